This is an optimization exercise on Yosys and OpenROAD, whose aim is small area and a short achievable clock period, not a production implementation. At most, simulation tests tie the RTL to the original design; equivalence was not proved. Runs are listed by start time; runs that overlapped did not see each other's results, and the first one shown may already differ from the original design. Not every run is shown, and edits may drop behaviour that the tests do not exercise. For run 1, only the layout was checked, not whether the RTL still works. No activity file was given, so power comes from the tool's default toggle rates.

==> flow/design.v <==
module cla(
		input  [3:0] A, B,
		input  CIN,
		output COUT,
		output [3:0] SUM,
		output [3:0] BAND,
		output [3:0] BXOR
	);
	wire [3:0] P, G; 
	assign P = A ^ B;
	assign G = A & B;
	wire [3:0] CARRY;
	assign CARRY[0] = G[0] | (P[0] & CIN);																															 
	assign CARRY[1] = G[1] | (P[1] & G[0]) | (P[1] & P[0] & CIN);																							 
	assign CARRY[2] = G[2] | (P[2] & G[1]) | (P[2] & P[1] & G[0]) | (P[2] & P[1] & P[0] & CIN);													 
	assign CARRY[3] = G[3] | (P[3] & G[2]) | (P[3] & P[2] & G[1]) | (P[3] & P[2] & P[1] & G[0]) | (P[3] & P[2] & P[1] & P[0] & CIN);  
	assign COUT  = CARRY[3];
	assign SUM = P ^ {CARRY[2:0], CIN};
	assign BXOR = P;
	assign BAND = G;
endmodule 
module cla_add(
		input  [3:0] A, B,
		input  CIN,
		output COUT,
		output [3:0] SUM
	);
	wire [3:0] P, G; 
	assign P = A ^ B;
	assign G = A & B;
	wire [3:0] CARRY;
	assign CARRY[0] = G[0] | (P[0] & CIN);																															 
	assign CARRY[1] = G[1] | (P[1] & G[0]) | (P[1] & P[0] & CIN);																							 
	assign CARRY[2] = G[2] | (P[2] & G[1]) | (P[2] & P[1] & G[0]) | (P[2] & P[1] & P[0] & CIN);													 
	assign CARRY[3] = G[3] | (P[3] & G[2]) | (P[3] & P[2] & G[1]) | (P[3] & P[2] & P[1] & G[0]) | (P[3] & P[2] & P[1] & P[0] & CIN);  
	assign COUT  = CARRY[3];
	assign SUM = P ^ {CARRY[2:0], CIN};
endmodule 
module cla32(
		input [31:0] A, B,
		input CIN,
		output OF,
		output [31:0] SUM, BAND, BXOR
	);
	wire [7:0] COUT;
	cla cla0(.A(A[3:0]  ), .B(B[3:0]), .CIN(CIN),     .COUT(COUT[0]), 
			   .SUM(SUM[3:0]  ), .BAND(BAND[3:0]  ), .BXOR(BXOR[3:0]  ));
	cla cla1(.A(A[7:4]  ), .B(B[7:4]), .CIN(COUT[0]), .COUT(COUT[1]), 
	         .SUM(SUM[7:4]  ), .BAND(BAND[7:4]  ), .BXOR(BXOR[7:4]  ));		
	cla cla2(.A(A[11:8] ), .B(B[11:8]), .CIN(COUT[1]), .COUT(COUT[2]), 
				.SUM(SUM[11:8] ), .BAND(BAND[11:8] ), .BXOR(BXOR[11:8] ));
	cla cla3(.A(A[15:12]), .B(B[15:12]), .CIN(COUT[2]), .COUT(COUT[3]), 
				.SUM(SUM[15:12]), .BAND(BAND[15:12]), .BXOR(BXOR[15:12]));
	cla cla4(.A(A[19:16]), .B(B[19:16]), .CIN(COUT[3]), .COUT(COUT[4]), 
				.SUM(SUM[19:16]), .BAND(BAND[19:16]), .BXOR(BXOR[19:16]));
	cla cla5(.A(A[23:20]), .B(B[23:20]), .CIN(COUT[4]), .COUT(COUT[5]), 
				.SUM(SUM[23:20]), .BAND(BAND[23:20]), .BXOR(BXOR[23:20]));
	cla cla6(.A(A[27:24]), .B(B[27:24]), .CIN(COUT[5]), .COUT(COUT[6]), 
				.SUM(SUM[27:24]), .BAND(BAND[27:24]), .BXOR(BXOR[27:24]));
	cla cla7(.A(A[31:28]), .B(B[31:28]), .CIN(COUT[6]), .COUT(COUT[7]), 
				.SUM(SUM[31:28]), .BAND(BAND[31:28]), .BXOR(BXOR[31:28]));
	assign OF = COUT[7];
endmodule 
module add(
		input [31:0] A, B,
		input CIN,
		output OF,
		output [31:0] SUM
	);
	wire [7:0] COUT;
	cla_add cla0(.A(A[3:0]  ), .B(B[3:0]), .CIN(CIN),     .COUT(COUT[0]), 
			   .SUM(SUM[3:0]  ));
	cla_add cla1(.A(A[7:4]  ), .B(B[7:4]), .CIN(COUT[0]), .COUT(COUT[1]), 
	         .SUM(SUM[7:4]  ));		
	cla_add cla2(.A(A[11:8] ), .B(B[11:8]), .CIN(COUT[1]), .COUT(COUT[2]), 
				.SUM(SUM[11:8] ));
	cla_add cla3(.A(A[15:12]), .B(B[15:12]), .CIN(COUT[2]), .COUT(COUT[3]), 
				.SUM(SUM[15:12]));
	cla_add cla4(.A(A[19:16]), .B(B[19:16]), .CIN(COUT[3]), .COUT(COUT[4]), 
				.SUM(SUM[19:16]));
	cla_add cla5(.A(A[23:20]), .B(B[23:20]), .CIN(COUT[4]), .COUT(COUT[5]), 
				.SUM(SUM[23:20]));
	cla_add cla6(.A(A[27:24]), .B(B[27:24]), .CIN(COUT[5]), .COUT(COUT[6]), 
				.SUM(SUM[27:24]));
	cla_add cla7(.A(A[31:28]), .B(B[31:28]), .CIN(COUT[6]), .COUT(COUT[7]), 
				.SUM(SUM[31:28]));
	assign OF = COUT[7];
endmodule 
`timescale 1ns / 1ps
module alu(
		input  [31:0] A, B,
		input  [3:0]  CTRL,
		input  [3:0]  BRANCHCONDITION,
		output reg [31:0] OUT,
		output reg BRANCHFLAG
	);
	reg  [31:0] A_ALU, B_ALU;
	wire [31:0] SUM, BAND, BXOR;
	reg   CIN;
	cla32 cla32_0(.A(A_ALU),  .B(B_ALU^{32{CIN}}),  .CIN(CIN),  .OF(),  .SUM(SUM),  .BAND(BAND),  .BXOR(BXOR));
	parameter ADD = 4'b0000,  SUB = 4'b0001,  SLL = 4'b0010, 
				 SRL = 4'b0011,  SRA = 4'b0100,  AND = 4'b0101,
				 OR  = 4'b0110,  XOR = 4'b0111,  SLT = 4'b1000, 
				 SLTU = 4'b1001;
	parameter BEQ = 4'b1000, BNE = 4'b1001, BLT = 4'b1100,
				 BGE = 4'b1101, BLTU= 4'b1110, BGEU= 4'b1111,
				 JMP = 4'b1010; 
	always@(*) begin
		case (CTRL)
			ADD: 
				begin 
					CIN <= 1'b0;  
					A_ALU <= A;     
					B_ALU <= B;     
					OUT <= SUM;     
				end
			SUB: 
				begin 
					CIN <= 1'b1;  
					A_ALU <= A;     
					B_ALU <= B;     
					OUT <= SUM;	    
				end
			AND: 
				begin 
					CIN <= 1'b0;  
					A_ALU <= A;     
					B_ALU <= B;	   
					OUT <= BAND;    
				end	
			OR:  
				begin 
					CIN <= 1'b0;  
					A_ALU <= A;     
					B_ALU <= B;     
					OUT <= A|B;     
				end
			XOR: 
				begin 
					CIN <= 1'b0;  
					A_ALU <= A;     
					B_ALU <= B;     
					OUT <= BXOR;    
				end
			SLL: 
				begin 
					CIN <= 1'b0;  
					A_ALU <= A; 
					B_ALU <= B;	
					OUT <= A << B;  
				end
			SRL: 
				begin 
					CIN <= 1'b0;  
					A_ALU <= A; 
					B_ALU <= B; 
					OUT <= A >> B;  
				end
			SRA: 
				begin 
					CIN <= 1'b0;  
					A_ALU <= A; 
					B_ALU <= B; 
					OUT <= $signed(A) >>> B; 
				end
			SLT: 
				begin 
					CIN <= 1'b1;  
					A_ALU <= A;     
					B_ALU <= B;     
					OUT <= {31'b0, SUM[31]}; 
				end
			SLTU:
				begin 
					CIN <= 1'b0;  
					A_ALU <= A; 
					B_ALU <= B; 
					OUT <= (A < B) ? 32'b1 : 32'b0; 
				end
			default:	
				begin	
					A_ALU <= A; 
					B_ALU <= B; 
					CIN	<= 1'b0; 
					OUT <= SUM;
				end
		endcase
		case(BRANCHCONDITION)
			BEQ:
				BRANCHFLAG <= ~|{SUM};
			BNE:
				BRANCHFLAG <= |{SUM};
			BLT:
				BRANCHFLAG <= OUT[0];
			BGE:
				BRANCHFLAG <= ~OUT[0];
			BLTU:
				BRANCHFLAG <= OUT[0];
			BGEU:
				BRANCHFLAG <= ~OUT[0];
			JMP:
				BRANCHFLAG <= 1'b1;
			default:
				BRANCHFLAG <= 1'b0;
		endcase
	end
endmodule 
module alu_ctrl(
		input [1:0] ALUOp,
		input [2:0] FUNC3,
		input FUNC7, IMMFLAG,
		output reg [3:0] ALUCTRL,
		output reg [3:0] BRANCHCONDITION
	);
	parameter ADD = 4'b0000,  SUB = 4'b0001,  SLL = 4'b0010, 
				 SRL = 4'b0011,  SRA = 4'b0100,  AND = 4'b0101,
				 OR  = 4'b0110,  XOR = 4'b0111,  SLT = 4'b1000, 
				 SLTU = 4'b1001;
	always@(*) begin
		if (ALUOp == 2'b10) begin	 
			case (FUNC3)
				3'b000:
					begin
						if (FUNC7 && ~IMMFLAG)
							ALUCTRL <= SUB;
						else
							ALUCTRL <= ADD;
					end
				3'b001:
					ALUCTRL <= SLL;
				3'b010:
					ALUCTRL <= SLT;
				3'b011:
					ALUCTRL <= SLTU;
				3'b100:
					ALUCTRL <= XOR;
				3'b101:
					begin
						if (~FUNC7) 
							ALUCTRL <= SRL;
						else 
							ALUCTRL <= SRA;
					end
				3'b110:
					ALUCTRL <= OR;
				3'b111:
					ALUCTRL <= AND;
				default:
					ALUCTRL <= ADD;
			endcase		
		end else if (ALUOp == 2'b00) begin
			ALUCTRL <= ADD;
		end else if (ALUOp == 2'b01) begin
			case(FUNC3[2:1])
				2'b00:
					ALUCTRL <= SUB;
				2'b10:
					ALUCTRL <= SLT;
				2'b11:
					ALUCTRL <= SLTU;
				default:
					ALUCTRL <= ADD;
			endcase
		end else begin
			ALUCTRL <= ADD;
		end
		if (ALUOp == 2'b01) begin
			BRANCHCONDITION <= {1'b1,FUNC3};
		end else if (ALUOp == 2'b11) begin
			BRANCHCONDITION <= 4'b1010;
		end else begin
			BRANCHCONDITION <= 4'b0000;
		end
	end	
endmodule 
`timescale 1ns / 1ps
module Control_Unit(
    input [31:0] instruction,   
	 input clk,
	 output reg MEMWRITE, ALUSRC, REGWRITE, IMMTOREG, STALLSIG,
	 output reg [1:0] ALUOP, BRANCH, REGWRITESEL
);
    always @(*) begin
        case (instruction[6:0])
            7'b0110011:  
					begin
						ALUSRC       <= 1'b0;
						IMMTOREG     <= 1'b0;
						STALLSIG		 <= 1'b0;
						REGWRITE     <= 1'b1;
						MEMWRITE     <= 1'b0;
						ALUOP        <= 2'b10;
						BRANCH       <= 2'b01;
						REGWRITESEL  <= 2'b00;
					end
            7'b0010011: 
					begin
						ALUSRC       <= 1'b1;
						IMMTOREG     <= 1'b0;
						STALLSIG		 <= 1'b0;
						REGWRITE     <= 1'b1;
						MEMWRITE     <= 1'b0;
						ALUOP        <= 2'b10;
						BRANCH       <= 2'b01;
						REGWRITESEL  <= 2'b00;
					end
            7'b0000011: 
					begin
						ALUSRC       <= 1'b1;
						IMMTOREG     <= 1'b1;
						STALLSIG		 <= 1'b1;
						REGWRITE     <= 1'b1;
						MEMWRITE     <= 1'b0;
						ALUOP        <= 2'b00;
						BRANCH       <= 2'b01;
						REGWRITESEL  <= 2'b01;
					end
            7'b1100111: 
					begin
						ALUSRC       <= 1'b1;
						IMMTOREG     <= 1'b0;
						STALLSIG		 <= 1'b0;
						REGWRITE     <= 1'b1;
						MEMWRITE     <= 1'b0;
						ALUOP        <= 2'b11;
						BRANCH       <= 2'b10;
						REGWRITESEL  <= 2'b10;
					end
            7'b0100011: 
					begin
						ALUSRC       <= 1'b1;
						IMMTOREG     <= 1'b0;
						STALLSIG		 <= 1'b0;
						REGWRITE     <= 1'b0;
						MEMWRITE     <= 1'b1;
						ALUOP        <= 2'b00;
						BRANCH       <= 2'b01;
						REGWRITESEL  <= 2'b00;
					end
            7'b1100011: 
					begin
						ALUSRC       <= 1'b0;
						IMMTOREG     <= 1'b0;
						STALLSIG		 <= 1'b0;
						REGWRITE     <= 1'b0;
						MEMWRITE     <= 1'b0;
						ALUOP        <= 2'b01;
						BRANCH       <= 2'b11;
						REGWRITESEL  <= 2'b00;
					end
            7'b0110111: 
					begin
						ALUSRC       <= 1'b1;
						IMMTOREG     <= 1'b1;
						STALLSIG		 <= 1'b0;
						REGWRITE     <= 1'b1;
						MEMWRITE     <= 1'b0;
						ALUOP        <= 2'b00;		 
						BRANCH       <= 2'b01;
						REGWRITESEL  <= 2'b00;		 
					end
            7'b0010111: 
					begin
						ALUSRC       <= 1'b1;
						IMMTOREG     <= 1'b0;
						STALLSIG		 <= 1'b0;
						REGWRITE     <= 1'b1;
						MEMWRITE     <= 1'b0;
						ALUOP        <= 2'b00;
						BRANCH       <= 2'b01;
						REGWRITESEL  <= 2'b11;
					end
            7'b1101111: 
					begin
						ALUSRC       <= 1'b1;
						IMMTOREG     <= 1'b0;
						STALLSIG		 <= 1'b0;
						REGWRITE     <= 1'b1;
						MEMWRITE     <= 1'b0;
						ALUOP        <= 2'b11;
						BRANCH       <= 2'b11;
						REGWRITESEL  <= 2'b10;
					end
            default: 
					begin
						ALUSRC       <= 1'b1;
						IMMTOREG     <= 1'b0;
						STALLSIG		 <= 1'b0;
						REGWRITE     <= 1'b0;
						MEMWRITE     <= 1'b0;
						ALUOP        <= 2'b00;
						BRANCH       <= 2'b01;
						REGWRITESEL  <= 2'b00;
					end
        endcase
    end
endmodule 
`timescale 1ns / 1ps
module datafwd(
		input [4:0] rs1, rs2, exerd, memrd, 
		input ctrl_alusrc, clk, E_REGWRITE, M_REGWRITE, E_MEMWRITE, M_MEMWRITE,
		output reg [1:0] rs1sel, rs2sel, ddatasel
	);
	always@(posedge clk) begin
		if ((rs1 == exerd) & (E_REGWRITE | E_MEMWRITE) & (rs1 != 5'b0))
			rs1sel <= 2'b01;
		else if ((rs1 == memrd) & (M_REGWRITE | M_MEMWRITE) & (rs1 != 5'b0))
			rs1sel <= 2'b10;
		else
			rs1sel <= 2'b00;
		if (ctrl_alusrc)
			rs2sel <= 2'b11;
		else if ((rs2 == exerd) & (E_REGWRITE | E_MEMWRITE) & (rs2 != 5'b0))
			rs2sel <= 2'b01;
		else if ((rs2 == memrd) & (M_REGWRITE | M_MEMWRITE) & (rs2 != 5'b0))
			rs2sel <= 2'b10;
		else
			rs2sel <= 2'b00;
		if ((rs2 == exerd) & (E_REGWRITE | E_MEMWRITE) & (rs2 != 5'b0))
			ddatasel <= 2'b01;
		else if ((rs2 == memrd) & (M_REGWRITE | M_MEMWRITE) & (rs2 != 5'b0))
			ddatasel <= 2'b10;
		else
			ddatasel <= 2'b00;
	end
endmodule 
`timescale 1ns / 1ps
module immediate_gen(
		input  [31:0] INSTRUCTION,
		output reg [31:0] IMMEDIATE_OUT
	);
	always@(*) begin
		case(INSTRUCTION[6:0])				
			7'b0110111:							 
				begin
					IMMEDIATE_OUT[31:12] <= INSTRUCTION[31:12];
					IMMEDIATE_OUT[11:0]  <= 12'b0;
				end
			7'b0010111:							 
				begin
					IMMEDIATE_OUT[31:11] <= {INSTRUCTION[31], INSTRUCTION[31:12]};
					IMMEDIATE_OUT[10:0]  <= 11'b0;
				end
			7'b1101111:							 
				begin
					IMMEDIATE_OUT[31:19] <= {13{INSTRUCTION[31]}};
					IMMEDIATE_OUT[18:11] <= INSTRUCTION[19:12];
					IMMEDIATE_OUT[10]    <= INSTRUCTION[20];
					IMMEDIATE_OUT[9:0]  <= INSTRUCTION[30:21];
				end
			7'b1100111:							 
				begin
					IMMEDIATE_OUT[31:12] <= {20{INSTRUCTION[31]}};
					IMMEDIATE_OUT[11:0]  <= INSTRUCTION[31:20];
				end
			7'b0010011:							 
				begin
					if ((INSTRUCTION[14:12] == 3'b001)|(INSTRUCTION[14:12] == 3'b101)) begin
						IMMEDIATE_OUT[31:5]  <= 27'b0;
						IMMEDIATE_OUT[4:0]   <= INSTRUCTION[24:20];
					end else begin
						IMMEDIATE_OUT[31:12] <= {20{INSTRUCTION[31]}};
						IMMEDIATE_OUT[11:0]  <= INSTRUCTION[31:20];
					end						
				end
			7'b0100011:		 
				begin
					IMMEDIATE_OUT[31:12] <= {20{INSTRUCTION[31]}};
					IMMEDIATE_OUT[11:5]  <= INSTRUCTION[31:25];
					IMMEDIATE_OUT[4:0]   <= INSTRUCTION[11:7];
				end
			7'b0000011:		 
				begin
					IMMEDIATE_OUT[31:12] <= {20{INSTRUCTION[31]}};
					IMMEDIATE_OUT[11:0]  <= INSTRUCTION[31:20];
				end
			7'b1100011:		 
				begin
					IMMEDIATE_OUT[31:12] <= {20{INSTRUCTION[31]}};
					IMMEDIATE_OUT[11]    <= INSTRUCTION[31];
					IMMEDIATE_OUT[10]    <= INSTRUCTION[7];
					IMMEDIATE_OUT[9:4]  <= INSTRUCTION[30:25];
					IMMEDIATE_OUT[3:0]   <= INSTRUCTION[11:8];
				end
			default:
				IMMEDIATE_OUT[31:0] <= 32'b0;
		endcase
	end
endmodule 
`timescale 1ns / 1ps
module Register_File(
    input [4:0] Read_reg01,  
    input [4:0] Read_reg02,  
    input [4:0] Write_reg,    
    input [31:0] Write_data,  
    output reg [31:0] Read_data01,
    output reg [31:0] Read_data02,
    input write_signal ,
    input clk
   );
    reg [31:0] registers [31:0]; 
    always @(*) begin
        Read_data01    = registers[Read_reg01];
        Read_data02    = registers[Read_reg02];
    end
    always @(negedge clk) begin
		registers[0] <= 32'b0;
        if (write_signal) begin
				if (Write_reg != 5'b0) 
					registers[Write_reg] <= Write_data;
        end
    end  
endmodule
`timescale 1ns / 1ps
module processor_main(
		input  clk, reset_n,                       
		input  [31:0] dmem_datain, 
		input  [31:0] imem_data,                   
		output [31:0] dmem_addr, dmem_dataout, PC,
		output dmem_rw, io_rw
   );
	reg [31:0] PFD_PC, PDE_PC, PEM_PC, PMW_PC, PFD_INST, PDE_IMM, PDE_RS1, PDE_RS2, PEM_RS2, PEM_PCADDIMM, PMW_PCADDIMM, PEM_ALUOUT, 
				  PEM_CALOUT, PMW_CALOUT, PMW_DOUT;				  
	reg [2:0] PDE_F3;
	reg PDE_F7, PDE_CTRL_MEMWRITE, PEM_CTRL_MEMWRITE, PDE_CTRL_REGWRITE, PEM_CTRL_REGWRITE, PMW_CTRL_REGWRITE, PDE_CTRL_ALUSRC, 
		 PDE_CRTL_IMMTOREG, PEM_BRANCHFLAG, PFD_TAKENFLAG, PDE_TAKENFLAG, PEM_TAKENFLAG;
	reg [1:0] PDE_CTRL_ALUOP, PDE_CTRL_BRANCH, PDE_CTRL_REGWRITESEL, PEM_CTRL_BRANCH, PEM_CTRL_REGWRITESEL, PMW_CTRL_REGWRITESEL;
	reg [4:0] PDE_RDA, PEM_RDA, PMW_RDA;
	wire STALL, PFD_FLUSH, PDE_FLUSH, TAKENFLAG;
	assign PC = PFD_PC;
	wire ALU_BRANCHFLAG, ALU_BRANCHFLAG_int;	
	assign ALU_BRANCHFLAG = (PEM_PC == 32'b0) ? 1'b0 : ALU_BRANCHFLAG_int;
   wire [31:0] next_instruction, PCADD4;     
   wire [31:0] inst;                 
	wire [31:0] data_rs1;
	wire [31:0] data_rs2, ALU_OUT, PCADDIMM;
	wire [31:0] REALBRANCH;
	assign REALBRANCH = ({(PDE_CTRL_BRANCH[1] & ALU_BRANCHFLAG), PDE_CTRL_BRANCH[0]} == 2'b00) ? PDE_PC :
							  ({(PDE_CTRL_BRANCH[1] & ALU_BRANCHFLAG), PDE_CTRL_BRANCH[0]} == 2'b01) ? PDE_PC :
							  ({(PDE_CTRL_BRANCH[1] & ALU_BRANCHFLAG), PDE_CTRL_BRANCH[0]} == 2'b10) ? ALU_OUT : PCADDIMM;
	add pcadd4(.A(PFD_PC), .B(32'd4), .CIN(1'b0), .OF(), .SUM(PCADD4));
	wire [31:0] NEXTPREDICTED;
	assign NEXTPREDICTED = PCADD4;	 
	assign TAKENFLAG = 1'b0;  
	assign next_instruction = (ALU_BRANCHFLAG ^ PDE_TAKENFLAG) ? REALBRANCH : NEXTPREDICTED;
	assign PFD_FLUSH = ALU_BRANCHFLAG ^ PDE_TAKENFLAG;
	assign PDE_FLUSH = ALU_BRANCHFLAG ^ PDE_TAKENFLAG;
   assign inst = imem_data;
	wire CTRL_MEMWRITE, CTRL_ALUSRC, CTRL_REGWRITE, CRTL_IMMTOREG;
	wire [1:0] CTRL_ALUOP, CTRL_BRANCH, CTRL_REGWRITESEL;
	Control_Unit cu(
		.instruction(PFD_INST),
		.clk(clk),
		.MEMWRITE(CTRL_MEMWRITE), 
		.ALUSRC(CTRL_ALUSRC), 
		.REGWRITE(CTRL_REGWRITE), 
		.IMMTOREG(CRTL_IMMTOREG),
		.STALLSIG(),
		.ALUOP(CTRL_ALUOP), 
		.BRANCH(CTRL_BRANCH), 
		.REGWRITESEL(CTRL_REGWRITESEL)
	);
	wire [31:0] REGWRITE_DATA;
	Register_File register(
		.Read_reg01(PFD_INST[19:15]),
		.Read_reg02(PFD_INST[24:20]),
		.Write_reg(PMW_RDA),
		.Write_data(REGWRITE_DATA),
		.Read_data01(data_rs1),
		.Read_data02(data_rs2),
		.write_signal(PMW_CTRL_REGWRITE),
		.clk(clk)
	);
	wire [31:0] IMM_EXT;  
	immediate_gen immgen(
		.INSTRUCTION(PFD_INST),
		.IMMEDIATE_OUT(IMM_EXT)		
	); 
	wire [3:0] ALU_OPCMD;
	wire [3:0] ALU_BRANCHCMD;
	wire [1:0] rs1sel, rs2sel, ddatasel;
	alu_ctrl aluctrl(
		.ALUOp(PDE_CTRL_ALUOP),
		.FUNC3(PDE_F3),
		.FUNC7(PDE_F7),
		.IMMFLAG(&{rs2sel}),  
		.ALUCTRL(ALU_OPCMD),
		.BRANCHCONDITION(ALU_BRANCHCMD)
	);
	datafwd fwd(
		.rs1(PFD_INST[19:15]), 
		.rs2(PFD_INST[24:20]), 
		.exerd(PDE_RDA), 
		.memrd(PEM_RDA), 
		.ctrl_alusrc(CTRL_ALUSRC),  
		.clk(clk),
		.E_REGWRITE(PDE_CTRL_REGWRITE), 
		.M_REGWRITE(PEM_CTRL_REGWRITE),
		.E_MEMWRITE(PDE_CTRL_MEMWRITE),
		.M_MEMWRITE(PEM_CTRL_MEMWRITE),
		.rs1sel(rs1sel), 
		.rs2sel(rs2sel),
		.ddatasel(ddatasel)
	);	
	wire [31:0] B_RS2_IMM;
	reg [31:0] ALU_A, ALU_B, E_RS2;
	always@(*) begin
		case (rs1sel)
			2'b00:
				ALU_A <= PDE_RS1;
			2'b01:
				ALU_A <= PEM_CALOUT;
			2'b10:
				ALU_A <= REGWRITE_DATA;
			2'b11:
				ALU_A <= PDE_RS1;
			default:
				ALU_A <= PDE_RS1;
		endcase
		case (rs2sel)
			2'b00:
				ALU_B <= PDE_RS2;
			2'b01:
				ALU_B <= PEM_CALOUT;
			2'b10:
				ALU_B <= REGWRITE_DATA;
			2'b11:
				ALU_B <= PDE_IMM;
			default:
				ALU_B <= PDE_RS2;
		endcase
		case (ddatasel)
			2'b00:
				E_RS2 <= PDE_RS2;
			2'b01:
				E_RS2 <= PEM_CALOUT;
			2'b10:
				E_RS2 <= REGWRITE_DATA;
			2'b11:
				E_RS2 <= PDE_RS2;
			default:
				E_RS2 <= PDE_RS2;
		endcase
	end
	alu alu(
		.A(ALU_A), 
		.B(ALU_B),
		.CTRL(ALU_OPCMD),
		.BRANCHCONDITION(ALU_BRANCHCMD),
		.OUT(ALU_OUT),
		.BRANCHFLAG(ALU_BRANCHFLAG_int)
	);
	wire [31:0] PCADDIMM_int;	
	add pcaddimm0(.A(PDE_PC), .B(PDE_IMM << 1), .CIN(1'b0), .OF(), .SUM(PCADDIMM_int));
	add pcaddimm1(.A(PCADDIMM_int), .B(~(32'd4)), .CIN(1'b1), .OF(), .SUM(PCADDIMM));
	wire [31:0] CAL_OUT;
	assign CAL_OUT = (PDE_CRTL_IMMTOREG == 1'b0) ? ALU_OUT : PDE_IMM;
	wire [31:0] DMEM_OUT;
	wire IOSEL;
	assign dmem_addr    = PEM_ALUOUT;
	assign dmem_dataout = PEM_RS2;
	assign DMEM_OUT     = dmem_datain;
	assign IOSEL = &{PEM_ALUOUT[31:2]};
	assign dmem_rw      = PEM_CTRL_MEMWRITE & ~IOSEL;
	assign io_rw        = PEM_CTRL_MEMWRITE & IOSEL;
	assign STALL = 1'b0;    
	assign REGWRITE_DATA = (PMW_CTRL_REGWRITESEL == 2'b00) ? PMW_CALOUT :
								  (PMW_CTRL_REGWRITESEL == 2'b01) ? PMW_DOUT : 
								  (PMW_CTRL_REGWRITESEL == 2'b10) ? PMW_PC : PMW_PCADDIMM;
	reg NEGEDGESTALL;
	always@(posedge clk or negedge reset_n) begin	
		if (~reset_n) begin
			PFD_PC   <= 32'b0;
			PFD_INST <= 32'b0;
			PFD_TAKENFLAG <= 1'b0;	
		end else	if (~STALL) begin
			if (PFD_FLUSH) begin
				PFD_PC   <= next_instruction;
				PFD_INST <= 32'b0;
				PFD_TAKENFLAG <= 1'b0;	
			end else begin
				PFD_PC   <= next_instruction;
				PFD_INST <= inst;
				PFD_TAKENFLAG <= TAKENFLAG;
			end
		end
	end
	always@(posedge clk or negedge reset_n) begin
		if (~reset_n) begin
			PDE_PC   <= 32'b0;
			PDE_F7   <= 1'b0;
			PDE_F3   <= 3'b0;
			PDE_IMM  <= 32'b0;
			PDE_RDA  <= 5'b0;
			PDE_RS1  <= 32'b0;
			PDE_RS2  <= 32'b0;
			PDE_TAKENFLAG		<= 1'b0;
			PDE_CTRL_REGWRITE <= 1'b0; 
			PDE_CTRL_MEMWRITE <= 1'b0; 
			PDE_CRTL_IMMTOREG <= 1'b0;			 
			PDE_CTRL_ALUOP    <= 1'b0;
			PDE_CTRL_BRANCH   <= 2'b01;
			PDE_CTRL_REGWRITESEL <= 2'b0;
		end else if (~STALL) begin
			if (PDE_FLUSH) begin
				PDE_PC   <= 32'b0;
				PDE_F7   <= 1'b0;
				PDE_F3   <= 3'b0;
				PDE_IMM  <= 32'b0;
				PDE_RDA  <= 5'b0;
				PDE_RS1  <= 32'b0;
				PDE_RS2  <= 32'b0;				
				PDE_TAKENFLAG		<= 1'b0;
				PDE_CTRL_REGWRITE <= 1'b0; 
				PDE_CTRL_MEMWRITE <= 1'b0; 
				PDE_CRTL_IMMTOREG <= 1'b0;			 
				PDE_CTRL_ALUOP    <= 1'b0;
				PDE_CTRL_BRANCH   <= 2'b01;
				PDE_CTRL_REGWRITESEL <= 2'b0;
			end else begin
				PDE_PC  <= PFD_PC;
				PDE_F7  <= PFD_INST[30];
				PDE_F3  <= PFD_INST[14:12];
				PDE_IMM <= IMM_EXT;
				PDE_RDA <= PFD_INST[11:7];
				PDE_RS1 <= data_rs1;
				PDE_RS2 <= data_rs2;
				PDE_TAKENFLAG <= PFD_TAKENFLAG;
				PDE_CTRL_REGWRITE <= CTRL_REGWRITE; 
				PDE_CTRL_MEMWRITE <= CTRL_MEMWRITE; 
				PDE_CRTL_IMMTOREG <= CRTL_IMMTOREG;			 
				PDE_CTRL_ALUOP    <= CTRL_ALUOP;				 
				PDE_CTRL_BRANCH   <= CTRL_BRANCH;	
				PDE_CTRL_REGWRITESEL <= CTRL_REGWRITESEL;
			end
		end
	end
	always@(posedge clk or negedge reset_n) begin
		if (~reset_n) begin
			PEM_PC      <= 32'b0;
			PEM_PCADDIMM <= 32'b0;
			PEM_RDA		<= 5'b0;
			PEM_ALUOUT  <= 32'b0;
			PEM_BRANCHFLAG <= 1'b0;
			PEM_RS2		<= 32'b0;
			PEM_CALOUT	<= 32'b0;
			PEM_TAKENFLAG <= 1'b0;
			PEM_CTRL_REGWRITE <= 1'b0;
			PEM_CTRL_MEMWRITE <= 1'b0;
			PEM_CTRL_BRANCH	<= 2'b01;
			PEM_CTRL_REGWRITESEL <= 2'b0;
		end else if (~STALL) begin
			PEM_PC      <= PDE_PC;
			PEM_PCADDIMM <= PCADDIMM;
			PEM_RDA		<= PDE_RDA;
			PEM_ALUOUT  <= ALU_OUT;
			PEM_BRANCHFLAG <= ALU_BRANCHFLAG;
			PEM_RS2		<= E_RS2;
			PEM_CALOUT	<= CAL_OUT;
			PEM_TAKENFLAG <= PDE_TAKENFLAG;
			PEM_CTRL_REGWRITE <= PDE_CTRL_REGWRITE;
			PEM_CTRL_MEMWRITE <= PDE_CTRL_MEMWRITE;
			PEM_CTRL_BRANCH	<= PDE_CTRL_BRANCH;
			PEM_CTRL_REGWRITESEL <= PDE_CTRL_REGWRITESEL;
		end
	end
	always@(posedge clk or negedge reset_n) begin
		if (~reset_n) begin
			PMW_PC       <= 32'b0;
			PMW_PCADDIMM <= 32'b0;
			PMW_RDA      <= 5'b0;
			PMW_CALOUT   <= 32'b0;
			PMW_DOUT     <= 32'b0;
			PMW_CTRL_REGWRITE <= 1'b0;
			PMW_CTRL_REGWRITESEL <= 2'b0;
		end else if (~STALL) begin
			PMW_PC       <= PEM_PC;
			PMW_PCADDIMM <= PEM_PCADDIMM;
			PMW_RDA      <= PEM_RDA;
			PMW_CALOUT   <= PEM_CALOUT;
			PMW_DOUT     <= DMEM_OUT;
			PMW_CTRL_REGWRITE <= PEM_CTRL_REGWRITE;
			PMW_CTRL_REGWRITESEL <= PEM_CTRL_REGWRITESEL;
		end		
	end								  
endmodule 
==> flow/constraint.sdc <==
create_clock -name core_clock -period 11.0 [get_ports {clk}]
set_input_delay 2.2000 -clock core_clock [delete_from_list [all_inputs] [get_ports {clk}]]
set_output_delay 2.2000 -clock core_clock [all_outputs]
set_load 0.01 [all_outputs]
==> flow/config.mk <==
export PLATFORM = sky130hd
export DESIGN_NAME = processor_main
export DESIGN_NICKNAME = processor_main
export VERILOG_FILES = /design/flow/design.v
export SDC_FILE = /design/flow/constraint.sdc
export NUM_CORES = 4
export LEC_CHECK = 0
export CAP_MARGIN = 20
export CORE_MARGIN = 2
export CORE_UTILIZATION = 40
export SLEW_MARGIN = 20
==> flow/run.sh <==
#!/bin/bash
# synth_recipe.tcl (not shown) runs the flow's synth.tcl, then flattens the netlist and writes it again
# the make line also repeats each setting of config.mk as NAME=value (left out here)
make -C /OpenROAD-flow-scripts/flow DESIGN_CONFIG=/design/flow/config.mk WORK_HOME=/design/flow/orfs CLKGATE_MAP_FILE= SYNTH_SCRIPT=/design/flow/synth_recipe.tcl finish
==> summary.txt, run 1 <==
DIE HEIGHT - 445 um
Worst R2R End - PDE_RS1[7]$_DFF_PN0_
Clock Skew - 76.8 ps
status - complete, no violations
number of enable flip-flop cells after synthesis - 992
sw power - 6.04 mW
I/O Buffers - 163
synth warn - 7
r2r setup slk - 1640 ps
delay-heaviest family, CP - simple AND/OR/NAND/NOR gates
Core Area - 193000 um2
critical setup path kind - reg2reg
Slew @ Worst Pin - 1210 ps
Hold Path End - PMW_PCADDIMM[19]$_DFF_PN0_
Final Setup Violations - 0
slowest CP cell - a221oi_1
Fin Setup TNS - 0 ps
sw frac - 0.334
cts hold-fix bufs - 0
MaxCap Viol Count - 0
worst path arrival time - 10050 ps
clock-pin slew on the worst setup and hold paths - 70 ps
final WL - 308000 um
final net count - 6555
internal power - 12.1 mW
combinational power share - 0.178
commonest non-fill, non-tap cell in the layout - inv_1
Via density - 6.20
Final period util - 0.851
initial core utilization - 0.403
num rows - 161
FF-to-FF path depth - 31
Peak supply drop - 0.000159 V
vias after detailed routing - 55.8k
layout cells sized above 1 - 0.212
Synth Register Bits - 1543
TritonCTS clock tree - built
Hold Crit Class - reg2reg
Setup Buffers After CTS - 0
Crit Path Max Fanout - 41
Worst R2R Start - PDE_F3[2]$_DFF_PN0_
min cycle time layout - 9360 ps
die width - 445 um
IO Pins - 164
total CTS buffers - 170
sequential area share after synthesis - 0.558
min-delay src - PEM_PCADDIMM[19]$_DFF_PN0_
unrepaired setup endpoints after global routing - no
Final Max Slew Viols - 0
Synth async-reset ratio - 0.332
Post-Synthesis Cells - 5101
Synth cell types - 102
Main synth FF type - edfxtp_1
Design Area, Final - 93200 um2
initial DRC count - 6525
drt first pass iters - 14
clock sink count - 1543
pwr dens - 194 nW/um2
Clock power frac - 0.421
post-cts resize count - 0
LEAKAGE - 37.4 nW
vias in the first global route - 57.4k
clock latency (worst-skew pair) - 850 ps
Syn Std Cell Area - 77800 um2
Critical path buffers and inverters - 5
first-pass GRT wire length - 427000 um
# H-tree levels - 4
pin count of the biggest net entering global routing - 145
final hold violations - 0
Startpoint Class - register
Area Overhead vs Synth - 19.8%
Root Driver - clkbuf_16
initial antenna violation count - 29
die area - 198000 um2
GRT Total Usage - 0.309
WP data required - 11690 ps
Tot Pwr - 18.1 mW
Setup crit end kind - register
slowest stage delay, CP - 620 ps
clock tree buffer depth - 3
Slew headroom - 0.182
WL per Instance - 34.2 um
GP Congestion - 1.02
hold path depth - 0
FMAX - 0.107 GHz
sequential share of power - 0.402
DPL Wire Length - 211000 um
DRC viols - 0
Placed Area - 83200 um2
Syn Area/Cell - 15.2 um2
GRT Residual Overflow - 0
most frequent cells in the layout - inv_1, edfxtp_1, mux4_2, dfrtp_1, nand2_1
post-route ant nets - 0
## worst reg2reg max path, delay by kind of cell (launching register included)
kind / cells / cell delay, ps
AO/OA/AOI/OAI: 8 / 2470
multiplexers: 1 / 280
adder cells (fa/ha/maj): 3 / 1220
flip-flops: 1 / 480
buffers and inverters: 5 / 1370
XOR/XNOR: 1 / 150
AND/OR/NAND/NOR: 13 / 3260
## cell type report
class,count,area [um2]
clock inverters,1148,5370
inverters,99,372
fillers,16773,99600
flip-flops and latches,1543,43400
diodes,17,42.5
clock buffers,191,4570
multi-input cells,3133,33000
well taps,2526,3160
repair buffers,356,3230
## Yosys cell counts (61+ instances only)
master | instances | share of area
nor3_1 | 61 | 0.0039
ha_1 | 147 | 0.024
mux4_2 | 674 | 0.20
mux2i_1 | 231 | 0.030
nor2_1 | 240 | 0.012
xnor2_1 | 94 | 0.011
nor2b_1 | 96 | 0.0077
edfxtp_1 | 992 | 0.38
dfrtp_1 | 512 | 0.16
nand3_1 | 75 | 0.0048
nand2_1 | 248 | 0.012
a21oi_1 | 151 | 0.0097
clkbuf_1 | 246 | 0.012
buf_1 | 64 | 0.0031
o21ai_0 | 160 | 0.010
mux2_2 | 96 | 0.014
a22oi_1 | 77 | 0.0074
inv_1 | 95 | 0.0046
## registers in the layout, indices dropped and copies added, names as in the netlist, 3 cells and up
register,cells
PMW_RDA,5
PDE_RS1,32
PDE_F3,3
PDE_RS2,32
PMW_PCADDIMM,32
PEM_RDA,5
PFD_INST,32
register.registers,1024
PMW_PC,31
PEM_ALUOUT,32
PDE_RDA,5
PEM_CALOUT,32
PDE_PC,32
PMW_DOUT,32
PDE_IMM,32
PEM_PCADDIMM,32
PFD_PC,32
PMW_CALOUT,32
PEM_RS2,32
PEM_PC,31
## worst max path at each step
stage	to	start	cells after the start
6_report	PDE_RS1[7]$_DFF_PN0_	PDE_F3[2]$_DFF_PN0_	31
5_1_grt	PDE_RS2[10]$_DFF_PN0_	PDE_F3[2]$_DFF_PN0_	31
4_1_cts	PDE_RS1[9]$_DFF_PN0_	PDE_F3[2]$_DFF_PN0_	31
3_5_place_dp	PDE_IMM[2]$_DFF_PN0_	PDE_F3[2]$_DFF_PN0_	31
3_3_place_gp	PDE_RS2[9]$_DFF_PN0_	PDE_F3[2]$_DFF_PN0_	31
2_1_floorplan	register.registers[7][0]$_DFFE_NP_	PMW_RDA[4]$_DFF_PN0_	2
## logic make-up (layout without fill, tap and decap cells)
group	Yosys count	after routing	synth area share
DFF	1543	1543	0.558
muxes	1001	1001	0.239
xor gates and xnor gates	127	127	0.0145
and+or+nand+nor	990	990	0.0642
buffers and inverters	456	1794	0.0238
other	1	49	0.0000482
adders and majority gates	162	162	0.0275
AOI/OAI and AO/OA	821	821	0.0732
## stage by stage
stage                     hold WS [ps]  instances  setup WS, ps   util
after floorplan                    331       5132          2760      -
after global placement             333       7657          2010  0.431
after detailed placement           335       7657          1870  0.431
after CTS                          339       8995          1860  0.483
after global routing               351       9000          1080  0.483
final                              340       9013          1640  0.483
## metal layers
metal	GRT usage	wire, um
met2	0.484	146000
met1	0.388	118000
met5	0	61
met4	0.185	18800
met3	0.0763	25100
## power by group through the flow
stage	Clock (mW)	Sequential, mW	Combinational (mW)
2_1_floorplan	0.551	7.13	1.65
3_3_place_gp	0.551	7.35	3.14
3_5_place_dp	0.551	7.35	3.15
4_1_cts	7.78	7.27	3.16
5_1_grt	8.31	7.29	3.34
6_report	7.62	7.28	3.22
==> run 2, diff against run 1 <==
==> flow/design.v (replaced) <==
module alu(
    input  [31:0] A, B,
    input         sub,
    input         s_sum, s_slt, s_sltu, s_and, s_or, s_xor, s_sll, s_sr, s_imm,
    input         sra,
    input  [31:0] imm,
    output [31:0] out,
    output [31:0] sum,
    output        lt,       
    output        ltu,      
    output        eq        
);
    wire [31:0] bx = B ^ {32{sub}};
    wire [32:0] s  = {1'b0, A} + {1'b0, bx} + {32'b0, sub};
    assign sum = s[31:0];
    assign lt  = s[31];
    assign ltu = ~s[32];
    assign eq  = (A == B);
    wire big  = |B[31:5];
    wire fill = sra & A[31];
    wire [31:0] shl = A << B[4:0];
    wire [31:0] shr = $signed({fill, A}) >>> B[4:0];
    assign out = ({32{s_sum}}  & sum)
               | ({32{s_slt}}  & {31'b0, lt})
               | ({32{s_sltu}} & {31'b0, ltu})
               | ({32{s_and}}  & (A & B))
               | ({32{s_or}}   & (A | B))
               | ({32{s_xor}}  & (A ^ B))
               | ({32{s_sll & ~big}} & shl)
               | ({32{s_sr}}   & (big ? {32{fill}} : shr[31:0]))
               | ({32{s_imm}}  & imm);
endmodule
module Register_File(
    input             clk,
    input      [4:0]  ra1, ra2,
    output     [31:0] rd1, rd2,
    input             we,
    input      [4:0]  wa,
    input      [31:0] wd
);
    reg [31:0] regs [1:31];
    genvar i;
    generate
        for (i = 1; i < 32; i = i + 1) begin : g_reg
            always @(posedge clk)
                if (we && wa == i) regs[i] <= wd;
        end
    endgenerate
    reg [31:0] r1, r2;
    integer k;
    always @(*) begin
        r1 = 32'b0;
        r2 = 32'b0;
        for (k = 1; k < 32; k = k + 1) begin
            if (ra1 == k) r1 = regs[k];
            if (ra2 == k) r2 = regs[k];
        end
    end
    assign rd1 = r1;
    assign rd2 = r2;
endmodule
`timescale 1ns / 1ps
module processor_main(
    input  clk, reset_n,
    input  [31:0] dmem_datain,
    input  [31:0] imem_data,
    output [31:0] dmem_addr, dmem_dataout, PC,
    output dmem_rw, io_rw
);
    reg  [31:0] pc_q;                  
    reg  [31:0] fd_inst;
    reg         fd_valid;
    reg  [31:0] de_pc, de_rs1, de_rs2, de_imm;
    reg  [4:0]  de_rd;
    reg         de_z;                  
    reg         de_we, de_me;
    reg         de_j, de_beq, de_bne, de_blt, de_bge, de_bltu, de_bgeu;
    reg         de_jalr, de_link, de_auipc, de_load;
    reg         de_fa, de_fb, de_alusrc, de_sub, de_sra;
    reg         de_s_sum, de_s_slt, de_s_sltu, de_s_and, de_s_or, de_s_xor,
                de_s_sll, de_s_sr, de_s_imm;
    reg  [31:0] em_cal, em_x, em_st;
    reg  [4:0]  em_rd;
    reg         em_we, em_me, em_load, em_xsel;
    reg  [31:0] mw_val;
    reg  [4:0]  mw_rd;
    reg         mw_we;
    wire [31:0] ex_a  = de_fa ? em_cal : de_rs1;
    wire [31:0] ex_r2 = de_fb ? em_cal : de_rs2;
    wire [31:0] ex_b  = de_alusrc ? de_imm : ex_r2;
    wire [31:0] alu_out, alu_sum;
    wire        lt, ltu, eq;
    alu u_alu(
        .A(ex_a), .B(ex_b), .sub(de_sub),
        .s_sum(de_s_sum), .s_slt(de_s_slt), .s_sltu(de_s_sltu), .s_and(de_s_and),
        .s_or(de_s_or), .s_xor(de_s_xor), .s_sll(de_s_sll), .s_sr(de_s_sr),
        .s_imm(de_s_imm), .sra(de_sra), .imm(de_imm),
        .out(alu_out), .sum(alu_sum), .lt(lt), .ltu(ltu), .eq(eq)
    );
    wire [31:0] pc_rel = de_pc + {de_imm[30:0], 1'b0} - 32'd4;
    wire taken = de_j | (de_beq & eq) | (de_bne & ~eq) | (de_blt & lt) | (de_bge & ~lt)
               | (de_bltu & ltu) | (de_bgeu & ~ltu);
    wire flush = taken;
    wire [31:0] target = de_jalr ? alu_sum : pc_rel;
    wire [31:0] pc_next = flush ? target : pc_q + 32'd4;
    wire [31:0] ex_x = de_link ? de_pc : de_auipc ? pc_rel : alu_sum;
    wire io_sel = &em_x[31:2];
    assign dmem_addr    = em_x;
    assign dmem_dataout = em_st;
    assign dmem_rw      = em_me & ~io_sel;
    assign io_rw        = em_me & io_sel;
    assign PC           = pc_q;
    wire [31:0] m_val = em_load ? dmem_datain : em_xsel ? em_x : em_cal;
    wire [6:0] op  = fd_inst[6:0];
    wire [2:0] f3  = fd_inst[14:12];
    wire       f7b = fd_inst[30];
    wire [4:0] rs1 = fd_inst[19:15];
    wire [4:0] rs2 = fd_inst[24:20];
    wire [4:0] rd  = fd_inst[11:7];
    wire is_r     = (op == 7'b0110011);
    wire is_i     = (op == 7'b0010011);
    wire is_ld    = (op == 7'b0000011);
    wire is_jalr  = (op == 7'b1100111);
    wire is_st    = (op == 7'b0100011);
    wire is_br    = (op == 7'b1100011);
    wire is_lui   = (op == 7'b0110111);
    wire is_auipc = (op == 7'b0010111);
    wire is_jal   = (op == 7'b1101111);
    wire is_alu   = is_r | is_i;
    wire d_we     = is_r | is_i | is_ld | is_jalr | is_lui | is_auipc | is_jal;
    wire d_alusrc = ~(is_r | is_br);
    reg [31:0] d_imm;
    always @(*) begin
        case (op)
            7'b0110111: d_imm = {fd_inst[31:12], 12'b0};
            7'b0010111: d_imm = {fd_inst[31], fd_inst[31:12], 11'b0};
            7'b1101111: d_imm = {{13{fd_inst[31]}}, fd_inst[19:12], fd_inst[20], fd_inst[30:21]};
            7'b1100111: d_imm = {{20{fd_inst[31]}}, fd_inst[31:20]};
            7'b0010011: d_imm = (f3 == 3'b001 || f3 == 3'b101) ? {27'b0, fd_inst[24:20]}
                                                                : {{20{fd_inst[31]}}, fd_inst[31:20]};
            7'b0100011: d_imm = {{20{fd_inst[31]}}, fd_inst[31:25], fd_inst[11:7]};
            7'b0000011: d_imm = {{20{fd_inst[31]}}, fd_inst[31:20]};
            7'b1100011: d_imm = {{20{fd_inst[31]}}, fd_inst[31], fd_inst[7], fd_inst[30:25], fd_inst[11:8]};
            default:    d_imm = 32'b0;
        endcase
    end
    wire [31:0] rf1, rf2;
    Register_File u_rf(
        .clk(clk), .ra1(rs1), .ra2(rs2), .rd1(rf1), .rd2(rf2),
        .we(mw_we), .wa(mw_rd), .wd(mw_val)
    );
    wire m_fwd = em_we | em_me;
    wire m_hit1 = (rs1 == em_rd) & m_fwd & (rs1 != 5'b0);
    wire m_hit2 = (rs2 == em_rd) & m_fwd & (rs2 != 5'b0);
    wire w_hit1 = (rs1 == mw_rd) & mw_we & (rs1 != 5'b0);
    wire w_hit2 = (rs2 == mw_rd) & mw_we & (rs2 != 5'b0);
    wire [31:0] d_rs1 = m_hit1 ? m_val : w_hit1 ? mw_val : rf1;
    wire [31:0] d_rs2 = m_hit2 ? m_val : w_hit2 ? mw_val : rf2;
    wire e_fwd = de_we | de_me;
    wire e_hit1 = (rs1 == de_rd) & e_fwd & (rs1 != 5'b0);
    wire e_hit2 = (rs2 == de_rd) & e_fwd & (rs2 != 5'b0);
    wire f3_0 = (f3 == 3'b000), f3_1 = (f3 == 3'b001), f3_2 = (f3 == 3'b010), f3_3 = (f3 == 3'b011);
    wire f3_4 = (f3 == 3'b100), f3_5 = (f3 == 3'b101), f3_6 = (f3 == 3'b110), f3_7 = (f3 == 3'b111);
    wire d_s_imm  = is_ld | is_lui;
    wire d_s_sll  = is_alu & f3_1;
    wire d_s_slt  = is_alu & f3_2;
    wire d_s_sltu = is_alu & f3_3;
    wire d_s_xor  = is_alu & f3_4;
    wire d_s_sr   = is_alu & f3_5;
    wire d_s_or   = is_alu & f3_6;
    wire d_s_and  = is_alu & f3_7;
    wire d_s_sum  = ~d_s_imm & ~(is_alu & ~f3_0);
    wire d_sub    = is_br | (is_r & f3_0 & f7b) | (is_alu & (f3_2 | f3_3));
    wire bg = fd_valid & ~flush & ~de_z;
    always @(posedge clk or negedge reset_n) begin
        if (~reset_n) begin
            pc_q     <= 32'b0;
            fd_valid <= 1'b0;
            de_z     <= 1'b1;
            de_we    <= 1'b0;
            de_me    <= 1'b0;
            de_j     <= 1'b0;
            de_beq   <= 1'b0;
            de_bne   <= 1'b0;
            de_blt   <= 1'b0;
            de_bge   <= 1'b0;
            de_bltu  <= 1'b0;
            de_bgeu  <= 1'b0;
            em_we    <= 1'b0;
            em_me    <= 1'b0;
            mw_we    <= 1'b0;
        end else begin
            pc_q     <= pc_next;
            fd_valid <= ~flush;
            de_z     <= flush | (pc_q == 32'b0);
            de_we    <= fd_valid & ~flush & d_we;
            de_me    <= fd_valid & ~flush & is_st;
            de_j     <= bg & (is_jal | is_jalr | (is_br & f3_2));
            de_beq   <= bg & is_br & f3_0;
            de_bne   <= bg & is_br & f3_1;
            de_blt   <= bg & is_br & f3_4;
            de_bge   <= bg & is_br & f3_5;
            de_bltu  <= bg & is_br & f3_6;
            de_bgeu  <= bg & is_br & f3_7;
            em_we    <= de_we;
            em_me    <= de_me;
            mw_we    <= em_we;
        end
    end
    always @(posedge clk) begin
        fd_inst   <= imem_data;
        de_pc     <= pc_q;
        de_rs1    <= d_rs1;
        de_rs2    <= d_rs2;
        de_imm    <= d_imm;
        de_rd     <= rd;
        de_jalr   <= is_jalr;
        de_link   <= is_jal | is_jalr;
        de_auipc  <= is_auipc;
        de_load   <= is_ld;
        de_fa     <= e_hit1;
        de_fb     <= e_hit2;
        de_alusrc <= d_alusrc;
        de_sub    <= d_sub;
        de_sra    <= f7b;
        de_s_sum  <= d_s_sum;
        de_s_slt  <= d_s_slt;
        de_s_sltu <= d_s_sltu;
        de_s_and  <= d_s_and;
        de_s_or   <= d_s_or;
        de_s_xor  <= d_s_xor;
        de_s_sll  <= d_s_sll;
        de_s_sr   <= d_s_sr;
        de_s_imm  <= d_s_imm;
        em_cal    <= alu_out;
        em_x      <= ex_x;
        em_st     <= ex_r2;
        em_rd     <= de_rd;
        em_load   <= de_load;
        em_xsel   <= de_link | de_auipc;
        mw_val    <= m_val;
        mw_rd     <= em_rd;
    end
endmodule
==> summary.txt, run 2 <==
worst path arrival time - 7390 ps
crit path cell chain - buf_4 -> mux2_2 -> o21ai_2 -> buf_4 -> inv_2 -> o21a_1 -> fa_1 -> a211o_1 -> a211o_1 -> and3_4 -> o21ai_1 -> a31oi_1 -> a311o_1 -> a211o_1 -> a21o_1 -> o2111ai_4 -> buf_4 -> mux2_2
WL per Instance - 38.4 um
Critical path buffers and inverters - 4
Startpoint Class - register
Syn Std Cell Area - 68400 um2
Synth Register Bits - 1361
slowest CP cell - buf_4
Final period util - 0.608
Via density - 6.82
number of enable flip-flop cells after synthesis - 992
slowest stage delay, CP - 650 ps
met2 wire length - 147000 um
commonest non-fill, non-tap cell in the layout - edfxtp_1
internal power - 10.3 mW
layout cells sized above 1 - 0.119
drt first pass iters - 10
delay-heaviest family, CP - compound AO/OA/AOI/OAI gates
Setup Buffers After CTS - 0
initial antenna violation count - 26
Sequential cell area - 37400 um2
Slew headroom - 0.122
Core Area - 170000 um2
synth warn - 3
Slew @ Worst Pin - 1300 ps
die width - 417 um
Final Max Slew Viols - 0
Fin Setup TNS - 0 ps
Clock power frac - 0.335
post-route ant nets - 0
clock sink count - 1361
vias after detailed routing - 59.6k
final net count - 6604
Top Layer Used - met5
LEAKAGE - 28.5 nW
Final Setup Violations - 0
Syn Area/Cell - 11.0 um2
IO Pins - 164
cell accounting for the most synthesized area - edfxtp_1
Setup crit end kind - register
PnR worst setup slack - 4310 ps
pwr dens - 196 nW/um2
final WL - 335000 um
GRT Residual Overflow - 0
most frequent cells in the layout - edfxtp_1, nand2_1, o21ai_0, mux2i_1, nor2_1
I/O Buffers - 163
cts hold-fix bufs - 0
final hold violations - 0
XOR/XNOR Fraction of Synth Area - 0.0168
total CTS buffers - 151
post-synth top area share - 0.436
Main synth FF type - edfxtp_1
post-synthesis mux area share - 0.0848
WP data required - 11700 ps
sequential share of power - 0.427
simple-gate share of the synthesized area - 0.0974
combinational power share - 0.239
TritonCTS clock tree - built
clock-pin slew on the worst setup and hold paths - 70 ps
sw power - 5.15 mW
die area - 174000 um2
first-pass GRT wire length - 455000 um
post-cts resize count - 0
DRC viols - 0
sequential area share after synthesis - 0.547
DPL Wire Length - 234000 um
DIE HEIGHT - 417 um
clock tree buffer depth - 3
# H-tree levels - 4
WL met3 - 41900 um
# fillers - 15.6k
Peak supply drop - 0.000163 V
Post-Synthesis Cells - 6221
Largest Register - u_rf.regs
Clock Skew - 79.6 ps
GRT Total Usage - 0.373
met1 wire length - 116000 um
FMAX - 0.149 GHz
post-synthesis compound-gate area fraction - 0.188
initial DRC count - 9286
Synth area leaders - edfxtp_1, dfxtp_1, mux2i_1
Hold Crit Class - reg2reg
count leader, synth - edfxtp_1
num rows - 151
min cycle time layout - 6690 ps
clock latency (worst-skew pair) - 860 ps
Root Driver - clkbuf_16
flip-flop count of the largest register after layout - 992
Worst Hold Slack - 332 ps
status - complete, no violations
MaxCap Viol Count - 0
vias in the first global route - 56.2k
Crit Path Max Fanout - 43
GP Congestion - 1.02
initial core utilization - 0.403
sw frac - 0.334
Tot Pwr - 15.4 mW
unrepaired setup endpoints after global routing - no
Place WS - 4450 ps
critical setup path kind - reg2reg
Synth async-reset ratio - 0.0338
Synth cell types - 93
Multi-input gate area - 28900 um2
synth cell count leaders - edfxtp_1, nand2_1, o21ai_0
Area Overhead vs Synth - 15.1%
largest family of logic cells by synthesized area - compound AO/OA/AOI/OAI gates
pin count of the biggest net entering global routing - 75
Adder-Cell Fraction of Synth Area - 0.0293
-- run 2: cell count changes after synthesis, sizes merged, moves of 78 or more --
cell and delta:
dfrtp -467, nor2 +152, inv +140, o22ai +139, nand2 +276, dfxtp +285, a22oi +108, mux2i +153
clkbuf +78, mux4 -650, a21oi +201, o21ai +262
-- run 2: logic make-up (layout without fill, tap and decap cells) --
| family | count (synthesis) | in the layout |
|---|---|---|
| xor+xnor | 131 | 131 |
| other cells | 0 | 13 |
| fa+ha+maj | 159 | 159 |
| compound gates | 1917 | 1917 |
| flops | 1361 | 1361 |
| simple gates | 1466 | 1466 |
| mux | 533 | 533 |
| buf+inv | 654 | 937 |
-- run 2: worst paths after layout --
check,start,to,slack (ps),depth (start not counted)
worst max register to register,de_fb$_DFF_P_,pc_q[0]$_DFFE_PN0N_,4310,18
worst min register to register,de_load$_DFF_P_,em_load$_DFF_P_,330,0
worst min-delay path,de_load$_DFF_P_,em_load$_DFF_P_,330,0
worst max-delay path,de_fb$_DFF_P_,pc_q[0]$_DFFE_PN0N_,4310,18
min in group asynchronous,reset_n,pc_q[14]$_DFF_PN0_,1510,2
max in group asynchronous,reset_n,mw_we$_DFF_PN0_,8990,2
-- run 2: power by group through the flow --
stage | logic, mW | clock network, mW | registers (mW)
finish | 3.68 | 5.15 | 6.57
global route | 3.90 | 5.36 | 6.58
CTS | 3.58 | 5.16 | 6.54
detailed placement | 3.56 | 0 | 6.65
global placement | 3.54 | 0 | 6.65
floorplan | 1.96 | 0 | 6.50
-- run 2: layer usage --
layer,global-route usage,vias up
met5,0,-
met4,0.274,28
met3,0.115,1205
met2,0.572,4693
met1,0.443,29369
li1,-,24282
-- run 2: final cells by class --
class                      count  area share
multi-input combinational   4206       0.367
clock buffer                 206      0.0533
inverter                     239      0.0114
tap                         2218      0.0353
timing repair buffer         420      0.0465
antenna                       13    0.000414
clock inverter                72     0.00962
sequential                  1361       0.476
-- run 2: worst register-to-register path, cell delays in order, from the launching register on --
cell and delay, ps:
dfxtp_1 310, buf_4 460, mux2_2 490, o21ai_2 120, buf_4 370, inv_2 290
o21a_1 300, fa_1 490, a211o_1 360, a211o_1 340, and3_4 220, o21ai_1 300
a31oi_1 240, a311o_1 480, a211o_1 300, a21o_1 230, o2111ai_4 180, buf_4 650
mux2_2 430
-- run 2: metrics by stage --
stage / utilization / area [um2] / cells
floorplan: - / 68400 / 6221
global placement: 0.433 / 73500 / 8438
detailed placement: 0.434 / 73600 / 8440
CTS: 0.463 / 78600 / 8718
global route: 0.463 / 78600 / 8722
finish: 0.464 / 78700 / 8735
==> run 3, diff against run 2 <==
--- a/flow/config.mk
+++ b/flow/config.mk
@@ -7,5 +7,6 @@
 export LEC_CHECK = 0
 export CAP_MARGIN = 20
 export CORE_MARGIN = 2
-export CORE_UTILIZATION = 40
+export CORE_UTILIZATION = 60
+export CTS_BUF_LIST = sky130_fd_sc_hd__clkbuf_4 sky130_fd_sc_hd__clkbuf_8
 export SLEW_MARGIN = 20
==> summary.txt, run 3 <==
min cycle time layout - 7150 ps
Setup Buffers After CTS - 0
Core Area - 113000 um2
Synth area leaders - edfxtp_1, dfxtp_1, mux2i_1
Startpoint Class - register
slowest CP cell - buf_4
clock latency (worst-skew pair) - 970 ps
# fillers - 8354
FF-to-FF path depth - 17
worst path arrival time - 8010 ps
slowest stage delay, CP - 720 ps
cts hold-fix bufs - 0
synth warn - 3
clock-pin slew on the worst setup and hold paths - 70 ps
Area Overhead vs Synth - 12.7%
Slew @ Worst Pin - 1260 ps
I/O Buffers - 163
critical setup path kind - reg2reg
Clock Skew - 33.8 ps
GRT Total Usage - 0.505
Final period util - 0.650
DPL Wire Length - 211000 um
final WL - 302000 um
Final Max Slew Viols - 0
clock tree buffer depth - 3
flip-flop count of the largest register after layout - 992
post-synth top area share - 0.436
pin count of the biggest net entering global routing - 83
initial antenna violation count - 34
GP Congestion - 1.09
Root Driver - clkbuf_8
Syn Std Cell Area - 68400 um2
Syn Area/Cell - 11.0 um2
Placed Area - 72500 um2
Via density - 7.57
Synth cell types - 93
Worst Hold Slack - 340 ps
Design Area, Final - 77100 um2
sequential area share after synthesis - 0.547
initial core utilization - 0.606
Crit Path Max Fanout - 66
Largest Register - u_rf.regs
Peak supply drop - 0.000208 V
die area - 117000 um2
total CTS buffers - 217
min-delay src - de_load$_DFF_P_
IO Pins - 164
crit path cell chain - buf_4 -> mux2_2 -> mux2i_4 -> buf_4 -> xnor2_1 -> ha_1 -> a211o_1 -> a211o_1 -> and3_4 -> o21ai_1 -> a31oi_1 -> a311o_1 -> a211o_1 -> a21o_1 -> o2111ai_4 -> buf_4 -> mux2_2
number of enable flip-flop cells after synthesis - 992
die width - 342 um
placed cells - 7699
post-route ant nets - 0
final hold violations - 0
initial DRC count - 13.0k
WL per Instance - 37.1 um
FMAX - 0.140 GHz
Setup crit end kind - register
fin cells - 8129
first-pass GRT wire length - 417000 um
Synth Register Bits - 1361
LEAKAGE - 28.3 nW
Post-Synthesis Cells - 6221
post-cts resize count - 0
unrepaired setup endpoints after global routing - no
r2r setup slk - 3850 ps
GRT Residual Overflow - 0
cell accounting for the most synthesized area - edfxtp_1
TritonCTS clock tree - built
Hold Crit Class - reg2reg
layout cells sized above 1 - 0.137
Hold Path End - em_load$_DFF_P_
delay-heaviest family, CP - compound AO/OA/AOI/OAI gates
most frequent cells in the layout - edfxtp_1, nand2_1, o21ai_0, mux2i_1, nor2_1
# H-tree levels - 4
synth cell count leaders - edfxtp_1, nand2_1, o21ai_0
Worst R2R Start - de_fb$_DFF_P_
drt first pass iters - 12
Fin Setup TNS - 0 ps
hold path depth - 0
WP data required - 11850 ps
count leader, synth - edfxtp_1
DIE HEIGHT - 342 um
clock sink count - 1361
MaxCap Viol Count - 0
commonest non-fill, non-tap cell in the layout - edfxtp_1
num rows - 123
DRC viols - 0
Main synth FF type - edfxtp_1
Final Setup Violations - 0
vias after detailed routing - 61.5k
status - complete, no violations
Worst R2R End - pc_q[1]$_DFFE_PN0N_
final net count - 6643
Critical path buffers and inverters - 3
Post-Route Utilization - 0.683
Synth async-reset ratio - 0.0338
vias in the first global route - 56.6k
Slew headroom - 0.151
pwr dens - 191 nW/um2
==> run 3: worst max-delay path by stage <==
stage                        startpoint                  end  cells past startpoint
after detailed placement  de_fb$_DFF_P_   pc_q[31]$_DFF_PN0_                     17
final                     de_fb$_DFF_P_  pc_q[1]$_DFFE_PN0N_                     17
after floorplan           de_fb$_DFF_P_   pc_q[28]$_DFF_PN0_                     21
after CTS                 de_fb$_DFF_P_   pc_q[31]$_DFF_PN0_                     17
after global placement    de_fb$_DFF_P_   pc_q[31]$_DFF_PN0_                     17
after global routing      de_fb$_DFF_P_  pc_q[0]$_DFFE_PN0N_                     17
==> run 3: kinds of logic (layout without fill, tap and decap cells) <==
group,Yosys count,in the layout,share of synthesized area
AO/OA/AOI/OAI,1917,1917,0.188
XOR/XNOR,131,131,0.0168
adder cells (fa/ha/maj),159,159,0.0293
buffers and inverters,654,1036,0.0367
flip-flops,1361,1361,0.547
multiplexers,533,533,0.0848
other,0,26,0
AND/OR/NAND/NOR,1466,1466,0.0974
==> run 3: where the power goes <==
| group | internal (mW) | switching (mW) |
|---|---|---|
| clock network | 2.37 | 2.15 |
| logic | 1.31 | 2.25 |
| registers | 6.05 | 0.608 |
==> run 3: area by class of cell <==
| class | count | area, um2 | share of cell area |
|---|---|---|---|
| Sequential cell | 1361 | 37500 | 0.486 |
| Multi-Input combinational cell | 4206 | 28900 | 0.375 |
| Clock buffer | 309 | 3780 | 0.0490 |
| Timing Repair Buffer | 393 | 3390 | 0.0440 |
| Tap cell | 1500 | 1880 | 0.0244 |
| Inverter | 239 | 897 | 0.0116 |
| Clock inverter | 95 | 668 | 0.00867 |
| Antenna cell | 26 | 65.1 | 0.000844 |
==> run 3: per-stage QoR <==
step                      setup slack, ps  power [mW]
after floorplan                      5200        8.47
after detailed placement             4170        10.1
after global routing                 3810        15.1
final                                3850        14.7
after global placement               4180        10.0
after CTS                            4150        14.5
==> run 3: worst reg2reg max path: stages (launching register included) <==
cell and delay (ps):
dfxtp_1 310, buf_4 490, mux2_2 460, mux2i_4 140, buf_4 720, xnor2_1 170, ha_1 420, a211o_1 330
a211o_1 330, and3_4 220, o21ai_1 460, a31oi_1 360, a311o_1 530, a211o_1 430, a21o_1 280, o2111ai_4 180
buf_4 710, mux2_2 510
==> run 3: metal layers <==
metal,vias up,wire length [um],GRT usage
met4,26,17500,0.239
met3,1302,58200,0.248
li1,24394,-,-
met1,29334,108000,0.684
met2,6449,118000,0.673
met5,-,384,0.0110
==> run 4, diff against run 3 <==
--- a/flow/design.v
+++ b/flow/design.v
@@ -1,8 +1,10 @@
 module alu(
-    input  [31:0] A, B,
+    input  [31:0] A,
+    input  [31:0] B,        
+    input  [4:0]  sh,       
     input         sub,
     input         s_sum, s_slt, s_sltu, s_and, s_or, s_xor, s_sll, s_sr, s_imm,
-    input         sra,
+    input         sra,      
     input  [31:0] imm,
     output [31:0] out,
     output [31:0] sum,
@@ -10,33 +12,39 @@
     output        ltu,      
     output        eq        
 );
-    wire [31:0] bx = B ^ {32{sub}};
-    wire [32:0] s  = {1'b0, A} + {1'b0, bx} + {32'b0, sub};
+    wire [32:0] s  = {1'b0, A} + {1'b0, B} + {32'b0, sub};
     assign sum = s[31:0];
     assign lt  = s[31];
     assign ltu = ~s[32];
-    assign eq  = (A == B);
+    assign eq  = &(A ^ B);      
+    function [31:0] rev(input [31:0] v);
+        integer i;
+        for (i = 0; i < 32; i = i + 1) rev[i] = v[31 - i];
+    endfunction
     wire big  = |B[31:5];
     wire fill = sra & A[31];
-    wire [31:0] shl = A << B[4:0];
-    wire [31:0] shr = $signed({fill, A}) >>> B[4:0];
+    wire [31:0] sh_in = s_sll ? rev(A) : A;
+    wire [32:0] shr   = $signed({fill, sh_in}) >>> sh;
+    wire [31:0] shres = big ? {32{fill}} : shr[31:0];
     assign out = ({32{s_sum}}  & sum)
                | ({32{s_slt}}  & {31'b0, lt})
                | ({32{s_sltu}} & {31'b0, ltu})
                | ({32{s_and}}  & (A & B))
                | ({32{s_or}}   & (A | B))
                | ({32{s_xor}}  & (A ^ B))
-               | ({32{s_sll & ~big}} & shl)
-               | ({32{s_sr}}   & (big ? {32{fill}} : shr[31:0]))
+               | ({32{s_sll}}  & rev(shres))
+               | ({32{s_sr}}   & shres)
                | ({32{s_imm}}  & imm);
 endmodule
 module Register_File(
     input             clk,
-    input      [4:0]  ra1, ra2,
-    output     [31:0] rd1, rd2,
     input             we,
     input      [4:0]  wa,
-    input      [31:0] wd
+    input      [31:0] wd,
+    input      [31:1] oh1, oh2,       
+    input      [2:0]  bs1, bs2,       
+    input      [31:0] bv0, bv1, bv2,
+    output reg [31:0] rd1, rd2
 );
     reg [31:0] regs [1:31];
     genvar i;
@@ -49,15 +57,15 @@
     reg [31:0] r1, r2;
     integer k;
     always @(*) begin
-        r1 = 32'b0;
-        r2 = 32'b0;
+        r1 = ({32{bs1[0]}} & bv0) | ({32{bs1[1]}} & bv1);
+        r2 = ({32{bs2[0]}} & bv0) | ({32{bs2[1]}} & bv1);
         for (k = 1; k < 32; k = k + 1) begin
-            if (ra1 == k) r1 = regs[k];
-            if (ra2 == k) r2 = regs[k];
-        end
-    end
-    assign rd1 = r1;
-    assign rd2 = r2;
+            r1 = r1 | ({32{oh1[k]}} & regs[k]);
+            r2 = r2 | ({32{oh2[k]}} & regs[k]);
+        end
+        rd1 = bs1[2] ? bv2 : r1;
+        rd2 = bs2[2] ? bv2 : r2;
+    end
 endmodule
 `timescale 1ns / 1ps
 module processor_main(
@@ -69,48 +77,54 @@
 );
     reg  [31:0] pc_q;                  
     reg  [31:0] fd_inst;
+    reg  [31:0] fd_pc;                 
     reg         fd_valid;
-    reg  [31:0] de_pc, de_rs1, de_rs2, de_imm;
+    reg  [31:0] de_rs1, de_b, de_o;    
+    reg  [4:0]  de_sh;
     reg  [4:0]  de_rd;
     reg         de_z;                  
     reg         de_we, de_me;
     reg         de_j, de_beq, de_bne, de_blt, de_bge, de_bltu, de_bgeu;
     reg         de_jalr, de_link, de_auipc, de_load;
-    reg         de_fa, de_fb, de_alusrc, de_sub, de_sra;
+    reg         de_sub, de_sra;
+    reg  [31:1] fd_oh1, fd_oh2;
+    reg  [2:0]  fd_bs1, fd_bs2;
     reg         de_s_sum, de_s_slt, de_s_sltu, de_s_and, de_s_or, de_s_xor,
                 de_s_sll, de_s_sr, de_s_imm;
-    reg  [31:0] em_cal, em_x, em_st;
+    reg  [31:0] em_v, em_st;            
     reg  [4:0]  em_rd;
-    reg         em_we, em_me, em_load, em_xsel;
+    reg         em_we, em_rw, em_io, em_load;
     reg  [31:0] mw_val;
     reg  [4:0]  mw_rd;
     reg         mw_we;
-    wire [31:0] ex_a  = de_fa ? em_cal : de_rs1;
-    wire [31:0] ex_r2 = de_fb ? em_cal : de_rs2;
-    wire [31:0] ex_b  = de_alusrc ? de_imm : ex_r2;
+    wire [31:0] ex_a  = de_rs1;
+    wire [31:0] ex_b  = de_b;
+    wire [31:0] ex_st = de_o;
+    wire [31:0] io_p = ex_a ^ ex_b;
+    wire [31:0] io_g = ex_a & ex_b;
+    wire        io_c2 = io_g[1] | (io_p[1] & io_g[0]);
+    wire        io_ex = (io_p[2] ^ io_c2) & (&(io_p[31:3] ^ io_g[30:2]));
     wire [31:0] alu_out, alu_sum;
     wire        lt, ltu, eq;
     alu u_alu(
-        .A(ex_a), .B(ex_b), .sub(de_sub),
+        .A(ex_a), .B(ex_b), .sh(de_sh), .sub(de_sub),
         .s_sum(de_s_sum), .s_slt(de_s_slt), .s_sltu(de_s_sltu), .s_and(de_s_and),
         .s_or(de_s_or), .s_xor(de_s_xor), .s_sll(de_s_sll), .s_sr(de_s_sr),
-        .s_imm(de_s_imm), .sra(de_sra), .imm(de_imm),
+        .s_imm(de_s_imm), .sra(de_sra), .imm(de_o),
         .out(alu_out), .sum(alu_sum), .lt(lt), .ltu(ltu), .eq(eq)
     );
-    wire [31:0] pc_rel = de_pc + {de_imm[30:0], 1'b0} - 32'd4;
     wire taken = de_j | (de_beq & eq) | (de_bne & ~eq) | (de_blt & lt) | (de_bge & ~lt)
                | (de_bltu & ltu) | (de_bgeu & ~ltu);
     wire flush = taken;
-    wire [31:0] target = de_jalr ? alu_sum : pc_rel;
+    wire [31:0] target = de_jalr ? alu_sum : de_o;
     wire [31:0] pc_next = flush ? target : pc_q + 32'd4;
-    wire [31:0] ex_x = de_link ? de_pc : de_auipc ? pc_rel : alu_sum;
-    wire io_sel = &em_x[31:2];
-    assign dmem_addr    = em_x;
+    wire [31:0] ex_v = de_load ? alu_sum : de_link ? fd_pc : de_auipc ? de_o : alu_out;
+    assign dmem_addr    = em_v;
     assign dmem_dataout = em_st;
-    assign dmem_rw      = em_me & ~io_sel;
-    assign io_rw        = em_me & io_sel;
+    assign dmem_rw      = em_rw;
+    assign io_rw        = em_io;
     assign PC           = pc_q;
-    wire [31:0] m_val = em_load ? dmem_datain : em_xsel ? em_x : em_cal;
+    wire [31:0] m_val = em_load ? dmem_datain : em_v;
     wire [6:0] op  = fd_inst[6:0];
     wire [2:0] f3  = fd_inst[14:12];
     wire       f7b = fd_inst[30];
@@ -144,18 +158,36 @@
             default:    d_imm = 32'b0;
         endcase
     end
-    wire [31:0] rf1, rf2;
+    wire [31:0] d_rs1v, d_rs2v;
     Register_File u_rf(
-        .clk(clk), .ra1(rs1), .ra2(rs2), .rd1(rf1), .rd2(rf2),
-        .we(mw_we), .wa(mw_rd), .wd(mw_val)
+        .clk(clk), .we(mw_we), .wa(mw_rd), .wd(mw_val),
+        .oh1(fd_oh1), .oh2(fd_oh2), .bs1(fd_bs1), .bs2(fd_bs2),
+        .bv0(mw_val), .bv1(em_v), .bv2(dmem_datain),
+        .rd1(d_rs1v), .rd2(d_rs2v)
     );
-    wire m_fwd = em_we | em_me;
-    wire m_hit1 = (rs1 == em_rd) & m_fwd & (rs1 != 5'b0);
-    wire m_hit2 = (rs2 == em_rd) & m_fwd & (rs2 != 5'b0);
-    wire w_hit1 = (rs1 == mw_rd) & mw_we & (rs1 != 5'b0);
-    wire w_hit2 = (rs2 == mw_rd) & mw_we & (rs2 != 5'b0);
-    wire [31:0] d_rs1 = m_hit1 ? m_val : w_hit1 ? mw_val : rf1;
-    wire [31:0] d_rs2 = m_hit2 ? m_val : w_hit2 ? mw_val : rf2;
+    wire [31:0] imm_pc = ~fd_inst[2] ? {{19{fd_inst[31]}}, fd_inst[31], fd_inst[7], fd_inst[30:25], fd_inst[11:8], 1'b0}
+                       :  fd_inst[3] ? {{11{fd_inst[31]}}, fd_inst[31], fd_inst[19:12], fd_inst[20], fd_inst[30:21], 1'b0}
+                       :               {fd_inst[31:12], 12'b0};
+    wire [31:0] pc_rel = fd_pc + imm_pc;
+    wire        d_pcrel = is_br | is_jal | is_auipc;
+    wire [4:0] f_rs1 = imem_data[19:15];
+    wire [4:0] f_rs2 = imem_data[24:20];
+    wire f_mh1 = (f_rs1 == de_rd) & (de_we | de_me) & (f_rs1 != 5'b0);
+    wire f_mh2 = (f_rs2 == de_rd) & (de_we | de_me) & (f_rs2 != 5'b0);
+    wire f_wh1 = (f_rs1 == em_rd) & em_we & (f_rs1 != 5'b0);
+    wire f_wh2 = (f_rs2 == em_rd) & em_we & (f_rs2 != 5'b0);
+    wire [2:0] f_bs1 = {f_mh1 & de_load, f_mh1 & ~de_load, ~f_mh1 & f_wh1};
+    wire [2:0] f_bs2 = {f_mh2 & de_load, f_mh2 & ~de_load, ~f_mh2 & f_wh2};
+    reg  [31:1] busy;
+    reg  [31:1] f_oh1, f_oh2;
+    integer j;
+    always @(*) begin
+        for (j = 1; j < 32; j = j + 1) begin
+            busy[j]  = ((de_rd == j) & (de_we | de_me)) | ((em_rd == j) & em_we);
+            f_oh1[j] = (f_rs1 == j) & ~busy[j];
+            f_oh2[j] = (f_rs2 == j) & ~busy[j];
+        end
+    end
     wire e_fwd = de_we | de_me;
     wire e_hit1 = (rs1 == de_rd) & e_fwd & (rs1 != 5'b0);
     wire e_hit2 = (rs2 == de_rd) & e_fwd & (rs2 != 5'b0);
@@ -171,6 +203,7 @@
     wire d_s_and  = is_alu & f3_7;
     wire d_s_sum  = ~d_s_imm & ~(is_alu & ~f3_0);
     wire d_sub    = is_br | (is_r & f3_0 & f7b) | (is_alu & (f3_2 | f3_3));
+    wire [31:0] d_bval = d_alusrc ? d_imm : e_hit2 ? alu_out : d_rs2v;
     wire bg = fd_valid & ~flush & ~de_z;
     always @(posedge clk or negedge reset_n) begin
         if (~reset_n) begin
@@ -187,7 +220,8 @@
             de_bltu  <= 1'b0;
             de_bgeu  <= 1'b0;
             em_we    <= 1'b0;
-            em_me    <= 1'b0;
+            em_rw    <= 1'b0;
+            em_io    <= 1'b0;
             mw_we    <= 1'b0;
         end else begin
             pc_q     <= pc_next;
@@ -203,26 +237,29 @@
             de_bltu  <= bg & is_br & f3_6;
             de_bgeu  <= bg & is_br & f3_7;
             em_we    <= de_we;
-            em_me    <= de_me;
+            em_rw    <= de_me & ~io_ex;
+            em_io    <= de_me & io_ex;
             mw_we    <= em_we;
         end
     end
     always @(posedge clk) begin
         fd_inst   <= imem_data;
-        de_pc     <= pc_q;
-        de_rs1    <= d_rs1;
-        de_rs2    <= d_rs2;
-        de_imm    <= d_imm;
+        fd_pc     <= pc_q;
+        fd_oh1    <= f_oh1;
+        fd_oh2    <= f_oh2;
+        fd_bs1    <= f_bs1;
+        fd_bs2    <= f_bs2;
+        de_rs1    <= e_hit1 ? alu_out : d_rs1v;
+        de_b      <= d_bval ^ {32{d_sub}};
+        de_sh     <= d_bval[4:0] & {5{d_s_sll | d_s_sr}};
+        de_o      <= is_st ? (e_hit2 ? alu_out : d_rs2v) : d_pcrel ? pc_rel : d_imm;
         de_rd     <= rd;
         de_jalr   <= is_jalr;
         de_link   <= is_jal | is_jalr;
         de_auipc  <= is_auipc;
         de_load   <= is_ld;
-        de_fa     <= e_hit1;
-        de_fb     <= e_hit2;
-        de_alusrc <= d_alusrc;
         de_sub    <= d_sub;
-        de_sra    <= f7b;
+        de_sra    <= d_s_sr & f7b;
         de_s_sum  <= d_s_sum;
         de_s_slt  <= d_s_slt;
         de_s_sltu <= d_s_sltu;
@@ -232,12 +269,10 @@
         de_s_sll  <= d_s_sll;
         de_s_sr   <= d_s_sr;
         de_s_imm  <= d_s_imm;
-        em_cal    <= alu_out;
-        em_x      <= ex_x;
-        em_st     <= ex_r2;
+        em_v      <= ex_v;
+        em_st     <= ex_st;
         em_rd     <= de_rd;
         em_load   <= de_load;
-        em_xsel   <= de_link | de_auipc;
         mw_val    <= m_val;
         mw_rd     <= em_rd;
     end
==> flow/flow/run.sh (new file) <==
#!/bin/bash
set -euo pipefail
bash standard.sh "BUFFER_PORTS_ARGS=-buffer_cell sky130_fd_sc_hd__buf_2" SETUP_SLACK_MARGIN=7.5 finish > standard_flow.log 2>&1
==> flow/standard.sh (new file) <==
#!/bin/bash
# synth_recipe.tcl (not shown) runs the flow's synth.tcl, then flattens the netlist and writes it again
# the make line also repeats each setting of config.mk as NAME=value (left out here)
make -C /OpenROAD-flow-scripts/flow DESIGN_CONFIG=/design/flow/config.mk WORK_HOME=/design/flow/orfs CLKGATE_MAP_FILE= SYNTH_SCRIPT=/design/flow/synth_recipe.tcl "${@:-finish}"
--- a/flow/config.mk
+++ b/flow/config.mk
@@ -7,6 +7,7 @@
 export LEC_CHECK = 0
 export CAP_MARGIN = 20
 export CORE_MARGIN = 2
-export CORE_UTILIZATION = 60
-export CTS_BUF_LIST = sky130_fd_sc_hd__clkbuf_4 sky130_fd_sc_hd__clkbuf_8
+export CORE_UTILIZATION = 40
+export CTS_CLUSTER_DIAMETER = 60
+export CTS_CLUSTER_SIZE = 20
 export SLEW_MARGIN = 20
removed: flow/run.sh
==> summary.txt, run 4 <==
status - complete, no violations
slowest CP cell - o32ai_2
post-route ant nets - 0
# H-tree levels - 3
FMAX - 0.269 GHz
Slew headroom - 0.121
cts hold-fix bufs - 0
I/O Buffers - 163
combinational power share - 0.162
internal power - 9.05 mW
final hold violations - 0
Clock power frac - 0.342
GRT Residual Overflow - 0
sequential share of power - 0.497
DPL Wire Length - 228000 um
TritonCTS clock tree - built
Critical path buffers and inverters - 1
final WL - 369000 um
IO Pins - 164
# fillers - 14.6k
Slew @ Worst Pin - 1320 ps
synth warn - 4
clock-pin slew on the worst setup and hold paths - 80 ps
flip-flop count of the largest register after layout - 992
Largest Register - u_rf.regs
min cycle time layout - 3710 ps
cell accounting for the most synthesized area - edfxtp_1
Final Max Slew Viols - 0
critical setup path kind - reg2reg
sw power - 4.11 mW
Post-Route Utilization - 0.475
worst path arrival time - 4180 ps
first-pass GRT wire length - 487000 um
sw frac - 0.312
Main synth FF type - edfxtp_1
pin count of the biggest net entering global routing - 59
layout cells sized above 1 - 0.241
Area Overhead vs Synth - 18.0%
Core Area - 165000 um2
sequential area share after synthesis - 0.575
most frequent cells in the layout - edfxtp_1, a221oi_1, a22o_1, buf_4, a22oi_1
commonest non-fill, non-tap cell in the layout - edfxtp_1
initial core utilization - 0.403
delay-heaviest family, CP - compound AO/OA/AOI/OAI gates
Fin Setup TNS - 0 ps
Worst Hold Slack - 363 ps
DIE HEIGHT - 412 um
MaxCap Viol Count - 0
Startpoint Class - register
Root Driver - clkbuf_16
Final period util - 0.337
vias in the first global route - 56.1k
Synth area leaders - edfxtp_1, dfxtp_1, a221oi_1
Via density - 7.79
Syn Std Cell Area - 66400 um2
Clock Skew - 116 ps
vias after detailed routing - 61.8k
Crit Path Max Fanout - 23
final net count - 5810
Setup crit end kind - register
drt first pass iters - 31
Hold Crit Class - reg2reg
slowest stage delay, CP - 1110 ps
count leader, synth - edfxtp_1
Syn Area/Cell - 12.4 um2
Synth async-reset ratio - 0.0336
clock sink count - 1399
die area - 169000 um2
initial antenna violation count - 35
DRC viols - 0
WL per Instance - 46.5 um
initial DRC count - 14.6k
Final Setup Violations - 0
Post-Synthesis Cells - 5348
die width - 412 um
num rows - 149
total CTS buffers - 115
Synth cell types - 92
synth cell count leaders - edfxtp_1, a221oi_1, a22o_1
number of enable flip-flop cells after synthesis - 992
GP Congestion - 1.03
clock tree buffer depth - 3
WP data required - 11470 ps
Peak supply drop - 0.000145 V
clock latency (worst-skew pair) - 870 ps
pwr dens - 168 nW/um2
LEAKAGE - 27.0 nW
unrepaired setup endpoints after global routing - yes
crit path cell chain - buf_4 -> a22o_1 -> a221oi_1 -> nand4_1 -> o32ai_2 -> mux2i_1
Synth Register Bits - 1399
post-synth top area share - 0.448
GRT Total Usage - 0.420
## run 4: changes by cell type after synthesis, moves of 134 or more
cell / change
a221oi_1: +313
nand2_1: -307
inv_1: -134
mux2i_1: -253
nor2_1: -211
a21oi_1: -163
o21ai_0: -275
a22o_1: +328
o22ai_1: -138
## run 4: final cells by class
type	instances	area (um2)	share of cell area
Multi-Input combinational cell	3431	28000	0.357
Antenna cell	28	70.1	0.000894
Inverter	108	417	0.00532
Clock buffer	139	3060	0.0390
Sequential cell	1399	38600	0.492
Timing Repair Buffer	560	4530	0.0578
Timing Repair inverter	1	5.00	0.0000639
Clock inverter	78	973	0.0124
Tap cell	2189	2740	0.0349
## run 4: cells by family after synthesis
family | share of synthesized area
mux | 0.0545
fa+ha+maj | 0.0277
flops | 0.575
xor+xnor | 0.0177
buf+inv | 0.0304
simple gates | 0.0802
compound gates | 0.215
## run 4: path summary, 6_finish.rpt
kind | startpoint | to | slack [ps] | cells after the start
max | fd_oh1[4]$_DFF_P_ | de_rs1[17]$_DFF_P_ | 7290 | 6
min | fd_inst[9]$_DFF_P_ | de_rd[2]$_DFF_P_ | 360 | 0
min reg2reg | fd_inst[9]$_DFF_P_ | de_rd[2]$_DFF_P_ | 360 | 0
max reg2reg | fd_oh1[4]$_DFF_P_ | de_rs1[17]$_DFF_P_ | 7290 | 6
min in group asynchronous | reset_n | pc_q[18]$_DFF_PN0_ | 1540 | 2
max in group asynchronous | reset_n | em_io$_DFF_PN0_ | 8950 | 2
## run 4: what timing repair did
item                                   4_1_cts  5_1_grt
resized for setup                          418      166
setup endpoints to repair                  241      178
pin swaps                                   48       50
setup buffers                              111       67
cloned                                       8        1
endpoints found under the hold margin        0        0
## run 4: metal layers
layer / GRT usage / vias to the layer above / wire length (um)
li1: - / 22479 / -
met1: 0.497 / 29777 / 120000
met2: 0.586 / 7192 / 147000
met3: 0.195 / 2299 / 63800
met4: 0.330 / 44 / 37900
met5: 0.00509 / - / 472
## run 4: per-stage QoR
step | power, mW | setup slack [ps] | area, um2 | std cells
after floorplan | 7.26 | 7480 | 66400 | 5348
after global placement | 8.24 | 5780 | 70300 | 7498
after detailed placement | 8.24 | 5700 | 70400 | 7499
after CTS | 12.9 | 7330 | 77000 | 7835
after global routing | 13.4 | 7330 | 78300 | 7905
final | 13.2 | 7290 | 78400 | 7933
## run 4: power by group through the flow
stage	Combinational (mW)	Sequential [mW]	Clock, mW
2_1_floorplan	0.834	6.42	0
3_3_place_gp	1.60	6.64	0
3_5_place_dp	1.59	6.65	0
4_1_cts	1.89	6.51	4.47
5_1_grt	2.17	6.53	4.66
6_report	2.13	6.54	4.49
==> run 5, diff against run 4 <==
--- a/flow/config.mk
+++ b/flow/config.mk
@@ -8,6 +8,6 @@
 export CAP_MARGIN = 20
 export CORE_MARGIN = 2
 export CORE_UTILIZATION = 40
-export CTS_CLUSTER_DIAMETER = 60
-export CTS_CLUSTER_SIZE = 20
+export CTS_CLUSTER_DIAMETER = 80
+export CTS_CLUSTER_SIZE = 24
 export SLEW_MARGIN = 20
==> summary.txt, run 5 <==
status - complete, no violations
largest family of logic cells by synthesized area - compound AO/OA/AOI/OAI gates
Hold Crit Class - reg2reg
Synth area leaders - edfxtp_1, dfxtp_1, a221oi_1
final net count - 5808
Final Max Slew Viols - 0
synth warn - 4
drt first pass iters - 27
MaxCap Viol Count - 0
TritonCTS clock tree - built
DPL Wire Length - 228000 um
Final Setup Violations - 0
clock tree buffer depth - 3
Tot Pwr - 12.5 mW
clock sink count - 1399
pwr dens - 160 nW/um2
unrepaired setup endpoints after global routing - yes
synth cell count leaders - edfxtp_1, a221oi_1, a22o_1
WL per Instance - 46.7 um
number of enable flip-flop cells after synthesis - 992
final hold violations - 0
placed cells - 7499
Startpoint Class - register
Clock Skew - 99.5 ps
DRC viols - 0
LEAKAGE - 26.7 nW
min cycle time layout - 3840 ps
IO Pins - 164
total CTS buffers - 88
Place WS - 5700 ps
WP data required - 11670 ps
commonest non-fill, non-tap cell in the layout - edfxtp_1
Largest Register - u_rf.regs
simple-gate share of the synthesized area - 0.0802
FMAX - 0.260 GHz
Post-Synthesis Cells - 5348
critical setup path kind - reg2reg
Fin Setup TNS - 0 ps
XOR/XNOR Fraction of Synth Area - 0.0177
layout cells sized above 1 - 0.243
initial antenna violation count - 33
Root Driver - clkbuf_16
# H-tree levels - 3
I/O Buffers - 163
die width - 412 um
Via density - 7.75
GRT Total Usage - 0.420
cell accounting for the most synthesized area - edfxtp_1
clock-pin slew on the worst setup and hold paths - 100 ps
clock latency (worst-skew pair) - 810 ps
Design Area, Final - 77900 um2
Slew @ Worst Pin - 1410 ps
post-route ant nets - 0
die area - 169000 um2
initial DRC count - 13.9k
Post-Route Utilization - 0.472
cts hold-fix bufs - 0
post-synthesis compound-gate area fraction - 0.215
Crit Path Max Fanout - 9
Setup crit end kind - register
vias after detailed routing - 61.2k
num rows - 149
DIE HEIGHT - 412 um
Synth cell types - 92
Slew headroom - 0.0577
fin cells - 7896
Adder-Cell Fraction of Synth Area - 0.0277
post-synth top area share - 0.448
GRT Residual Overflow - 0
most frequent cells in the layout - edfxtp_1, a221oi_1, buf_4, a22o_1, a22oi_1
final WL - 369000 um
PnR worst setup slack - 7160 ps
pin count of the biggest net entering global routing - 59
Core Area - 165000 um2
Worst Hold Slack - 364 ps
sequential area share after synthesis - 0.575
Main synth FF type - edfxtp_1
post-synthesis mux area share - 0.0545
Syn Area/Cell - 12.4 um2
Syn Std Cell Area - 66400 um2
first-pass GRT wire length - 487000 um
Area Overhead vs Synth - 17.2%
Synth async-reset ratio - 0.0336
GP Congestion - 1.03
Final period util - 0.349
Placed Area - 70400 um2
vias in the first global route - 56.1k
count leader, synth - edfxtp_1
worst path arrival time - 4510 ps
Synth Register Bits - 1399
initial core utilization - 0.403
Peak supply drop - 0.000161 V
flip-flop count of the largest register after layout - 992
==> run 5: cell types whose count changed in the layout (fill, tap and decap cells not counted), moves of 7 or more <==
cell | previous run | this run
clkbuf_16 | 118 | 90
clkinv_4 | 10 | 3
buf_4 | 365 | 384
diode_2 | 28 | 21
o21ai_0 | 128 | 120
o21ai_2 | 6 | 14
==> run 5: path summary, 6_finish.rpt <==
| kind | slack, ps | endpoint | startpoint | depth (start not counted) |
|---|---|---|---|---|
| worst max register to register | 7160 | de_b[31]$_DFF_P_ | de_sra$_DFF_P_ | 8 |
| worst min register to register | 360 | de_rd[2]$_DFF_P_ | fd_inst[9]$_DFF_P_ | 0 |
| max in group asynchronous | 8900 | pc_q[22]$_DFF_PN0_ | reset_n | 2 |
| worst max-delay path | 7160 | de_b[31]$_DFF_P_ | de_sra$_DFF_P_ | 8 |
| worst min-delay path | 360 | de_rd[2]$_DFF_P_ | fd_inst[9]$_DFF_P_ | 0 |
| min in group asynchronous | 1550 | pc_q[10]$_DFF_PN0_ | reset_n | 2 |
==> run 5: final cells by class <==
type | instances | area (um2)
repair buffers | 585 | 4710
inverters | 108 | 413
clock buffers | 107 | 2290
fillers | 14696 | 87100
clock inverters | 55 | 743
diodes | 21 | 52.6
multi-input cells | 3431 | 28300
well taps | 2189 | 2740
flip-flops and latches | 1399 | 38600
repair inverters | 1 | 5.00
==> run 5: critical path: stages (launching register included) <==
cell and delay [ps]:
dfxtp_1 870, nand2_1 510, a21oi_1 890, a21o_1 190, o31a_1 430, o41a_1 210
o21a_1 180, o21ai_2 100, xnor2_2 350
==> run 5: what timing repair did <==
item	CTS	global route
pin swaps	51	87
buffers inserted	125	79
gates resized for setup	440	203
endpoints found under the setup margin	242	183
cloned	7	2
==> run 5: kinds of logic (layout without fill, tap and decap cells) <==
| logic type | count (synthesis) | count (layout) |
|---|---|---|
| compound gates | 1849 | 1849 |
| xor+xnor | 134 | 134 |
| fa+ha+maj | 128 | 128 |
| buf+inv | 518 | 856 |
| flops | 1399 | 1399 |
| mux | 262 | 262 |
| other cells | 0 | 21 |
| simple gates | 1058 | 1058 |
==> run 5: report_power, final <==
part	switching (mW)	internal [mW]	total, mW	leakage, nW
clock	2.11	1.65	3.76	1.46
combinational	1.36	0.807	2.16	12.7
sequential	0.487	6.05	6.53	12.6
total	3.96	8.50	12.5	26.7
==> run 5: per-layer routing <==
| metal | wire length (um) | global-route usage | vias up |
|---|---|---|---|
| met2 | 147000 | 0.586 | 7031 |
| met4 | 39200 | 0.329 | 48 |
| met3 | 63500 | 0.195 | 2253 |
| li1 | - | - | 22437 |
| met1 | 119000 | 0.496 | 29461 |
| met5 | 862 | 0.0161 | - |
==> run 6, diff against run 5 <==
--- a/flow/config.mk
+++ b/flow/config.mk
@@ -11,3 +11,4 @@
 export CTS_CLUSTER_DIAMETER = 80
 export CTS_CLUSTER_SIZE = 24
 export SLEW_MARGIN = 20
+export TNS_END_PERCENT = 5
==> summary.txt, run 6 <==
first-pass GRT wire length - 481000 um
Worst R2R Start - fd_oh2[24]$_DFF_P_
Area Overhead vs Synth - 13.4%
slowest stage delay, CP - 1120 ps
worst path arrival time - 4410 ps
vias in the first global route - 55.3k
Synth Register Bits - 1399
Final Max Slew Viols - 0
final WL - 365000 um
most frequent cells in the layout - edfxtp_1, a221oi_1, a22o_1, a22oi_1, buf_4
commonest non-fill, non-tap cell in the layout - edfxtp_1
slowest CP cell - dfxtp_2
unrepaired setup endpoints after global routing - yes
critical setup path kind - reg2reg
GRT Residual Overflow - 0
layout cells sized above 1 - 0.195
# H-tree levels - 3
GP Congestion - 1.03
# fillers - 14.9k
Fin Setup TNS - 0 ps
Slew headroom - 0.0310
number of enable flip-flop cells after synthesis - 992
FMAX - 0.262 GHz
clock-pin slew on the worst setup and hold paths - 90 ps
TritonCTS clock tree - built
Setup crit end kind - register
sequential area share after synthesis - 0.575
DRC viols - 0
Core Area - 165000 um2
Synth async-reset ratio - 0.0336
Hold Path End - de_rd[2]$_DFF_P_
pin count of the biggest net entering global routing - 59
total CTS buffers - 88
Crit Path Max Fanout - 17
clock latency (worst-skew pair) - 810 ps
I/O Buffers - 163
DPL Wire Length - 228000 um
Post-Synthesis Cells - 5348
Clock Skew - 97.1 ps
Syn Area/Cell - 12.4 um2
fin cells - 7755
Startpoint Class - register
status - complete, no violations
num rows - 149
Peak supply drop - 0.000164 V
hold path depth - 0
flip-flop count of the largest register after layout - 992
clock tree buffer depth - 3
synth cell count leaders - edfxtp_1, a221oi_1, a22o_1
Hold Crit Class - reg2reg
count leader, synth - edfxtp_1
min cycle time layout - 3820 ps
Main synth FF type - edfxtp_1
FF-to-FF path depth - 9
vias after detailed routing - 61.0k
GRT Total Usage - 0.415
placed cells - 7499
IO Pins - 164
Synth cell types - 92
Final period util - 0.347
post-route ant nets - 0
Via density - 7.86
cts hold-fix bufs - 0
post-synth top area share - 0.448
Worst R2R End - de_b[13]$_DFF_P_
initial DRC count - 14.2k
Root Driver - clkbuf_16
DIE HEIGHT - 412 um
drt first pass iters - 27
synth warn - 4
crit path cell chain - buf_4 -> a22o_1 -> a221oi_1 -> nand4_1 -> o32a_1 -> nand2_1 -> o21ai_0 -> o21ai_0 -> xnor2_2
MaxCap Viol Count - 0
WL per Instance - 47.0 um
Largest Register - u_rf.regs
initial antenna violation count - 39
Synth area leaders - edfxtp_1, dfxtp_1, a221oi_1
Syn Std Cell Area - 66400 um2
most used cell, CP - o21ai_0
Slew @ Worst Pin - 1450 ps
final net count - 5662
cell accounting for the most synthesized area - edfxtp_1
WP data required - 11590 ps
die width - 412 um
min-delay src - fd_inst[9]$_DFF_P_
Final Setup Violations - 0
r2r setup slk - 7180 ps
initial core utilization - 0.403
clock sink count - 1399
die area - 169000 um2
Post-Route Utilization - 0.456
final hold violations - 0
pwr dens - 162 nW/um2
LEAKAGE - 25.7 nW
## run 6: cell counts after synthesis
Identical to the previous run, type by type.
## run 6: final cells by class
class | count | area (um2) | area share
sequential | 1399 | 38400 | 0.510
clock inverter | 55 | 743 | 0.00987
multi-input combinational | 3432 | 27500 | 0.366
timing repair inverter | 1 | 5.00 | 0.0000665
inverter | 108 | 409 | 0.00543
antenna | 26 | 65.1 | 0.000864
clock buffer | 107 | 2290 | 0.0305
timing repair buffer | 438 | 3120 | 0.0414
tap | 2189 | 2740 | 0.0364
## run 6: kinds of logic (layout without fill, tap and decap cells)
kind of cell             count (synthesis)  count (layout)  synth area share
multiplexers                           262             262            0.0545
buffers and inverters                  518             709            0.0304
AO/OA/AOI/OAI                         1849            1849             0.215
XOR/XNOR                               134             134            0.0177
AND/OR/NAND/NOR                       1058            1059            0.0802
flip-flops                            1399            1399             0.575
other                                    0              26                 0
adder cells (fa/ha/maj)                128             128            0.0277
## run 6: worst max-delay path by stage
stage / from / end / depth (start not counted)
after detailed placement: de_rs1[4]$_DFF_P_ / pc_q[24]$_DFF_PN0_ / 12
after global routing: de_sh[0]$_DFF_P_ / de_o[29]$_DFF_P_ / 12
final: fd_oh2[24]$_DFF_P_ / de_b[13]$_DFF_P_ / 9
after floorplan: fd_inst[2]$_DFF_P_ / de_o[25]$_DFF_P_ / 14
after global placement: de_rs1[4]$_DFF_P_ / pc_q[3]$_DFF_PN0_ / 12
after CTS: de_sh[0]$_DFF_P_ / de_b[31]$_DFF_P_ / 10
## run 6: critical path: cells and delay by family, from the launching register on
family          cells  cell delay (ps)
compound gates      5             1130
flops               1             1120
buf+inv             1              580
xor+xnor            1              430
simple gates        2              310
## run 6: timing repair
item	CTS	global route
buffers inserted	34	25
setup endpoints to repair	242	218
cloned	4	3
pin swaps	22	31
gates resized for setup	213	93
## run 6: layer usage
metal | wire, um | vias up | track usage
li1 | - | 22138 | -
met1 | 119000 | 29451 | 0.494
met2 | 145000 | 7058 | 0.580
met3 | 60900 | 2270 | 0.186
met4 | 38700 | 43 | 0.326
met5 | 856 | - | 0.0215
## run 6: stage by stage
stage / instance area [um2] / setup WS, ps / hold slack, ps / total power [mW]
5_1_grt: 75300 / 7210 / 376 / 12.4
6_report: 75300 / 7180 / 361 / 12.2
3_5_place_dp: 70400 / 5700 / 341 / 8.24
4_1_cts: 74500 / 7250 / 361 / 11.9
2_1_floorplan: 66400 / 7480 / 329 / 7.26
3_3_place_gp: 70300 / 5780 / 350 / 8.24
## run 6: report_power, final
group          switching [mW]  total [mW]  leakage [nW]  internal (mW)
Clock                    2.11        3.76          1.46           1.65
Combinational            1.20        1.82          11.7          0.624
Sequential              0.556        6.59          12.6           6.03
Total                    3.87        12.2          25.7           8.31
==> run 7, diff against run 6 <==
--- a/flow/config.mk
+++ b/flow/config.mk
@@ -8,7 +8,7 @@
 export CAP_MARGIN = 20
 export CORE_MARGIN = 2
 export CORE_UTILIZATION = 40
-export CTS_CLUSTER_DIAMETER = 80
-export CTS_CLUSTER_SIZE = 24
+export CTS_CLUSTER_DIAMETER = 60
+export CTS_CLUSTER_SIZE = 20
 export SLEW_MARGIN = 20
 export TNS_END_PERCENT = 5
==> summary.txt, run 7 <==
critical setup path kind - reg2reg
Synth async-reset ratio - 0.0336
LEAKAGE - 26.4 nW
min-delay src - fd_inst[9]$_DFF_P_
# H-tree levels - 3
Worst Hold Slack - 362 ps
IO Pins - 164
number of enable flip-flop cells after synthesis - 992
I/O Buffers - 163
final WL - 365000 um
clock latency (worst-skew pair) - 880 ps
DRC viols - 0
Setup crit end kind - register
vias in the first global route - 55.7k
num rows - 149
clock tree buffer depth - 3
clock sink count - 1399
Hold Path End - de_rd[2]$_DFF_P_
pin count of the biggest net entering global routing - 59
# fillers - 14.8k
Design Area, Final - 76600 um2
Worst R2R Start - fd_oh1[16]$_DFF_P_
Tot Pwr - 13.0 mW
Root Driver - clkbuf_16
Via density - 7.80
Crit Path Max Fanout - 21
final hold violations - 0
Syn Std Cell Area - 66400 um2
MaxCap Viol Count - 0
Post-Synthesis Cells - 5348
FMAX - 0.261 GHz
die width - 412 um
GRT Total Usage - 0.416
Worst R2R End - de_rs1[12]$_DFF_P_
layout cells sized above 1 - 0.210
post-route ant nets - 0
cts hold-fix bufs - 0
initial core utilization - 0.403
Slew headroom - 0.116
Fin Setup TNS - 0 ps
Main synth FF type - edfxtp_1
FF-to-FF path depth - 6
pwr dens - 169 nW/um2
first-pass GRT wire length - 482000 um
r2r setup slk - 7170 ps
Synth Register Bits - 1399
WP data required - 11520 ps
DPL Wire Length - 228000 um
min cycle time layout - 3830 ps
sequential area share after synthesis - 0.575
Clock Skew - 115 ps
Slew @ Worst Pin - 1320 ps
flip-flop count of the largest register after layout - 992
sw power - 4.05 mW
DIE HEIGHT - 412 um
PnR worst setup slack - 7170 ps
commonest non-fill, non-tap cell in the layout - edfxtp_1
synth cell count leaders - edfxtp_1, a221oi_1, a22o_1
Syn Area/Cell - 12.4 um2
Placed Area - 70400 um2
worst path arrival time - 4350 ps
clock-pin slew on the worst setup and hold paths - 80 ps
initial antenna violation count - 31
WL per Instance - 46.7 um
post-synth top area share - 0.448
status - complete, no violations
Hold Crit Class - reg2reg
drt first pass iters - 28
Synth area leaders - edfxtp_1, dfxtp_1, a221oi_1
Final Max Slew Viols - 0
sequential share of power - 0.508
Area Overhead vs Synth - 15.3%
Final Setup Violations - 0
hold path depth - 0
combinational power share - 0.144
Largest Register - u_rf.regs
Peak supply drop - 0.000150 V
most frequent cells in the layout - edfxtp_1, a221oi_1, a22o_1, a22oi_1, buf_4
Startpoint Class - register
Clock power frac - 0.348
initial DRC count - 14.1k
unrepaired setup endpoints after global routing - yes
total CTS buffers - 115
vias after detailed routing - 61.0k
Core Area - 165000 um2
Place WS - 5700 ps
synth warn - 4
GRT Residual Overflow - 0
die area - 169000 um2
GP Congestion - 1.03
count leader, synth - edfxtp_1
cell accounting for the most synthesized area - edfxtp_1
TritonCTS clock tree - built
sw frac - 0.312
final net count - 5702
Synth cell types - 92
Final period util - 0.348
internal power - 8.90 mW
## run 7: changes by cell type in the layout (fill, tap and decap cells not counted), moves of 6 or more
cell        change
buf_4          +13
clkbuf_16      +29
clkinv_4        +7
clkinvlp_4      +6
dfrtp_1        -24
dfrtp_2        +24
dfxtp_1         -7
dfxtp_2        -24
dfxtp_4        +31
## run 7: how the worst max path moves through the flow
stage	from	end	slack, ps	depth (start not counted)
2_1_floorplan	fd_inst[2]$_DFF_P_	de_o[25]$_DFF_P_	7480	14
3_5_place_dp	de_rs1[4]$_DFF_P_	pc_q[24]$_DFF_PN0_	5700	12
6_report	fd_oh1[16]$_DFF_P_	de_rs1[12]$_DFF_P_	7170	6
5_1_grt	de_sh[0]$_DFF_P_	de_b[14]$_DFF_P_	7270	11
4_1_cts	pc_q[27]$_DFF_PN0_	PC[27]	7310	1
3_3_place_gp	de_rs1[4]$_DFF_P_	pc_q[3]$_DFF_PN0_	5780	12
## run 7: repair_timing
action,4_1_cts,5_1_grt
pin swaps,24,31
endpoints found under the setup margin,241,211
cloned,6,2
gates resized for setup,271,93
buffers inserted,38,34
## run 7: cells by family (layout without fill, tap and decap cells)
logic type | count (synthesis) | in the layout | synth area share
compound gates | 1849 | 1849 | 0.215
xor+xnor | 134 | 134 | 0.0177
fa+ha+maj | 128 | 128 | 0.0277
buf+inv | 518 | 778 | 0.0304
flops | 1399 | 1399 | 0.575
mux | 262 | 262 | 0.0545
other cells | 0 | 26 | 0
simple gates | 1058 | 1058 | 0.0802
## run 7: area by class of cell
type	count	area, um2	area share
flip-flops and latches	1399	38500	0.503
multi-input cells	3431	27500	0.359
repair buffers	452	3310	0.0433
clock buffers	139	3060	0.0400
well taps	2189	2740	0.0358
clock inverters	78	973	0.0127
inverters	108	413	0.00539
diodes	26	65.1	0.000849
repair inverters	1	5.00	0.0000653
## run 7: layer usage
| metal | up-vias | track usage | routed length (um) |
|---|---|---|---|
| met1 | 29461 | 0.497 | 120000 |
| met5 | - | 0.0280 | 852 |
| li1 | 22283 | - | - |
| met3 | 2268 | 0.181 | 60600 |
| met2 | 6974 | 0.581 | 145000 |
| met4 | 30 | 0.328 | 39300 |
## run 7: stage by stage
step / util / std cells
final: 0.464 / 7823
after global routing: 0.464 / 7798
after CTS: 0.459 / 7760
after detailed placement: 0.426 / 7499
after global placement: 0.426 / 7498
after floorplan: - / 5348
## run 7: worst max-delay path, cell delays in order, from the launching register on
cell and delay [ps]:
dfxtp_2 670, buf_4 500, a22o_1 280, a221oi_1 220, nand4_1 160, o32ai_1 1120, a21oi_1 490
## run 7: power by group through the flow
| stage | clock network (mW) | logic (mW) | registers (mW) |
|---|---|---|---|
| floorplan | 0 | 0.834 | 6.42 |
| global placement | 0 | 1.60 | 6.64 |
| detailed placement | 0 | 1.59 | 6.65 |
| CTS | 4.47 | 1.69 | 6.54 |
| global route | 4.66 | 1.90 | 6.57 |
| finish | 4.51 | 1.86 | 6.58 |

==> separate check: timing with driven ports <==
No port has a modelled driver above. Below, the same layouts with a new extraction and two added sets of constraints.
Step 1, drivers: a clkbuf_16 drives clk and a buf_2 each remaining input, both assumed.
Step 2, shift: input delay + t, output delay - t, t = (earliest + latest rising clock arrival at the registers) / 2. This alone moves slack from input paths to output paths.
Three values: ideal ports, drivers, drivers and shift; two values: the first two.
run | shift t [ns] | slack for setup (ns) | worst hold slack (ns)
run 2 | 0.901 | 4.307 / 4.307 / 4.307 | 0.332 / 0.332 / 0.332
run 3 | 1.038 | 3.846 / 3.846 / 3.846 | 0.340 / 0.340 / 0.340
run 4 | 0.900 | 7.289 / 7.232 / 7.004 | 0.363 / 0.363 / 0.363
run 5 | 0.842 | 7.160 / 7.160 / 6.997 | 0.364 / 0.364 / 0.364
run 6 | 0.841 | 7.179 / 7.125 / 6.984 | 0.361 / 0.361 / 0.361
run 7 | 0.904 | 7.169 / 7.169 / 6.892 | 0.362 / 0.362 / 0.362
After both steps setup and hold are still met in every run listed. For run 4, which loses most, drivers alone change the setup slack by -0.057 ns; drivers and shift together by -0.285 ns.
